This is an optimization exercise on Yosys and OpenROAD, whose aim is small area, not a production implementation.
Function was checked by simulation only, so behaviour that the tests miss may differ from the original.
The runs stand in the order in which they began. Some may have run side by side, so a run need not build on the results above it, and the first need not be the original design.
The series may have gaps, and a smaller design here may also do less where the tests do not look.
Power and IR drop assume default switching activity.

==> flow/design.v <==
`resetall
`timescale 1ns / 1ps
`default_nettype none
module axis_delay # (
    parameter DATA_WIDTH = 8,
    parameter LATENCY = 10
)(
    input wire clk,
    input wire rst,
    input wire [DATA_WIDTH-1:0] s_axis_tdata,
    input wire s_axis_tvalid,
    input wire s_axis_tlast,
    output wire [DATA_WIDTH-1:0] m_axis_tdata,
    output wire m_axis_tvalid,
    output wire m_axis_tlast
);
    integer i;
    reg [DATA_WIDTH-1:0] tdata[LATENCY-1:0];
    reg tvalid[LATENCY-1:0];
    reg tlast[LATENCY-1:0];
    assign m_axis_tdata = tdata[LATENCY-1];
    assign m_axis_tvalid = tvalid[LATENCY-1];
    assign m_axis_tlast = tlast[LATENCY-1];
    always @ (posedge clk)
        if (rst) begin
            for (i = 0; i < LATENCY; i=i+1) begin
                tdata[i] <= {DATA_WIDTH{1'b0}};
                tvalid[i] <= 1'b0;
                tlast[i] <= 1'b0;
            end
        end else begin
            if (s_axis_tvalid) begin
                tdata[0] <= s_axis_tdata;
                tvalid[0] <= 1'b1;
                tlast[0] <= s_axis_tlast;
            end else begin
                tvalid[0] <= 1'b0;
                tlast[0] <= 1'b0;
            end
            for (i = 1; i < LATENCY; i=i+1) begin
                tdata[i] <= tdata[i-1];
                tvalid[i] <= tvalid[i-1];
                tlast[i] <= tlast[i-1];
            end
        end
endmodule
`resetall
`resetall
`timescale 1ns / 1ps
`default_nettype none
module averager_tree # (
    parameter IN_DATA_WIDTH = 256,
    parameter OUT_DATA_WIDTH = 16
)(
    input wire clk,
    input wire rst,
    input wire start_signal,
    input wire [15:0] persist_cycle_length,
    input wire [IN_DATA_WIDTH-1:0] s_tdata,   
    input wire s_tvalid,
    output wire [OUT_DATA_WIDTH-1:0] m_tdata,
    output wire m_tvalid
);
    reg [15:0] r1_adder_1;
    reg [15:0] r1_adder_2;
    reg [15:0] r1_adder_3;
    reg [15:0] r1_adder_4;
    reg [15:0] r1_adder_5;
    reg [15:0] r1_adder_6;
    reg [15:0] r1_adder_7;
    reg [15:0] r1_adder_8;
    reg [15:0] r2_adder_1;
    reg [15:0] r2_adder_2;
    reg [15:0] r2_adder_3;
    reg [15:0] r2_adder_4;
    reg [15:0] r3_adder_1;
    reg [15:0] r3_adder_2;
    reg [15:0] r4_adder_1;
    reg r1_valid;
    reg r2_valid;
    reg r3_valid;
    reg r4_valid;
    assign m_tdata = r4_adder_1;
    assign m_tvalid = r4_valid;
    reg [15:0] cycle_count;
    always @ (posedge clk) begin
        if (rst) begin
            r1_adder_1 <= 16'd0;
            r1_adder_2 <= 16'd0;
            r1_adder_3 <= 16'd0;
            r1_adder_4 <= 16'd0;
            r1_adder_5 <= 16'd0;
            r1_adder_6 <= 16'd0;
            r1_adder_7 <= 16'd0;
            r1_adder_8 <= 16'd0;
            r1_valid <= 1'b0;
            r2_adder_1 <= 16'd0;
            r2_adder_2 <= 16'd0;
            r2_adder_3 <= 16'd0;
            r2_adder_4 <= 16'd0;
            r2_valid <= 1'b0;
            r3_adder_1 <= 16'd0;
            r3_adder_2 <= 16'd0;
            r3_valid <= 1'b0;
            r4_adder_1 <= 16'd0;
            r4_valid <= 1'b0;
            cycle_count <= 0;
        end else if (start_signal) begin
            cycle_count <= 0;
        end else if (s_tvalid && cycle_count < persist_cycle_length + 4) begin   
            r1_adder_1 <= (s_tdata[15:0] + s_tdata[31:16])/2;
            r1_adder_2 <= (s_tdata[47:32] + s_tdata[63:48])/2;
            r1_adder_3 <= (s_tdata[79:64] + s_tdata[95:80])/2;
            r1_adder_4 <= (s_tdata[111:96] + s_tdata[127:112])/2;
            r1_adder_5 <= (s_tdata[143:128] + s_tdata[159:144])/2;
            r1_adder_6 <= (s_tdata[175:160] + s_tdata[191:176])/2;
            r1_adder_7 <= (s_tdata[207:192] + s_tdata[223:208])/2;
            r1_adder_8 <= (s_tdata[239:224] + s_tdata[255:240])/2;
            r1_valid <= s_tvalid;
            r2_adder_1 <= (r1_adder_1 + r1_adder_2)/2;
            r2_adder_2 <= (r1_adder_3 + r1_adder_4)/2;
            r2_adder_3 <= (r1_adder_5 + r1_adder_6)/2;
            r2_adder_4 <= (r1_adder_7 + r1_adder_8)/2;
            r2_valid <= r1_valid;
            r3_adder_1 <= (r2_adder_1 + r2_adder_2)/2;
            r3_adder_2 <= (r2_adder_3 + r2_adder_4)/2;
            r3_valid <= r2_valid;
            r4_adder_1 <= (r3_adder_1 + r3_adder_2)/2;
            r4_valid <= r3_valid;
            cycle_count <= cycle_count + 1;
        end else begin
            r4_adder_1 <= 0;
            r4_valid <= 0;
        end
    end
endmodule
`resetall
`resetall
`timescale 1ns / 1ps
`default_nettype none
module loss_compensator # (
    parameter DATA_WIDTH = 256,
    parameter WORD_WIDTH = 16
)(
    input wire clk,
    input wire rst,
    input wire [DATA_WIDTH-1:0] pre_mul_tdata,
    input wire pre_mul_tvalid,
    output reg pre_mul_tready,
    input wire [WORD_WIDTH-1:0] multiply,
    output reg [DATA_WIDTH-1:0] post_mul_tdata,
    output reg post_mul_tvalid,
    input wire post_mul_tready  
);
    integer i;
    reg [DATA_WIDTH-1:0] tdata;
    reg tvalid;
    wire [DATA_WIDTH-1:0] shifted_tdata;
    wire shifted_tvalid;
   always @ (posedge clk)
        if (rst) begin
            post_mul_tdata <= 0;
            post_mul_tvalid <= 1'b0;
            pre_mul_tready <= 1'b1;  
        end else begin
            post_mul_tdata <= tdata;
            post_mul_tvalid <= tvalid;
            pre_mul_tready <= 1'b1;  
        end
    always @ (posedge clk)
        if (rst) begin
            tdata <= 0;
            tvalid <= 0;
        end else begin
            if (pre_mul_tvalid) begin
                for (i=0; i<DATA_WIDTH/WORD_WIDTH; i=i+1) begin
                    tdata[i*WORD_WIDTH +: WORD_WIDTH] <= pre_mul_tdata[i*WORD_WIDTH+7 +: 8] * multiply;
                end
                tvalid <= 1'b1;
            end else begin
                tdata <= {DATA_WIDTH{1'b0}};
                tvalid <= 1'b0;
            end
        end
endmodule
`resetall
`resetall
`timescale 1ns / 1ps
`default_nettype none
module preamble_detect # (
    parameter CYCLE_SAMPLE_NUM = 16,
    parameter DATA_WIDTH = 256
)(
    input wire clk,
    input wire rst,
    input wire state_changed,
    input wire [DATA_WIDTH-1:0] input_adc_tdata,
    input wire input_adc_tvalid,
    input wire [15:0] monitor_cycle_length,
    input wire [15:0] preamble_cycle_length,
    output reg [255:0] pattern_match_agg,
    output reg [15:0]  matched_pattern,
    output reg [DATA_WIDTH-1:0] output_detected_tdata,
    output reg output_detected_tvalid
);
    reg [15:0] pattern_match [15:0];
    reg [15:0] pattern_match_error;
    wire [CYCLE_SAMPLE_NUM-1:0] average_tdata;
    wire average_tvalid;
    wire [DATA_WIDTH-1:0] delay_tdata;
    wire delay_tvalid;
    reg [DATA_WIDTH-1:0] buffer_tdata;
    reg buffer_tvalid;
    reg [DATA_WIDTH-1:0] post_tail_tdata;
    reg post_tail_tvalid;
    reg [15:0] compare_with_average;
    integer x;
    always @ (posedge clk)
        if (rst) begin
            output_detected_tdata <= {DATA_WIDTH{1'b0}};
            output_detected_tvalid <= 1'b0;
            for (x=0; x<16; x=x+1) begin
                pattern_match[x] <= 0;
            end
            pattern_match_error <= 0;
            compare_with_average <= 16'd0;
            pattern_match_agg <= 0;
            matched_pattern <= 16'd0;
            post_tail_tdata <= {DATA_WIDTH{1'b0}};
            post_tail_tvalid <= 1'b0;
        end else if (state_changed) begin
            output_detected_tdata <= {DATA_WIDTH{1'b0}};
            output_detected_tvalid <= 1'b0;
            for (x=0; x<16; x=x+1) begin
                pattern_match[x] <= 0;
            end
            pattern_match_error <= 0;
            compare_with_average <= 16'd0;
            pattern_match_agg <= 0;
        end else begin
            for (x=0; x<16; x=x+1) begin
                pattern_match_agg[x*16 +: 16] <= pattern_match[x];
            end
            if (average_tvalid) begin
                for (x=0; x<16; x=x+1) begin
                    if (delay_tdata[x*16 +: 16] < average_tdata) begin
                        compare_with_average[x] <= 1'b0;
                    end else begin
                        compare_with_average[x] <= 1'b1;
                    end
                end
                if (compare_with_average == 16'b0000_0000_1111_1111) begin
                    pattern_match[0] <= pattern_match[0] + 1;
                end else if (compare_with_average == 16'b0000_0001_1111_1110) begin
                    pattern_match[1] <= pattern_match[1] + 1;
                end else if (compare_with_average == 16'b0000_0011_1111_1100) begin
                    pattern_match[2] <= pattern_match[2] + 1;
                end else if (compare_with_average == 16'b0000_0111_1111_1000) begin
                    pattern_match[3] <= pattern_match[3] + 1;
                end else if (compare_with_average == 16'b0000_1111_1111_0000) begin
                    pattern_match[4] <= pattern_match[4] + 1;
                end else if (compare_with_average == 16'b0001_1111_1110_0000) begin
                    pattern_match[5] <= pattern_match[5] + 1;
                end else if (compare_with_average == 16'b0011_1111_1100_0000) begin
                    pattern_match[6] <= pattern_match[6] + 1;
                end else if (compare_with_average == 16'b0111_1111_1000_0000) begin
                    pattern_match[7] <= pattern_match[7] + 1;
                end else if (compare_with_average == 16'b1111_1111_0000_0000) begin
                    pattern_match[8] <= pattern_match[8] + 1;
                end else if (compare_with_average == 16'b1111_1110_0000_0001) begin
                    pattern_match[9] <= pattern_match[9] + 1;
                end else if (compare_with_average == 16'b1111_1100_0000_0011) begin
                    pattern_match[10] <= pattern_match[10] + 1;
                end else if (compare_with_average == 16'b1111_1000_0000_0111) begin
                    pattern_match[11] <= pattern_match[11] + 1;
                end else if (compare_with_average == 16'b1111_0000_0000_1111) begin
                    pattern_match[12] <= pattern_match[12] + 1;
                end else if (compare_with_average == 16'b1110_0000_0001_1111) begin
                    pattern_match[13] <= pattern_match[13] + 1;
                end else if (compare_with_average == 16'b1100_0000_0011_1111) begin
                    pattern_match[14] <= pattern_match[14] + 1;
                end else if (compare_with_average == 16'b1000_0000_0111_1111) begin
                    pattern_match[15] <= pattern_match[15] + 1;
                end else begin
                    pattern_match_error <= pattern_match_error + 1;
                end
            end 
            if (pattern_match[0] >= preamble_cycle_length && preamble_cycle_length > 0) begin
                output_detected_tdata <= post_tail_tdata;
                output_detected_tvalid <= post_tail_tvalid;
                matched_pattern <= 16'b0000_0000_1111_1111;
            end else if (pattern_match[1] >= preamble_cycle_length-1 && preamble_cycle_length > 0) begin
                output_detected_tdata <= {delay_tdata[15:0], post_tail_tdata[255:16]};
                output_detected_tvalid <= post_tail_tvalid;
                matched_pattern <= 16'b0000_0001_1111_1110;
            end else if (pattern_match[2] >= preamble_cycle_length-1 && preamble_cycle_length > 0) begin
                output_detected_tdata <= {delay_tdata[31:0], post_tail_tdata[255:32]};
                output_detected_tvalid <= post_tail_tvalid;
                matched_pattern <= 16'b0000_0011_1111_1100;
            end else if (pattern_match[3] >= preamble_cycle_length-1 && preamble_cycle_length > 0) begin
                output_detected_tdata <= {delay_tdata[47:0], post_tail_tdata[255:48]};
                output_detected_tvalid <= post_tail_tvalid;
                matched_pattern <= 16'b0000_0111_1111_1000;
            end else if (pattern_match[4] >= preamble_cycle_length-1 && preamble_cycle_length > 0) begin
                output_detected_tdata <= {delay_tdata[63:0], post_tail_tdata[255:64]};
                output_detected_tvalid <= post_tail_tvalid;
                matched_pattern <= 16'b0000_1111_1111_0000;
            end else if (pattern_match[5] >= preamble_cycle_length-1 && preamble_cycle_length > 0) begin
                output_detected_tdata <= {delay_tdata[79:0], post_tail_tdata[255:80]};
                output_detected_tvalid <= post_tail_tvalid;
                matched_pattern <= 16'b0001_1111_1110_0000;
            end else if (pattern_match[6] >= preamble_cycle_length-1 && preamble_cycle_length > 0) begin
                output_detected_tdata <= {delay_tdata[95:0], post_tail_tdata[255:96]};
                output_detected_tvalid <= post_tail_tvalid;
                matched_pattern <= 16'b0011_1111_1100_0000;
            end else if (pattern_match[7] >= preamble_cycle_length-1 && preamble_cycle_length > 0) begin
                output_detected_tdata <= {delay_tdata[111:0], post_tail_tdata[255:112]};
                output_detected_tvalid <= post_tail_tvalid;
                matched_pattern <= 16'b0111_1111_1000_0000;
            end else if (pattern_match[8] >= preamble_cycle_length-1 && preamble_cycle_length > 0) begin
                output_detected_tdata <= {delay_tdata[127:0], post_tail_tdata[255:128]};
                output_detected_tvalid <= post_tail_tvalid;
                matched_pattern <= 16'b1111_1111_0000_0000;
            end else if (pattern_match[9] >= preamble_cycle_length-1 && preamble_cycle_length > 0) begin
                output_detected_tdata <= {delay_tdata[143:0], post_tail_tdata[255:144]};
                output_detected_tvalid <= post_tail_tvalid;
                matched_pattern <= 16'b1111_1110_0000_0001;
            end else if (pattern_match[10] >= preamble_cycle_length-1 && preamble_cycle_length > 0) begin
                output_detected_tdata <= {delay_tdata[159:0], post_tail_tdata[255:160]};
                output_detected_tvalid <= post_tail_tvalid;
                matched_pattern <= 16'b1111_1100_0000_0011;
            end else if (pattern_match[11] >= preamble_cycle_length-1 && preamble_cycle_length > 0) begin
                output_detected_tdata <= {delay_tdata[175:0], post_tail_tdata[255:176]};
                output_detected_tvalid <= post_tail_tvalid;
                matched_pattern <= 16'b1111_1000_0000_0111;
            end else if (pattern_match[12] >= preamble_cycle_length-1 && preamble_cycle_length > 0) begin
                output_detected_tdata <= {delay_tdata[191:0], post_tail_tdata[255:192]};
                output_detected_tvalid <= post_tail_tvalid;
                matched_pattern <= 16'b1111_0000_0000_1111;
            end else if (pattern_match[13] >= preamble_cycle_length-1 && preamble_cycle_length > 0) begin
                output_detected_tdata <= {delay_tdata[207:0], post_tail_tdata[255:208]};
                output_detected_tvalid <= post_tail_tvalid;
                matched_pattern <= 16'b1110_0000_0001_1111;
            end else if (pattern_match[14] >= preamble_cycle_length-1 && preamble_cycle_length > 0) begin
                output_detected_tdata <= {delay_tdata[223:0], post_tail_tdata[255:224]};
                output_detected_tvalid <= post_tail_tvalid;
                matched_pattern <= 16'b1100_0000_0011_1111;
            end else if (pattern_match[15] >= preamble_cycle_length-1 && preamble_cycle_length > 0) begin
                output_detected_tdata <= {delay_tdata[239:0], post_tail_tdata[255:240]};
                output_detected_tvalid <= post_tail_tvalid;
                matched_pattern <= 16'b1000_0000_0111_1111;
            end else begin
                output_detected_tdata <= {DATA_WIDTH{1'b0}};
                output_detected_tvalid <= 1'b0;
                matched_pattern <= 16'd0;
            end
            post_tail_tdata <= delay_tdata;
            post_tail_tvalid <= delay_tvalid;
        end
    generate
        averager_tree # (
        ) averager_tree_preamble_detection_inst(
            .clk(clk),
            .rst(rst),
            .start_signal(state_changed),
            .persist_cycle_length(monitor_cycle_length),
            .s_tdata(input_adc_tdata),
            .s_tvalid(input_adc_tvalid),
            .m_tdata(average_tdata),
            .m_tvalid(average_tvalid)
        );
    endgenerate
    generate
        axis_delay # (
            .DATA_WIDTH(DATA_WIDTH),
            .LATENCY(4)  
        ) axis_delay_preamble_detection_inst (
            .clk(clk),
            .rst(rst),
            .s_axis_tdata(input_adc_tdata),
            .s_axis_tvalid(input_adc_tvalid),
            .s_axis_tlast(),
            .m_axis_tdata(delay_tdata),
            .m_axis_tvalid(delay_tvalid),
            .m_axis_tlast()
        );
    endgenerate
endmodule
`resetall
`resetall
`timescale 1ns / 1ps
`default_nettype none
module adc_frontend (
    input  wire         clk,
    input  wire         rst,
    input  wire [255:0] adc_tdata,
    input  wire         adc_tvalid,
    input  wire         state_changed,
    input  wire [15:0]  optical_loss,
    input  wire [15:0]  monitor_cycle_length,
    input  wire [15:0]  preamble_cycle_length,
    output wire [255:0] pattern_match_agg,
    output wire [15:0]  matched_pattern,
    output wire [255:0] detected_tdata,
    output wire         detected_tvalid
);
    wire [255:0] amplified_tdata;
    wire         amplified_tvalid;
    loss_compensator loss_compensator_inst (
        .clk(clk),
        .rst(rst),
        .pre_mul_tdata(adc_tdata),
        .pre_mul_tvalid(adc_tvalid),
        .pre_mul_tready(),
        .multiply(optical_loss),
        .post_mul_tdata(amplified_tdata),
        .post_mul_tvalid(amplified_tvalid),
        .post_mul_tready(1'b1)
    );
    preamble_detect preamble_detect_inst (
        .clk(clk),
        .rst(rst),
        .state_changed(state_changed),
        .input_adc_tdata(amplified_tdata),
        .input_adc_tvalid(amplified_tvalid),
        .monitor_cycle_length(monitor_cycle_length),
        .preamble_cycle_length(preamble_cycle_length),
        .pattern_match_agg(pattern_match_agg),
        .matched_pattern(matched_pattern),
        .output_detected_tdata(detected_tdata),
        .output_detected_tvalid(detected_tvalid)
    );
endmodule
`resetall
==> flow/run.sh <==
#!/bin/bash
# synth_recipe.tcl (not shown) runs the flow's synth.tcl, then flattens the netlist and writes it again
# the make line also repeats each setting of config.mk as NAME=value (left out here)
make -C /OpenROAD-flow-scripts/flow DESIGN_CONFIG=/design/flow/config.mk WORK_HOME=/design/flow/orfs CLKGATE_MAP_FILE= SYNTH_SCRIPT=/design/flow/synth_recipe.tcl finish
==> flow/config.mk <==
export PLATFORM = sky130hd
export DESIGN_NAME = adc_frontend
export DESIGN_NICKNAME = adc_frontend
export VERILOG_FILES = /design/flow/design.v
export SDC_FILE = /design/flow/constraint.sdc
export NUM_CORES = 8
export LEC_CHECK = 0
export CAP_MARGIN = 20
export CORE_MARGIN = 2
export CORE_UTILIZATION = 40
export SLEW_MARGIN = 20
==> flow/constraint.sdc <==
create_clock -name core_clock -period 6.0 [get_ports {clk}]
set_input_delay 1.2000 -clock core_clock [delete_from_list [all_inputs] [get_ports {clk}]]
set_output_delay 1.2000 -clock core_clock [all_outputs]
set_load 0.01 [all_outputs]
==> out/results.txt, run 1 <==
status - no timing/DRC/antenna violations
gpl congestion - 1.033
crit-path max FO - 12
Worst path slowest cell - or4_4
CP delay by family, top - compound AO/OA/AOI/OAI gates
Die Ht - 679.1 um
largest net degree at the start of global routing - 220
Mapped Cells - 20860
reg-to-reg startpoint - preamble_detect_inst.pattern_match[14][0]
Hold Violations, Final - 0
dpl cells - 27580
global route total overflow - 0
Switching Fraction - 0.3253
FF+latch count, synth - 2860
Internal Power - 39.61 mW
cell row count - 247
drt wl/cell - 27.99 um
async set-reset flop share out of synthesis - 0
Unique masters post-synth - 99
DR DRC count - 0
share of layout cells above drive strength 1 - 0.1197
crit path cell chain - clkdlybuf4s50_1 > buf_4 > or4_4 > buf_4 > nor3_1 > buf_4 > xnor2_2 > ha_1 > and3_1 > a221o_1 > a221oi_2 > buf_4 > and2_4 > buf_4 > buf_4 > a221oi_1 > o21ai_0 > buf_4 > nor2_1 > o31a_1 > o41ai_1
Die X - 679.1 um
storage element area - 57280 um2
fin crit share - 0.9773
Pleak - 89.93 nW
Final HPWL DP - 580400 um
RSZ-0062 raised after global routing - no
combinational cell fraction of total power - 0.310
WL final - 789000 um
Filler Cell Count - 42830
pwr dens - 268.5 nW/um2
ANT nets after route - 0
Tightest Pin Transition - 1.377 ns
H-tree levels - 5
mean post-synth cell area - 8.738 um2
most frequent CP cell - buf_4
Max Buffers Root-to-Sink - 4
multi-input logic area - 114000 um2
Clock Power Share - 0.345
overall power - 58.70 mW
startpoint types - input pin
critical path capture point type - register
Max-slew headroom - 0.08094
WP data arrival - 6.67 ns
clock transition at the registers of the reported paths - 0.06 ns
Core Box Area - 453100 um2
clock sinks - 2860
I/O Buffers - 708
HP Class - register to register
vias in the first global route - 159000
critical path type - input pin to register
initial DRC count - 20920
Slew Limit Fails - 0
sequential share of power - 0.345
mapped cell area - 182300 um2
Seq/Total Area, Yosys - 0.3141
CP required - 6.80 ns
crit-path max cell delay - 0.54 ns
antenna violations before repair - 78
all-layer global routing usage - 0.3308
nets@finish - 24330
vias - 167700
final number of setup-violating endpoints - 0
synthesis warning total - 8
VDD IR max - 0.3063 mV
clk_skew - 0.1019 ns
Psw - 19.09 mW
fmax - 170.5 MHz
worst setup path start - preamble_cycle_length[12]
synthesis-to-layout area growth - 19.93%
clock latency on the worst-skew pair - 1.01 ns
drt first pass iters - 10
post-layout min period - 5.864 ns
first-pass GRT wire length - 1135000 um
buffer and inverter count on the worst path - 8
Layout Cells excl Fill - 28190
full die area - 461100 um2
clock root buffer master - clkbuf_16
Initial Util - 0.4024
Max-Cap Viols - 0
TritonCTS clock tree - done
Post-synth EDFFs - 0
main flop type after synthesis - dfxtp_1
DR vias/cell - 5.949
total CTS buffers - 309
Ports - 837
-- power by group through the flow --
stage               Combinational (mW)  Sequential, mW  Clock [mW]
floorplan                         11.3            20.3           0
global placement                  17.8            20.6           0
detailed placement                18.0            20.6           0
CTS                               18.1            20.2        20.5
global route                      20.4            20.3        21.3
finish                            18.2            20.2        20.3
-- layout make-up --
class,instances,share of cell area
Multi-Input combinational cell,15010,0.5215
Sequential cell,2860,0.2620
Timing Repair Buffer,2637,0.1137
Clock buffer,393,0.03912
Tap cell,5976,0.03420
Inverter,1105,0.01897
Clock inverter,165,0.009930
Antenna cell,48,0.0005494
-- worst paths after layout --
check                                                     to  slack [ns]  depth (start not counted)
max reg2reg  preamble_detect_inst.output_detected_tdata[139]        1.14                         18
max          preamble_detect_inst.output_detected_tdata[139]        0.14                         21
min                                                 register        0.39                          1
min reg2reg                                         register        0.39                          1
-- placed cells by master (no fill, tap or decap), drive strengths merged, types with 66 or more instances in the layout --
cell type / n
ha: 1124
a221o: 267
o21a: 114
o31ai: 179
o21ai: 592
a211oi: 123
nor3: 318
and3: 98
clkbuf: 393
o211ai: 108
a31oi: 255
xor2: 342
fa: 975
nand2: 1754
nor2b: 1132
nand2b: 216
o31a: 136
a21oi: 655
clkinv: 79
mux2i: 539
a22oi: 308
o311ai: 187
clkdlybuf4s50: 690
nand3: 306
or3: 259
xnor2: 397
a221oi: 497
nor2: 1966
o22ai: 66
o32a: 174
a21o: 113
inv: 1130
o41ai: 215
buf: 1947
dfxtp: 2860
and2: 1089
-- what timing repair did --
| action | CTS | global route |
|---|---|---|
| setup endpoints to repair | 0 | 9 |
| gates resized for setup | 0 | 4 |
| hold buffers | 0 | 0 |
| buffers inserted | 0 | 2 |
-- synthesized netlist by cell type, drive strengths merged, types with 37 or more instances --
library cell  number  area share
xnor2            397       0.019
o31a             136      0.0065
o31ai            179      0.0074
o41ai            215       0.011
nand4             45      0.0015
o211ai           108      0.0044
nor2b           1132       0.039
a22o              49      0.0024
a21oi            655       0.018
fa               975        0.11
xor2             342       0.016
o2111ai           37      0.0018
dfxtp           2860        0.31
a211o             37      0.0018
a221o            267       0.015
o21a             114      0.0047
a21o             113      0.0047
mux2i            539       0.030
and3              98      0.0034
nor2            1966       0.041
o221ai            42      0.0020
nand2           1754       0.036
or3              259      0.0089
and2            1089       0.037
o32a             174      0.0096
o311ai           187      0.0090
a221oi           497       0.025
a31oi            255      0.0088
clkbuf          1584       0.033
inv             1105       0.023
ha              1124       0.077
nor3             318      0.0088
o21ai            592       0.016
o22ai             66      0.0023
buf              307      0.0082
nand2b           216      0.0074
a22oi            308       0.013
nand3            306      0.0084
a211oi           123      0.0051
-- metal layers --
layer  global-route usage  part of all wire  vias to the layer above
li1                     -                 -                    74250
met2               0.4615              0.39                    10170
met5             0.001041           0.00050                        -
met4               0.1992             0.075                       60
met3               0.1070              0.12                     2725
met1               0.4414              0.41                    80510
-- through the flow --
stage	worst slack [ns]	instance area [um2]	TNS, ns	util	hold WS [ns]
finish	0.1365	218600	0	0.4825	0.3899
global route	0.01724	218500	0	0.4823	0.4180
CTS	0.07515	218400	0	0.4822	0.3887
detailed placement	-0.8932	207700	-131.96	0.4585	0.4204
global placement	-0.9452	207700	-130.05	0.4585	0.4164
floorplan	0.03583	182300	0	-	0.4138
-- kinds of logic after synthesis --
group / count (synthesis) / share of synthesized area
AO/OA/AOI/OAI: 4343 / 0.1771
AND/OR/NAND/NOR: 7285 / 0.1957
XOR/XNOR: 739 / 0.03551
adder cells (fa/ha/maj): 2101 / 0.1843
flip-flops: 2860 / 0.3141
buffers and inverters: 2996 / 0.06361
multiplexers: 539 / 0.02960
==> run 2, diff against run 1 <==
==> flow/design.v (replaced) <==
`resetall
`timescale 1ns / 1ps
`default_nettype none
module averager_tree (
    input  wire [255:0] s_tdata,
    output wire [15:0]  m_tdata
);
    wire [16:0] l1 [0:7];
    wire [16:0] l2 [0:3];
    wire [16:0] l3 [0:1];
    wire [16:0] l4;
    genvar g;
    generate
        for (g = 0; g < 8; g = g + 1) begin : a1
            assign l1[g] = {1'b0, s_tdata[g*32 +: 16]} + {1'b0, s_tdata[g*32+16 +: 16]};
        end
        for (g = 0; g < 4; g = g + 1) begin : a2
            assign l2[g] = {1'b0, l1[2*g][16:1]} + {1'b0, l1[2*g+1][16:1]};
        end
        for (g = 0; g < 2; g = g + 1) begin : a3
            assign l3[g] = {1'b0, l2[2*g][16:1]} + {1'b0, l2[2*g+1][16:1]};
        end
    endgenerate
    assign l4 = {1'b0, l3[0][16:1]} + {1'b0, l3[1][16:1]};
    assign m_tdata = l4[16:1];
endmodule
`resetall
`resetall
`timescale 1ns / 1ps
`default_nettype none
module loss_compensator (
    input  wire [127:0] amp,
    input  wire [15:0]  gain,
    output wire [255:0] prod
);
    genvar g;
    generate
        for (g = 0; g < 16; g = g + 1) begin : lane
            assign prod[g*16 +: 16] = amp[g*8 +: 8] * gain;
        end
    endgenerate
endmodule
`resetall
`resetall
`timescale 1ns / 1ps
`default_nettype none
module adc_frontend (
    input  wire         clk,
    input  wire         rst,
    input  wire [255:0] adc_tdata,
    input  wire         adc_tvalid,
    input  wire         state_changed,
    input  wire [15:0]  optical_loss,
    input  wire [15:0]  monitor_cycle_length,
    input  wire [15:0]  preamble_cycle_length,
    output wire [255:0] pattern_match_agg,
    output wire [15:0]  matched_pattern,
    output wire [255:0] detected_tdata,
    output wire         detected_tvalid
);
    integer i;
    reg [127:0] t_amp;
    reg [15:0]  t_gain;
    reg         t_valid;
    reg [127:0] p_amp;
    reg [15:0]  p_gain;
    reg         p_valid;
    always @(posedge clk) begin
        if (adc_tvalid) begin
            for (i = 0; i < 16; i = i + 1)
                t_amp[i*8 +: 8] <= adc_tdata[i*16+7 +: 8];
            t_gain <= optical_loss;
        end
        t_valid <= !rst && adc_tvalid;
        p_amp   <= t_amp;
        p_gain  <= t_gain;
        p_valid <= !rst && t_valid;
    end
    wire [255:0] prod;
    loss_compensator mul_inst (
        .amp(p_amp),
        .gain(p_gain),
        .prod(prod)
    );
    reg [255:0] d0, d1, d2, d3;
    reg         v0, v1, v2, v3;
    always @(posedge clk) begin
        d0 <= prod;
        d1 <= d0;
        d2 <= d1;
        d3 <= d2;
        v0 <= !rst && p_valid;
        v1 <= !rst && v0;
        v2 <= !rst && v1;
        v3 <= !rst && v2;
    end
    reg [15:0] cycle_count;
    wire       avg_en = !rst && !state_changed && p_valid &&
                        ({1'b0, cycle_count} < {1'b0, monitor_cycle_length} + 17'd4);
    reg        avg_pend;        
    reg [15:0] avg_s1, avg_s2, avg_s3, avg_s4;
    reg [1:0]  avg_fill;        
    reg        avg_valid;
    wire [15:0] tree_avg;
    averager_tree tree_inst (
        .s_tdata(d0),
        .m_tdata(tree_avg)
    );
    wire [15:0] avg_stage1 = avg_pend ? tree_avg : avg_s1;
    always @(posedge clk) begin
        avg_pend <= avg_en;
        avg_s1   <= avg_stage1;
        if (avg_en) begin
            avg_s2 <= avg_stage1;
            avg_s3 <= avg_s2;
            avg_s4 <= avg_s3;
        end
        if (rst) begin
            cycle_count <= 16'd0;
            avg_fill    <= 2'd0;
            avg_valid   <= 1'b0;
        end else if (state_changed) begin
            cycle_count <= 16'd0;
        end else if (avg_en) begin
            cycle_count <= cycle_count + 16'd1;
            if (avg_fill != 2'd3)
                avg_fill <= avg_fill + 2'd1;
            avg_valid <= (avg_fill == 2'd3);
        end else begin
            avg_valid <= 1'b0;
        end
    end
    reg  [15:0] compare_with_average;
    reg  [255:0] agg;
    reg         inc_pend;
    reg  [3:0]  inc_idx;
    wire [15:0] pat_hit;
    genvar g;
    generate
        for (g = 0; g < 16; g = g + 1) begin : pat
            wire [31:0] rot = {16'h00FF, 16'h00FF} << g;
            assign pat_hit[g] = (compare_with_average == rot[31:16]);
        end
    endgenerate
    reg [3:0] hit_idx;
    always @(*) begin
        hit_idx = 4'd0;
        for (i = 15; i >= 0; i = i - 1)
            if (pat_hit[i]) hit_idx = i[3:0];
    end
    wire [255:0] cnt;
    generate
        for (g = 0; g < 16; g = g + 1) begin : counters
            assign cnt[g*16 +: 16] = agg[g*16 +: 16] +
                                     {15'd0, inc_pend && (inc_idx == g)};
        end
    endgenerate
    always @(posedge clk) begin
        if (rst || state_changed) begin
            compare_with_average <= 16'd0;
            agg      <= 256'd0;
            inc_pend <= 1'b0;
        end else begin
            if (avg_valid)
                for (i = 0; i < 16; i = i + 1)
                    compare_with_average[i] <= !(d3[i*16 +: 16] < avg_s4);
            agg      <= cnt;
            inc_pend <= avg_valid && (|pat_hit);
        end
        inc_idx <= hit_idx;
    end
    assign pattern_match_agg = agg;
    wire [15:0] qual;
    assign qual[0] = (preamble_cycle_length != 16'd0) &&
                     (cnt[15:0] >= preamble_cycle_length);
    generate
        for (g = 1; g < 16; g = g + 1) begin : q
            assign qual[g] = (preamble_cycle_length != 16'd0) &&
                             (cnt[g*16 +: 16] >= preamble_cycle_length - 16'd1);
        end
    endgenerate
    reg [3:0] sel_idx;
    always @(*) begin
        sel_idx = 4'd0;
        for (i = 15; i >= 0; i = i - 1)
            if (qual[i]) sel_idx = i[3:0];
    end
    reg [255:0] post_tail;
    reg         post_tail_valid;
    reg [255:0] prev_tail;
    reg         out_valid;
    reg         out_any;
    reg [3:0]   out_rot;
    always @(posedge clk) begin
        if (rst) begin
            post_tail_valid <= 1'b0;
            out_valid <= 1'b0;
            out_any   <= 1'b0;
        end else if (state_changed) begin
            out_valid <= 1'b0;
        end else begin
            post_tail       <= d3;
            post_tail_valid <= v3;
            out_valid <= (|qual) && post_tail_valid;
            out_any   <= |qual;
            out_rot   <= sel_idx;
        end
        prev_tail <= post_tail;
    end
    wire [511:0] both = {post_tail, prev_tail};
    assign detected_tdata  = both >> (out_rot * 16);
    assign detected_tvalid = out_valid;
    wire [31:0] mp = {16'h00FF, 16'h00FF} << out_rot;
    assign matched_pattern = out_any ? mp[31:16] : 16'd0;
endmodule
`resetall
==> run 2 against run 1 <==
  * Now fails the layout checks on setup timing
  * Non-clock buffer count down 1444
  * Die area down 25%
  * Clock skew up 0.0037 ns
==> out/results.txt, run 2 <==
status - finished with violations
Layout Check Failures - setup timing
fin crit share - 1.007 (+0.02932)
Ports - 837 (unchanged)
Final Cell Area - 161300 um2 (-26%)
clock latency on the worst-skew pair - 0.97 ns (-0.04 ns)
clk_skew - 0.1056 ns (+0.003706 ns)
WP data arrival - 6.66 ns (about the same)
largest family of logic cells by synthesized area - adder cells
reg-to-reg startpoint - d0[224]
largest net degree at the start of global routing - 126 (-43%)
CP required - 6.62 ns (-0.18 ns)
most frequent cells after synthesis - dfxtp_1, nand2_1, ha_1
reg-to-reg critical path endpoint - avg_s2[14]
Max-Cap Viols - 0 (unchanged)
Die X - 589.1 um (-13%)
full die area - 347000 um2 (-25%)
min setup slack post-route - -0.03946 ns (-0.1759 ns)
CP delay by family, top - compound AO/OA/AOI/OAI gates
Max-slew headroom - 0.2758 (+0.1948)
multiplexer area fraction after synthesis - 0.07494 (+0.04535)
crit-path max cell delay - 0.49 ns (-0.05 ns)
Layout Cells excl Fill - 18930 (-33%)
clock transition at the registers of the reported paths - 0.06 ns (about the same)
Post-Synth Simple-Gate Area - 0.1450 (-0.05076)
clock sinks - 2198 (-23%)
nets@finish - 16600 (-32%)
final number of setup-violating endpoints - 1 (+1)
main flop type after synthesis - dfxtp_1
Initial Util - 0.4023 (about the same)
Hold Violations, Final - 0 (unchanged)
I/O Buffers - 708 (unchanged)
Max Buffers Root-to-Sink - 4 (unchanged)
reg2reg setup slack - -0.04 ns (-1.18 ns)
share of layout cells above drive strength 1 - 0.1082 (-0.01146)
dominant cell type by area after synthesis - dfxtp_1
critical path capture point type - register
Setup TNS Final - -0.03946 ns (-0.03946 ns)
mean post-synth cell area - 10.29 um2 (+18%)
ANT nets after route - 0 (unchanged)
FF+latch count, synth - 2198 (-23%)
drt first pass iters - 6 (-4)
antenna violations before repair - 67 (-14%)
commonest non-fill, non-tap cell in the layout - dfxtp_1
buffer and inverter count on the worst path - 1 (-7)
global route total overflow - 0 (unchanged)
CTS Hold Bufs - 0 (unchanged)
post-layout min period - 6.039 ns (+0.1759 ns)
synthesis warning total - 2 (-6)
Die Ht - 589.1 um (-13%)
top-area cell type share of the netlist area - 0.2553 (-0.05880)
synth top area cells - dfxtp_1, fa_1, ha_1, edfxtp_1, and2_1
R2R cell count - 26 (+8)
pre-CTS WS - -0.3905 ns (+0.5027 ns)
H-tree levels - 4 (-1)
crit-path max FO - 6 (-6)
TritonCTS clock tree - done
synthesis-to-layout area growth - 17.78%
vias - 99750 (-41%)
Core Box Area - 340300 um2 (-25%)
dpl cells - 18430 (-33%)
Unique masters post-synth - 88 (-11%)
top-count cell post-synth - dfxtp_1
cell row count - 214 (-13%)
Tightest Pin Transition - 1.081 ns (-0.2957 ns)
fmax - 165.6 MHz (-2.9%)
clock root buffer master - clkbuf_16
startpoint types - register
first-pass GRT wire length - 647800 um (-43%)
Placed Area - 151600 um2 (-27%)
total CTS buffers - 241 (-22%)
Seq/Total Area, Yosys - 0.3544 (+0.04034)
DR vias/cell - 5.269 (-11%)
async set-reset flop share out of synthesis - 0 (unchanged)
Slew Limit Fails - 0 (unchanged)
Min-Delay Endpoint - d2[129]
DR DRC count - 0 (unchanged)
HP Start - d1[129]
Synth Area in Compound Gates - 0.07858 (-0.09855)
all-layer global routing usage - 0.2487 (-0.08211)
initial DRC count - 8832 (-58%)
most frequent cells in the layout - dfxtp_1, nand2_1, ha_1
vias in the first global route - 96980 (-39%)
Worst path slowest cell - or4_4
Mapped Cells - 13310 (-36%)
gpl congestion - 0.9792 (-5.2%)
critical path type - register to register
mapped cell area - 136900 um2 (-25%)
Post-synth EDFFs - 452 (+452)
adder-cell share of the synthesized area - 0.2482 (+0.06386)
WL final - 437300 um (-45%)
xor/xnor cell area share of the yosys netlist - 0.05303 (+0.01752)
Final HPWL DP - 352900 um (-39%)
HP Class - register to register
hold path cells - 0 (-1)
drt wl/cell - 23.10 um (-17%)
RSZ-0062 raised after global routing - yes
## run 2: what timing repair did
action | 4_1_cts | 5_1_grt
setup buffers | 8 | 17
endpoints found under the setup margin | 10 | 12
pin swaps | 28 | 87
resized for setup | 87 | 171
## run 2: cells by family after synthesis
group | Yosys count
and+or+nand+nor | 3986
adders and majority gates | 2131
xor gates and xnor gates | 829
AOI/OAI and AO/OA | 1759
DFF | 2198
buffers and inverters | 1650
muxes | 754
## run 2: worst max-delay path by stage
stage / start / depth (start not counted) / endpoint
2_1_floorplan: state_changed / 5 / out_rot[0]
3_3_place_gp: d0[97] / 27 / avg_s2[14]
3_5_place_dp: d0[113] / 24 / avg_s2[14]
4_1_cts: d0[225] / 27 / avg_s2[14]
5_1_grt: d0[224] / 28 / avg_s2[14]
6_report: d0[224] / 26 / avg_s2[14]
## run 2: area by class of cell
type	instances	area [um2]
Inverter	1064	4016
Antenna cell	27	67.56
Clock buffer	323	6686
Timing Repair Buffer	1193	11260
Fill cell	31560	179100
Clock inverter	131	1545
Tap cell	4536	5675
Sequential cell	2198	48600
Multi-Input combinational cell	9459	83410
## run 2: worst reg2reg max path, cell delays in order, from the launching register on
cell and delay (ns):
dfxtp_2 0.33, nand2_2 0.06, fa_2 0.40, nor2b_1 0.16, o31a_1 0.22, o21a_1 0.13, nor2_1 0.05, xnor2_1 0.25
ha_2 0.38, and3_1 0.19, a211o_1 0.32, a21oi_2 0.16, xnor2_1 0.12, ha_4 0.29, or2_4 0.12, o31ai_2 0.06
a21oi_2 0.21, buf_4 0.16, a211oi_2 0.05, or3_4 0.42, o21ai_1 0.23, xor2_1 0.13, ha_1 0.23, or4_4 0.49
a31oi_4 0.21, xnor2_2 0.09, mux2_4 0.27
## run 2: metrics by stage
| step | utilization | hold WS, ns |
|---|---|---|
| after global placement | 0.4453 | 0.3103 |
| after global routing | 0.4737 | 0.2693 |
| final | 0.4739 | 0.2695 |
| after CTS | 0.4709 | 0.2554 |
| after detailed placement | 0.4453 | 0.3121 |
| after floorplan | - | 0.3096 |
## run 2: layer usage
layer  track usage  wire (um)  vias up  part of all wire
li1              -          -    46550                 -
met1        0.3647     203200    49050              0.46
met2        0.3722     185200     3525              0.42
met3       0.03815      32410      609             0.074
met4       0.08395      16380       14             0.037
met5             0         93        -           0.00021
Power of run 2 is left out: the tool's default activity adds up to more than one toggle a clock period on the data nets, which glitch-free logic cannot reach.
==> run 3, diff against run 2 <==
==> flow/design.v (replaced) <==
`resetall
`timescale 1ns / 1ps
`default_nettype none
module averager_tree (
    input  wire [255:0] s_tdata,
    output wire [15:0]  m_tdata
);
    wire g1 = s_tdata[0] & s_tdata[16];
    wire g2 = s_tdata[32] & s_tdata[48];
    wire g3 = s_tdata[64] & s_tdata[80];
    wire g4 = s_tdata[96] & s_tdata[112];
    wire g5 = s_tdata[128] & s_tdata[144];
    wire g6 = s_tdata[160] & s_tdata[176];
    wire g7 = s_tdata[192] & s_tdata[208];
    wire g8 = s_tdata[224] & s_tdata[240];
    wire s9, c10;
    adder_fa u_s9 (.a(s_tdata[1]), .b(s_tdata[17]), .c(s_tdata[33]), .s(s9), .co(c10));
    wire s11, c12;
    adder_fa u_s11 (.a(s_tdata[49]), .b(g1), .c(g2), .s(s11), .co(c12));
    wire g13 = s9 & s11;
    wire s14, c15;
    adder_fa u_s14 (.a(s_tdata[65]), .b(s_tdata[81]), .c(s_tdata[97]), .s(s14), .co(c15));
    wire s16, c17;
    adder_fa u_s16 (.a(s_tdata[113]), .b(g3), .c(g4), .s(s16), .co(c17));
    wire g18 = s14 & s16;
    wire s19, c20;
    adder_fa u_s19 (.a(s_tdata[129]), .b(s_tdata[145]), .c(s_tdata[161]), .s(s19), .co(c20));
    wire s21, c22;
    adder_fa u_s21 (.a(s_tdata[177]), .b(g5), .c(g6), .s(s21), .co(c22));
    wire g23 = s19 & s21;
    wire s24, c25;
    adder_fa u_s24 (.a(s_tdata[193]), .b(s_tdata[209]), .c(s_tdata[225]), .s(s24), .co(c25));
    wire s26, c27;
    adder_fa u_s26 (.a(s_tdata[241]), .b(g7), .c(g8), .s(s26), .co(c27));
    wire g28 = s24 & s26;
    wire s29, c30;
    adder_fa u_s29 (.a(s_tdata[2]), .b(s_tdata[18]), .c(s_tdata[34]), .s(s29), .co(c30));
    wire s31, c32;
    adder_fa u_s31 (.a(s_tdata[50]), .b(s_tdata[66]), .c(s_tdata[82]), .s(s31), .co(c32));
    wire s33, c34;
    adder_fa u_s33 (.a(s_tdata[98]), .b(s_tdata[114]), .c(c10), .s(s33), .co(c34));
    wire s35, c36;
    adder_fa u_s35 (.a(c15), .b(s29), .c(s31), .s(s35), .co(c36));
    wire s37, c38;
    adder_fa u_s37 (.a(c12), .b(c17), .c(g13), .s(s37), .co(c38));
    wire s39, c40;
    adder_fa u_s39 (.a(g18), .b(s33), .c(s35), .s(s39), .co(c40));
    wire g41 = s37 & s39;
    wire s42, c43;
    adder_fa u_s42 (.a(s_tdata[130]), .b(s_tdata[146]), .c(s_tdata[162]), .s(s42), .co(c43));
    wire s44, c45;
    adder_fa u_s44 (.a(s_tdata[178]), .b(s_tdata[194]), .c(s_tdata[210]), .s(s44), .co(c45));
    wire s46, c47;
    adder_fa u_s46 (.a(s_tdata[226]), .b(s_tdata[242]), .c(c20), .s(s46), .co(c47));
    wire s48, c49;
    adder_fa u_s48 (.a(c25), .b(s42), .c(s44), .s(s48), .co(c49));
    wire s50, c51;
    adder_fa u_s50 (.a(c22), .b(c27), .c(g23), .s(s50), .co(c51));
    wire s52, c53;
    adder_fa u_s52 (.a(g28), .b(s46), .c(s48), .s(s52), .co(c53));
    wire g54 = s50 & s52;
    wire s55, c56;
    adder_fa u_s55 (.a(s_tdata[3]), .b(s_tdata[19]), .c(s_tdata[35]), .s(s55), .co(c56));
    wire s57, c58;
    adder_fa u_s57 (.a(s_tdata[51]), .b(s_tdata[67]), .c(s_tdata[83]), .s(s57), .co(c58));
    wire s59, c60;
    adder_fa u_s59 (.a(s_tdata[99]), .b(s_tdata[115]), .c(s_tdata[131]), .s(s59), .co(c60));
    wire s61, c62;
    adder_fa u_s61 (.a(s_tdata[147]), .b(s_tdata[163]), .c(s_tdata[179]), .s(s61), .co(c62));
    wire s63, c64;
    adder_fa u_s63 (.a(s_tdata[195]), .b(s_tdata[211]), .c(s_tdata[227]), .s(s63), .co(c64));
    wire s65, c66;
    adder_fa u_s65 (.a(s_tdata[243]), .b(c30), .c(c32), .s(s65), .co(c66));
    wire s67, c68;
    adder_fa u_s67 (.a(c43), .b(c45), .c(s55), .s(s67), .co(c68));
    wire s69, c70;
    adder_fa u_s69 (.a(s57), .b(s59), .c(s61), .s(s69), .co(c70));
    wire s71, c72;
    adder_fa u_s71 (.a(s63), .b(c34), .c(c47), .s(s71), .co(c72));
    wire s73, c74;
    adder_fa u_s73 (.a(c36), .b(c49), .c(s65), .s(s73), .co(c74));
    wire s75, c76;
    adder_fa u_s75 (.a(s67), .b(s69), .c(c38), .s(s75), .co(c76));
    wire s77, c78;
    adder_fa u_s77 (.a(c51), .b(s71), .c(c40), .s(s77), .co(c78));
    wire s79, c80;
    adder_fa u_s79 (.a(c53), .b(s73), .c(g41), .s(s79), .co(c80));
    wire s81, c82;
    adder_fa u_s81 (.a(g54), .b(s75), .c(s77), .s(s81), .co(c82));
    wire g83 = s79 & s81;
    wire s84, c85;
    adder_fa u_s84 (.a(s_tdata[4]), .b(s_tdata[20]), .c(s_tdata[36]), .s(s84), .co(c85));
    wire s86, c87;
    adder_fa u_s86 (.a(s_tdata[52]), .b(s_tdata[68]), .c(s_tdata[84]), .s(s86), .co(c87));
    wire s88, c89;
    adder_fa u_s88 (.a(s_tdata[100]), .b(s_tdata[116]), .c(s_tdata[132]), .s(s88), .co(c89));
    wire s90, c91;
    adder_fa u_s90 (.a(s_tdata[148]), .b(s_tdata[164]), .c(s_tdata[180]), .s(s90), .co(c91));
    wire s92, c93;
    adder_fa u_s92 (.a(s_tdata[196]), .b(s_tdata[212]), .c(s_tdata[228]), .s(s92), .co(c93));
    wire s94, c95;
    adder_fa u_s94 (.a(s_tdata[244]), .b(c56), .c(c58), .s(s94), .co(c95));
    wire s96, c97;
    adder_fa u_s96 (.a(c60), .b(c62), .c(c64), .s(s96), .co(c97));
    wire s98, c99;
    adder_fa u_s98 (.a(s84), .b(s86), .c(s88), .s(s98), .co(c99));
    wire s100, c101;
    adder_fa u_s100 (.a(s90), .b(s92), .c(c66), .s(s100), .co(c101));
    wire s102, c103;
    adder_fa u_s102 (.a(c68), .b(c70), .c(s94), .s(s102), .co(c103));
    wire s104, c105;
    adder_fa u_s104 (.a(s96), .b(s98), .c(c72), .s(s104), .co(c105));
    wire s106, c107;
    adder_fa u_s106 (.a(c74), .b(s100), .c(s102), .s(s106), .co(c107));
    wire s108, c109;
    adder_fa u_s108 (.a(c76), .b(s104), .c(c78), .s(s108), .co(c109));
    wire s110, c111;
    adder_fa u_s110 (.a(s106), .b(c80), .c(c82), .s(s110), .co(c111));
    wire s112, c113;
    adder_ha u_s112 (.a(s108), .b(g83), .s(s112), .co(c113));
    wire s114, c115;
    adder_fa u_s114 (.a(s_tdata[5]), .b(s_tdata[21]), .c(s_tdata[37]), .s(s114), .co(c115));
    wire s116, c117;
    adder_fa u_s116 (.a(s_tdata[53]), .b(s_tdata[69]), .c(s_tdata[85]), .s(s116), .co(c117));
    wire s118, c119;
    adder_fa u_s118 (.a(s_tdata[101]), .b(s_tdata[117]), .c(s_tdata[133]), .s(s118), .co(c119));
    wire s120, c121;
    adder_fa u_s120 (.a(s_tdata[149]), .b(s_tdata[165]), .c(s_tdata[181]), .s(s120), .co(c121));
    wire s122, c123;
    adder_fa u_s122 (.a(s_tdata[197]), .b(s_tdata[213]), .c(s_tdata[229]), .s(s122), .co(c123));
    wire s124, c125;
    adder_fa u_s124 (.a(s_tdata[245]), .b(c85), .c(c87), .s(s124), .co(c125));
    wire s126, c127;
    adder_fa u_s126 (.a(c89), .b(c91), .c(c93), .s(s126), .co(c127));
    wire s128, c129;
    adder_fa u_s128 (.a(s114), .b(s116), .c(s118), .s(s128), .co(c129));
    wire s130, c131;
    adder_fa u_s130 (.a(s120), .b(s122), .c(c95), .s(s130), .co(c131));
    wire s132, c133;
    adder_fa u_s132 (.a(c97), .b(c99), .c(s124), .s(s132), .co(c133));
    wire s134, c135;
    adder_fa u_s134 (.a(s126), .b(s128), .c(c101), .s(s134), .co(c135));
    wire s136, c137;
    adder_fa u_s136 (.a(c103), .b(s130), .c(s132), .s(s136), .co(c137));
    wire s138, c139;
    adder_fa u_s138 (.a(c105), .b(s134), .c(c107), .s(s138), .co(c139));
    wire s140, c141;
    adder_fa u_s140 (.a(s136), .b(c109), .c(s138), .s(s140), .co(c141));
    wire s142, c143;
    adder_ha u_s142 (.a(c111), .b(c113), .s(s142), .co(c143));
    wire s144, c145;
    adder_fa u_s144 (.a(s_tdata[6]), .b(s_tdata[22]), .c(s_tdata[38]), .s(s144), .co(c145));
    wire s146, c147;
    adder_fa u_s146 (.a(s_tdata[54]), .b(s_tdata[70]), .c(s_tdata[86]), .s(s146), .co(c147));
    wire s148, c149;
    adder_fa u_s148 (.a(s_tdata[102]), .b(s_tdata[118]), .c(s_tdata[134]), .s(s148), .co(c149));
    wire s150, c151;
    adder_fa u_s150 (.a(s_tdata[150]), .b(s_tdata[166]), .c(s_tdata[182]), .s(s150), .co(c151));
    wire s152, c153;
    adder_fa u_s152 (.a(s_tdata[198]), .b(s_tdata[214]), .c(s_tdata[230]), .s(s152), .co(c153));
    wire s154, c155;
    adder_fa u_s154 (.a(s_tdata[246]), .b(c115), .c(c117), .s(s154), .co(c155));
    wire s156, c157;
    adder_fa u_s156 (.a(c119), .b(c121), .c(c123), .s(s156), .co(c157));
    wire s158, c159;
    adder_fa u_s158 (.a(s144), .b(s146), .c(s148), .s(s158), .co(c159));
    wire s160, c161;
    adder_fa u_s160 (.a(s150), .b(s152), .c(c125), .s(s160), .co(c161));
    wire s162, c163;
    adder_fa u_s162 (.a(c127), .b(c129), .c(s154), .s(s162), .co(c163));
    wire s164, c165;
    adder_fa u_s164 (.a(s156), .b(s158), .c(c131), .s(s164), .co(c165));
    wire s166, c167;
    adder_fa u_s166 (.a(c133), .b(s160), .c(s162), .s(s166), .co(c167));
    wire s168, c169;
    adder_fa u_s168 (.a(c135), .b(s164), .c(c137), .s(s168), .co(c169));
    wire s170, c171;
    adder_fa u_s170 (.a(s166), .b(c139), .c(s168), .s(s170), .co(c171));
    wire s172, c173;
    adder_ha u_s172 (.a(c141), .b(s170), .s(s172), .co(c173));
    wire s174, c175;
    adder_fa u_s174 (.a(s_tdata[7]), .b(s_tdata[23]), .c(s_tdata[39]), .s(s174), .co(c175));
    wire s176, c177;
    adder_fa u_s176 (.a(s_tdata[55]), .b(s_tdata[71]), .c(s_tdata[87]), .s(s176), .co(c177));
    wire s178, c179;
    adder_fa u_s178 (.a(s_tdata[103]), .b(s_tdata[119]), .c(s_tdata[135]), .s(s178), .co(c179));
    wire s180, c181;
    adder_fa u_s180 (.a(s_tdata[151]), .b(s_tdata[167]), .c(s_tdata[183]), .s(s180), .co(c181));
    wire s182, c183;
    adder_fa u_s182 (.a(s_tdata[199]), .b(s_tdata[215]), .c(s_tdata[231]), .s(s182), .co(c183));
    wire s184, c185;
    adder_fa u_s184 (.a(s_tdata[247]), .b(c145), .c(c147), .s(s184), .co(c185));
    wire s186, c187;
    adder_fa u_s186 (.a(c149), .b(c151), .c(c153), .s(s186), .co(c187));
    wire s188, c189;
    adder_fa u_s188 (.a(s174), .b(s176), .c(s178), .s(s188), .co(c189));
    wire s190, c191;
    adder_fa u_s190 (.a(s180), .b(s182), .c(c155), .s(s190), .co(c191));
    wire s192, c193;
    adder_fa u_s192 (.a(c157), .b(c159), .c(s184), .s(s192), .co(c193));
    wire s194, c195;
    adder_fa u_s194 (.a(s186), .b(s188), .c(c161), .s(s194), .co(c195));
    wire s196, c197;
    adder_fa u_s196 (.a(c163), .b(s190), .c(s192), .s(s196), .co(c197));
    wire s198, c199;
    adder_fa u_s198 (.a(c165), .b(s194), .c(c167), .s(s198), .co(c199));
    wire s200, c201;
    adder_fa u_s200 (.a(s196), .b(c169), .c(s198), .s(s200), .co(c201));
    wire s202, c203;
    adder_ha u_s202 (.a(c171), .b(s200), .s(s202), .co(c203));
    wire s204, c205;
    adder_fa u_s204 (.a(s_tdata[8]), .b(s_tdata[24]), .c(s_tdata[40]), .s(s204), .co(c205));
    wire s206, c207;
    adder_fa u_s206 (.a(s_tdata[56]), .b(s_tdata[72]), .c(s_tdata[88]), .s(s206), .co(c207));
    wire s208, c209;
    adder_fa u_s208 (.a(s_tdata[104]), .b(s_tdata[120]), .c(s_tdata[136]), .s(s208), .co(c209));
    wire s210, c211;
    adder_fa u_s210 (.a(s_tdata[152]), .b(s_tdata[168]), .c(s_tdata[184]), .s(s210), .co(c211));
    wire s212, c213;
    adder_fa u_s212 (.a(s_tdata[200]), .b(s_tdata[216]), .c(s_tdata[232]), .s(s212), .co(c213));
    wire s214, c215;
    adder_fa u_s214 (.a(s_tdata[248]), .b(c175), .c(c177), .s(s214), .co(c215));
    wire s216, c217;
    adder_fa u_s216 (.a(c179), .b(c181), .c(c183), .s(s216), .co(c217));
    wire s218, c219;
    adder_fa u_s218 (.a(s204), .b(s206), .c(s208), .s(s218), .co(c219));
    wire s220, c221;
    adder_fa u_s220 (.a(s210), .b(s212), .c(c185), .s(s220), .co(c221));
    wire s222, c223;
    adder_fa u_s222 (.a(c187), .b(c189), .c(s214), .s(s222), .co(c223));
    wire s224, c225;
    adder_fa u_s224 (.a(s216), .b(s218), .c(c191), .s(s224), .co(c225));
    wire s226, c227;
    adder_fa u_s226 (.a(c193), .b(s220), .c(s222), .s(s226), .co(c227));
    wire s228, c229;
    adder_fa u_s228 (.a(c195), .b(s224), .c(c197), .s(s228), .co(c229));
    wire s230, c231;
    adder_fa u_s230 (.a(s226), .b(c199), .c(s228), .s(s230), .co(c231));
    wire s232, c233;
    adder_ha u_s232 (.a(c201), .b(s230), .s(s232), .co(c233));
    wire s234, c235;
    adder_fa u_s234 (.a(s_tdata[9]), .b(s_tdata[25]), .c(s_tdata[41]), .s(s234), .co(c235));
    wire s236, c237;
    adder_fa u_s236 (.a(s_tdata[57]), .b(s_tdata[73]), .c(s_tdata[89]), .s(s236), .co(c237));
    wire s238, c239;
    adder_fa u_s238 (.a(s_tdata[105]), .b(s_tdata[121]), .c(s_tdata[137]), .s(s238), .co(c239));
    wire s240, c241;
    adder_fa u_s240 (.a(s_tdata[153]), .b(s_tdata[169]), .c(s_tdata[185]), .s(s240), .co(c241));
    wire s242, c243;
    adder_fa u_s242 (.a(s_tdata[201]), .b(s_tdata[217]), .c(s_tdata[233]), .s(s242), .co(c243));
    wire s244, c245;
    adder_fa u_s244 (.a(s_tdata[249]), .b(c205), .c(c207), .s(s244), .co(c245));
    wire s246, c247;
    adder_fa u_s246 (.a(c209), .b(c211), .c(c213), .s(s246), .co(c247));
    wire s248, c249;
    adder_fa u_s248 (.a(s234), .b(s236), .c(s238), .s(s248), .co(c249));
    wire s250, c251;
    adder_fa u_s250 (.a(s240), .b(s242), .c(c215), .s(s250), .co(c251));
    wire s252, c253;
    adder_fa u_s252 (.a(c217), .b(c219), .c(s244), .s(s252), .co(c253));
    wire s254, c255;
    adder_fa u_s254 (.a(s246), .b(s248), .c(c221), .s(s254), .co(c255));
    wire s256, c257;
    adder_fa u_s256 (.a(c223), .b(s250), .c(s252), .s(s256), .co(c257));
    wire s258, c259;
    adder_fa u_s258 (.a(c225), .b(s254), .c(c227), .s(s258), .co(c259));
    wire s260, c261;
    adder_fa u_s260 (.a(s256), .b(c229), .c(s258), .s(s260), .co(c261));
    wire s262, c263;
    adder_ha u_s262 (.a(c231), .b(s260), .s(s262), .co(c263));
    wire s264, c265;
    adder_fa u_s264 (.a(s_tdata[10]), .b(s_tdata[26]), .c(s_tdata[42]), .s(s264), .co(c265));
    wire s266, c267;
    adder_fa u_s266 (.a(s_tdata[58]), .b(s_tdata[74]), .c(s_tdata[90]), .s(s266), .co(c267));
    wire s268, c269;
    adder_fa u_s268 (.a(s_tdata[106]), .b(s_tdata[122]), .c(s_tdata[138]), .s(s268), .co(c269));
    wire s270, c271;
    adder_fa u_s270 (.a(s_tdata[154]), .b(s_tdata[170]), .c(s_tdata[186]), .s(s270), .co(c271));
    wire s272, c273;
    adder_fa u_s272 (.a(s_tdata[202]), .b(s_tdata[218]), .c(s_tdata[234]), .s(s272), .co(c273));
    wire s274, c275;
    adder_fa u_s274 (.a(s_tdata[250]), .b(c235), .c(c237), .s(s274), .co(c275));
    wire s276, c277;
    adder_fa u_s276 (.a(c239), .b(c241), .c(c243), .s(s276), .co(c277));
    wire s278, c279;
    adder_fa u_s278 (.a(s264), .b(s266), .c(s268), .s(s278), .co(c279));
    wire s280, c281;
    adder_fa u_s280 (.a(s270), .b(s272), .c(c245), .s(s280), .co(c281));
    wire s282, c283;
    adder_fa u_s282 (.a(c247), .b(c249), .c(s274), .s(s282), .co(c283));
    wire s284, c285;
    adder_fa u_s284 (.a(s276), .b(s278), .c(c251), .s(s284), .co(c285));
    wire s286, c287;
    adder_fa u_s286 (.a(c253), .b(s280), .c(s282), .s(s286), .co(c287));
    wire s288, c289;
    adder_fa u_s288 (.a(c255), .b(s284), .c(c257), .s(s288), .co(c289));
    wire s290, c291;
    adder_fa u_s290 (.a(s286), .b(c259), .c(s288), .s(s290), .co(c291));
    wire s292, c293;
    adder_ha u_s292 (.a(c261), .b(s290), .s(s292), .co(c293));
    wire s294, c295;
    adder_fa u_s294 (.a(s_tdata[11]), .b(s_tdata[27]), .c(s_tdata[43]), .s(s294), .co(c295));
    wire s296, c297;
    adder_fa u_s296 (.a(s_tdata[59]), .b(s_tdata[75]), .c(s_tdata[91]), .s(s296), .co(c297));
    wire s298, c299;
    adder_fa u_s298 (.a(s_tdata[107]), .b(s_tdata[123]), .c(s_tdata[139]), .s(s298), .co(c299));
    wire s300, c301;
    adder_fa u_s300 (.a(s_tdata[155]), .b(s_tdata[171]), .c(s_tdata[187]), .s(s300), .co(c301));
    wire s302, c303;
    adder_fa u_s302 (.a(s_tdata[203]), .b(s_tdata[219]), .c(s_tdata[235]), .s(s302), .co(c303));
    wire s304, c305;
    adder_fa u_s304 (.a(s_tdata[251]), .b(c265), .c(c267), .s(s304), .co(c305));
    wire s306, c307;
    adder_fa u_s306 (.a(c269), .b(c271), .c(c273), .s(s306), .co(c307));
    wire s308, c309;
    adder_fa u_s308 (.a(s294), .b(s296), .c(s298), .s(s308), .co(c309));
    wire s310, c311;
    adder_fa u_s310 (.a(s300), .b(s302), .c(c275), .s(s310), .co(c311));
    wire s312, c313;
    adder_fa u_s312 (.a(c277), .b(c279), .c(s304), .s(s312), .co(c313));
    wire s314, c315;
    adder_fa u_s314 (.a(s306), .b(s308), .c(c281), .s(s314), .co(c315));
    wire s316, c317;
    adder_fa u_s316 (.a(c283), .b(s310), .c(s312), .s(s316), .co(c317));
    wire s318, c319;
    adder_fa u_s318 (.a(c285), .b(s314), .c(c287), .s(s318), .co(c319));
    wire s320, c321;
    adder_fa u_s320 (.a(s316), .b(c289), .c(s318), .s(s320), .co(c321));
    wire s322, c323;
    adder_ha u_s322 (.a(c291), .b(s320), .s(s322), .co(c323));
    wire s324, c325;
    adder_fa u_s324 (.a(s_tdata[12]), .b(s_tdata[28]), .c(s_tdata[44]), .s(s324), .co(c325));
    wire s326, c327;
    adder_fa u_s326 (.a(s_tdata[60]), .b(s_tdata[76]), .c(s_tdata[92]), .s(s326), .co(c327));
    wire s328, c329;
    adder_fa u_s328 (.a(s_tdata[108]), .b(s_tdata[124]), .c(s_tdata[140]), .s(s328), .co(c329));
    wire s330, c331;
    adder_fa u_s330 (.a(s_tdata[156]), .b(s_tdata[172]), .c(s_tdata[188]), .s(s330), .co(c331));
    wire s332, c333;
    adder_fa u_s332 (.a(s_tdata[204]), .b(s_tdata[220]), .c(s_tdata[236]), .s(s332), .co(c333));
    wire s334, c335;
    adder_fa u_s334 (.a(s_tdata[252]), .b(c295), .c(c297), .s(s334), .co(c335));
    wire s336, c337;
    adder_fa u_s336 (.a(c299), .b(c301), .c(c303), .s(s336), .co(c337));
    wire s338, c339;
    adder_fa u_s338 (.a(s324), .b(s326), .c(s328), .s(s338), .co(c339));
    wire s340, c341;
    adder_fa u_s340 (.a(s330), .b(s332), .c(c305), .s(s340), .co(c341));
    wire s342, c343;
    adder_fa u_s342 (.a(c307), .b(c309), .c(s334), .s(s342), .co(c343));
    wire s344, c345;
    adder_fa u_s344 (.a(s336), .b(s338), .c(c311), .s(s344), .co(c345));
    wire s346, c347;
    adder_fa u_s346 (.a(c313), .b(s340), .c(s342), .s(s346), .co(c347));
    wire s348, c349;
    adder_fa u_s348 (.a(c315), .b(s344), .c(c317), .s(s348), .co(c349));
    wire s350, c351;
    adder_fa u_s350 (.a(s346), .b(c319), .c(s348), .s(s350), .co(c351));
    wire s352, c353;
    adder_ha u_s352 (.a(c321), .b(s350), .s(s352), .co(c353));
    wire s354, c355;
    adder_fa u_s354 (.a(s_tdata[13]), .b(s_tdata[29]), .c(s_tdata[45]), .s(s354), .co(c355));
    wire s356, c357;
    adder_fa u_s356 (.a(s_tdata[61]), .b(s_tdata[77]), .c(s_tdata[93]), .s(s356), .co(c357));
    wire s358, c359;
    adder_fa u_s358 (.a(s_tdata[109]), .b(s_tdata[125]), .c(s_tdata[141]), .s(s358), .co(c359));
    wire s360, c361;
    adder_fa u_s360 (.a(s_tdata[157]), .b(s_tdata[173]), .c(s_tdata[189]), .s(s360), .co(c361));
    wire s362, c363;
    adder_fa u_s362 (.a(s_tdata[205]), .b(s_tdata[221]), .c(s_tdata[237]), .s(s362), .co(c363));
    wire s364, c365;
    adder_fa u_s364 (.a(s_tdata[253]), .b(c325), .c(c327), .s(s364), .co(c365));
    wire s366, c367;
    adder_fa u_s366 (.a(c329), .b(c331), .c(c333), .s(s366), .co(c367));
    wire s368, c369;
    adder_fa u_s368 (.a(s354), .b(s356), .c(s358), .s(s368), .co(c369));
    wire s370, c371;
    adder_fa u_s370 (.a(s360), .b(s362), .c(c335), .s(s370), .co(c371));
    wire s372, c373;
    adder_fa u_s372 (.a(c337), .b(c339), .c(s364), .s(s372), .co(c373));
    wire s374, c375;
    adder_fa u_s374 (.a(s366), .b(s368), .c(c341), .s(s374), .co(c375));
    wire s376, c377;
    adder_fa u_s376 (.a(c343), .b(s370), .c(s372), .s(s376), .co(c377));
    wire s378, c379;
    adder_fa u_s378 (.a(c345), .b(s374), .c(c347), .s(s378), .co(c379));
    wire s380, c381;
    adder_fa u_s380 (.a(s376), .b(c349), .c(s378), .s(s380), .co(c381));
    wire s382, c383;
    adder_ha u_s382 (.a(c351), .b(s380), .s(s382), .co(c383));
    wire s384, c385;
    adder_fa u_s384 (.a(s_tdata[14]), .b(s_tdata[30]), .c(s_tdata[46]), .s(s384), .co(c385));
    wire s386, c387;
    adder_fa u_s386 (.a(s_tdata[62]), .b(s_tdata[78]), .c(s_tdata[94]), .s(s386), .co(c387));
    wire s388, c389;
    adder_fa u_s388 (.a(s_tdata[110]), .b(s_tdata[126]), .c(s_tdata[142]), .s(s388), .co(c389));
    wire s390, c391;
    adder_fa u_s390 (.a(s_tdata[158]), .b(s_tdata[174]), .c(s_tdata[190]), .s(s390), .co(c391));
    wire s392, c393;
    adder_fa u_s392 (.a(s_tdata[206]), .b(s_tdata[222]), .c(s_tdata[238]), .s(s392), .co(c393));
    wire s394, c395;
    adder_fa u_s394 (.a(s_tdata[254]), .b(c355), .c(c357), .s(s394), .co(c395));
    wire s396, c397;
    adder_fa u_s396 (.a(c359), .b(c361), .c(c363), .s(s396), .co(c397));
    wire s398, c399;
    adder_fa u_s398 (.a(s384), .b(s386), .c(s388), .s(s398), .co(c399));
    wire s400, c401;
    adder_fa u_s400 (.a(s390), .b(s392), .c(c365), .s(s400), .co(c401));
    wire s402, c403;
    adder_fa u_s402 (.a(c367), .b(c369), .c(s394), .s(s402), .co(c403));
    wire s404, c405;
    adder_fa u_s404 (.a(s396), .b(s398), .c(c371), .s(s404), .co(c405));
    wire s406, c407;
    adder_fa u_s406 (.a(c373), .b(s400), .c(s402), .s(s406), .co(c407));
    wire s408, c409;
    adder_fa u_s408 (.a(c375), .b(s404), .c(c377), .s(s408), .co(c409));
    wire s410, c411;
    adder_fa u_s410 (.a(s406), .b(c379), .c(s408), .s(s410), .co(c411));
    wire s412, c413;
    adder_ha u_s412 (.a(c381), .b(s410), .s(s412), .co(c413));
    wire s414, c415;
    adder_fa u_s414 (.a(s_tdata[15]), .b(s_tdata[31]), .c(s_tdata[47]), .s(s414), .co(c415));
    wire s416, c417;
    adder_fa u_s416 (.a(s_tdata[63]), .b(s_tdata[79]), .c(s_tdata[95]), .s(s416), .co(c417));
    wire s418, c419;
    adder_fa u_s418 (.a(s_tdata[111]), .b(s_tdata[127]), .c(s_tdata[143]), .s(s418), .co(c419));
    wire s420, c421;
    adder_fa u_s420 (.a(s_tdata[159]), .b(s_tdata[175]), .c(s_tdata[191]), .s(s420), .co(c421));
    wire s422, c423;
    adder_fa u_s422 (.a(s_tdata[207]), .b(s_tdata[223]), .c(s_tdata[239]), .s(s422), .co(c423));
    wire s424, c425;
    adder_fa u_s424 (.a(s_tdata[255]), .b(c385), .c(c387), .s(s424), .co(c425));
    wire s426, c427;
    adder_fa u_s426 (.a(c389), .b(c391), .c(c393), .s(s426), .co(c427));
    wire s428, c429;
    adder_fa u_s428 (.a(s414), .b(s416), .c(s418), .s(s428), .co(c429));
    wire s430, c431;
    adder_fa u_s430 (.a(s420), .b(s422), .c(c395), .s(s430), .co(c431));
    wire s432, c433;
    adder_fa u_s432 (.a(c397), .b(c399), .c(s424), .s(s432), .co(c433));
    wire s434, c435;
    adder_fa u_s434 (.a(s426), .b(s428), .c(c401), .s(s434), .co(c435));
    wire s436, c437;
    adder_fa u_s436 (.a(c403), .b(s430), .c(s432), .s(s436), .co(c437));
    wire s438, c439;
    adder_fa u_s438 (.a(c405), .b(s434), .c(c407), .s(s438), .co(c439));
    wire s440, c441;
    adder_fa u_s440 (.a(s436), .b(c409), .c(s438), .s(s440), .co(c441));
    wire s442, c443;
    adder_ha u_s442 (.a(c411), .b(s440), .s(s442), .co(c443));
    wire s444, c445;
    adder_fa u_s444 (.a(c415), .b(c417), .c(c419), .s(s444), .co(c445));
    wire s446, c447;
    adder_fa u_s446 (.a(c421), .b(c423), .c(c425), .s(s446), .co(c447));
    wire s448, c449;
    adder_fa u_s448 (.a(c427), .b(c429), .c(s444), .s(s448), .co(c449));
    wire s450, c451;
    adder_fa u_s450 (.a(c431), .b(c433), .c(s446), .s(s450), .co(c451));
    wire s452, c453;
    adder_fa u_s452 (.a(s448), .b(c435), .c(c437), .s(s452), .co(c453));
    wire s454, c455;
    adder_fa u_s454 (.a(s450), .b(c439), .c(s452), .s(s454), .co(c455));
    wire s456, c457;
    adder_ha u_s456 (.a(c441), .b(s454), .s(s456), .co(c457));
    wire s458, c459;
    adder_fa u_s458 (.a(c445), .b(c447), .c(c449), .s(s458), .co(c459));
    wire s460, c461;
    adder_fa u_s460 (.a(c451), .b(s458), .c(c453), .s(s460), .co(c461));
    wire s462, c463;
    adder_ha u_s462 (.a(c455), .b(s460), .s(s462), .co(c463));
    wire s464, c465;
    adder_ha u_s464 (.a(c459), .b(c461), .s(s464), .co(c465));
    avg_cpa u_cpa (
        .a({c465, c463, c457, c443, c413, c383, c353, c323, c293, c263, c233, c203, c173, c143, s140, s110}),
        .b({1'b0, s464, s462, s456, s442, s412, s382, s352, s322, s292, s262, s232, s202, s172, s142, s112}),
        .s(m_tdata)
    );
endmodule
module avg_cpa (
    input  wire [15:0] a,
    input  wire [15:0] b,
    output wire [15:0] s
);
    assign s = a + b;
endmodule
`resetall
`resetall
`timescale 1ns / 1ps
`default_nettype none
module loss_compensator (
    input  wire [127:0] amp,
    input  wire [15:0]  gain,
    input  wire [15:0]  gain3,      
    output wire [255:0] prod
);
    genvar g;
    generate
        for (g = 0; g < 16; g = g + 1) begin : lane
            mul_lane u_lane (
                .amp(amp[g*8 +: 8]),
                .m(gain),
                .m3(gain3),
                .p(prod[g*16 +: 16])
            );
        end
    endgenerate
endmodule
module mul_lane (
    input  wire [7:0]  amp,
    input  wire [15:0] m,
    input  wire [15:0] m3,
    output wire [15:0] p
);
    wire s1_0 = amp[0] & ~amp[1];
    wire s2_0 = ~amp[0] & amp[1];
    wire s3_0 = amp[0] & amp[1];
    wire ppn0_0;
    mul_pp0 u_ppn0_0 (.s1(s1_0), .s3(s3_0), .x1(m[0]), .x3(m3[0]), .y_n(ppn0_0));
    wire ppn0_1;
    mul_pp u_ppn0_1 (.s1(s1_0), .s2(s2_0), .s3(s3_0), .x1(m[1]), .x2(m[0]), .x3(m3[1]), .y_n(ppn0_1));
    wire ppn0_2;
    mul_pp u_ppn0_2 (.s1(s1_0), .s2(s2_0), .s3(s3_0), .x1(m[2]), .x2(m[1]), .x3(m3[2]), .y_n(ppn0_2));
    wire ppn0_3;
    mul_pp u_ppn0_3 (.s1(s1_0), .s2(s2_0), .s3(s3_0), .x1(m[3]), .x2(m[2]), .x3(m3[3]), .y_n(ppn0_3));
    wire ppn0_4;
    mul_pp u_ppn0_4 (.s1(s1_0), .s2(s2_0), .s3(s3_0), .x1(m[4]), .x2(m[3]), .x3(m3[4]), .y_n(ppn0_4));
    wire ppn0_5;
    mul_pp u_ppn0_5 (.s1(s1_0), .s2(s2_0), .s3(s3_0), .x1(m[5]), .x2(m[4]), .x3(m3[5]), .y_n(ppn0_5));
    wire ppn0_6;
    mul_pp u_ppn0_6 (.s1(s1_0), .s2(s2_0), .s3(s3_0), .x1(m[6]), .x2(m[5]), .x3(m3[6]), .y_n(ppn0_6));
    wire ppn0_7;
    mul_pp u_ppn0_7 (.s1(s1_0), .s2(s2_0), .s3(s3_0), .x1(m[7]), .x2(m[6]), .x3(m3[7]), .y_n(ppn0_7));
    wire ppn0_8;
    mul_pp u_ppn0_8 (.s1(s1_0), .s2(s2_0), .s3(s3_0), .x1(m[8]), .x2(m[7]), .x3(m3[8]), .y_n(ppn0_8));
    wire ppn0_9;
    mul_pp u_ppn0_9 (.s1(s1_0), .s2(s2_0), .s3(s3_0), .x1(m[9]), .x2(m[8]), .x3(m3[9]), .y_n(ppn0_9));
    wire ppn0_10;
    mul_pp u_ppn0_10 (.s1(s1_0), .s2(s2_0), .s3(s3_0), .x1(m[10]), .x2(m[9]), .x3(m3[10]), .y_n(ppn0_10));
    wire ppn0_11;
    mul_pp u_ppn0_11 (.s1(s1_0), .s2(s2_0), .s3(s3_0), .x1(m[11]), .x2(m[10]), .x3(m3[11]), .y_n(ppn0_11));
    wire ppn0_12;
    mul_pp u_ppn0_12 (.s1(s1_0), .s2(s2_0), .s3(s3_0), .x1(m[12]), .x2(m[11]), .x3(m3[12]), .y_n(ppn0_12));
    wire ppn0_13;
    mul_pp u_ppn0_13 (.s1(s1_0), .s2(s2_0), .s3(s3_0), .x1(m[13]), .x2(m[12]), .x3(m3[13]), .y_n(ppn0_13));
    wire ppn0_14;
    mul_pp u_ppn0_14 (.s1(s1_0), .s2(s2_0), .s3(s3_0), .x1(m[14]), .x2(m[13]), .x3(m3[14]), .y_n(ppn0_14));
    wire ppn0_15;
    mul_pp u_ppn0_15 (.s1(s1_0), .s2(s2_0), .s3(s3_0), .x1(m[15]), .x2(m[14]), .x3(m3[15]), .y_n(ppn0_15));
    wire s1_1 = amp[2] & ~amp[3];
    wire s2_1 = ~amp[2] & amp[3];
    wire s3_1 = amp[2] & amp[3];
    wire ppn1_2;
    mul_pp0 u_ppn1_2 (.s1(s1_1), .s3(s3_1), .x1(m[0]), .x3(m3[0]), .y_n(ppn1_2));
    wire ppn1_3;
    mul_pp u_ppn1_3 (.s1(s1_1), .s2(s2_1), .s3(s3_1), .x1(m[1]), .x2(m[0]), .x3(m3[1]), .y_n(ppn1_3));
    wire ppn1_4;
    mul_pp u_ppn1_4 (.s1(s1_1), .s2(s2_1), .s3(s3_1), .x1(m[2]), .x2(m[1]), .x3(m3[2]), .y_n(ppn1_4));
    wire ppn1_5;
    mul_pp u_ppn1_5 (.s1(s1_1), .s2(s2_1), .s3(s3_1), .x1(m[3]), .x2(m[2]), .x3(m3[3]), .y_n(ppn1_5));
    wire ppn1_6;
    mul_pp u_ppn1_6 (.s1(s1_1), .s2(s2_1), .s3(s3_1), .x1(m[4]), .x2(m[3]), .x3(m3[4]), .y_n(ppn1_6));
    wire ppn1_7;
    mul_pp u_ppn1_7 (.s1(s1_1), .s2(s2_1), .s3(s3_1), .x1(m[5]), .x2(m[4]), .x3(m3[5]), .y_n(ppn1_7));
    wire ppn1_8;
    mul_pp u_ppn1_8 (.s1(s1_1), .s2(s2_1), .s3(s3_1), .x1(m[6]), .x2(m[5]), .x3(m3[6]), .y_n(ppn1_8));
    wire ppn1_9;
    mul_pp u_ppn1_9 (.s1(s1_1), .s2(s2_1), .s3(s3_1), .x1(m[7]), .x2(m[6]), .x3(m3[7]), .y_n(ppn1_9));
    wire ppn1_10;
    mul_pp u_ppn1_10 (.s1(s1_1), .s2(s2_1), .s3(s3_1), .x1(m[8]), .x2(m[7]), .x3(m3[8]), .y_n(ppn1_10));
    wire ppn1_11;
    mul_pp u_ppn1_11 (.s1(s1_1), .s2(s2_1), .s3(s3_1), .x1(m[9]), .x2(m[8]), .x3(m3[9]), .y_n(ppn1_11));
    wire ppn1_12;
    mul_pp u_ppn1_12 (.s1(s1_1), .s2(s2_1), .s3(s3_1), .x1(m[10]), .x2(m[9]), .x3(m3[10]), .y_n(ppn1_12));
    wire ppn1_13;
    mul_pp u_ppn1_13 (.s1(s1_1), .s2(s2_1), .s3(s3_1), .x1(m[11]), .x2(m[10]), .x3(m3[11]), .y_n(ppn1_13));
    wire ppn1_14;
    mul_pp u_ppn1_14 (.s1(s1_1), .s2(s2_1), .s3(s3_1), .x1(m[12]), .x2(m[11]), .x3(m3[12]), .y_n(ppn1_14));
    wire ppn1_15;
    mul_pp u_ppn1_15 (.s1(s1_1), .s2(s2_1), .s3(s3_1), .x1(m[13]), .x2(m[12]), .x3(m3[13]), .y_n(ppn1_15));
    wire s1_2 = amp[4] & ~amp[5];
    wire s2_2 = ~amp[4] & amp[5];
    wire s3_2 = amp[4] & amp[5];
    wire ppn2_4;
    mul_pp0 u_ppn2_4 (.s1(s1_2), .s3(s3_2), .x1(m[0]), .x3(m3[0]), .y_n(ppn2_4));
    wire ppn2_5;
    mul_pp u_ppn2_5 (.s1(s1_2), .s2(s2_2), .s3(s3_2), .x1(m[1]), .x2(m[0]), .x3(m3[1]), .y_n(ppn2_5));
    wire ppn2_6;
    mul_pp u_ppn2_6 (.s1(s1_2), .s2(s2_2), .s3(s3_2), .x1(m[2]), .x2(m[1]), .x3(m3[2]), .y_n(ppn2_6));
    wire ppn2_7;
    mul_pp u_ppn2_7 (.s1(s1_2), .s2(s2_2), .s3(s3_2), .x1(m[3]), .x2(m[2]), .x3(m3[3]), .y_n(ppn2_7));
    wire ppn2_8;
    mul_pp u_ppn2_8 (.s1(s1_2), .s2(s2_2), .s3(s3_2), .x1(m[4]), .x2(m[3]), .x3(m3[4]), .y_n(ppn2_8));
    wire ppn2_9;
    mul_pp u_ppn2_9 (.s1(s1_2), .s2(s2_2), .s3(s3_2), .x1(m[5]), .x2(m[4]), .x3(m3[5]), .y_n(ppn2_9));
    wire ppn2_10;
    mul_pp u_ppn2_10 (.s1(s1_2), .s2(s2_2), .s3(s3_2), .x1(m[6]), .x2(m[5]), .x3(m3[6]), .y_n(ppn2_10));
    wire ppn2_11;
    mul_pp u_ppn2_11 (.s1(s1_2), .s2(s2_2), .s3(s3_2), .x1(m[7]), .x2(m[6]), .x3(m3[7]), .y_n(ppn2_11));
    wire ppn2_12;
    mul_pp u_ppn2_12 (.s1(s1_2), .s2(s2_2), .s3(s3_2), .x1(m[8]), .x2(m[7]), .x3(m3[8]), .y_n(ppn2_12));
    wire ppn2_13;
    mul_pp u_ppn2_13 (.s1(s1_2), .s2(s2_2), .s3(s3_2), .x1(m[9]), .x2(m[8]), .x3(m3[9]), .y_n(ppn2_13));
    wire ppn2_14;
    mul_pp u_ppn2_14 (.s1(s1_2), .s2(s2_2), .s3(s3_2), .x1(m[10]), .x2(m[9]), .x3(m3[10]), .y_n(ppn2_14));
    wire ppn2_15;
    mul_pp u_ppn2_15 (.s1(s1_2), .s2(s2_2), .s3(s3_2), .x1(m[11]), .x2(m[10]), .x3(m3[11]), .y_n(ppn2_15));
    wire s1_3 = amp[6] & ~amp[7];
    wire s2_3 = ~amp[6] & amp[7];
    wire s3_3 = amp[6] & amp[7];
    wire ppn3_6;
    mul_pp0 u_ppn3_6 (.s1(s1_3), .s3(s3_3), .x1(m[0]), .x3(m3[0]), .y_n(ppn3_6));
    wire ppn3_7;
    mul_pp u_ppn3_7 (.s1(s1_3), .s2(s2_3), .s3(s3_3), .x1(m[1]), .x2(m[0]), .x3(m3[1]), .y_n(ppn3_7));
    wire ppn3_8;
    mul_pp u_ppn3_8 (.s1(s1_3), .s2(s2_3), .s3(s3_3), .x1(m[2]), .x2(m[1]), .x3(m3[2]), .y_n(ppn3_8));
    wire ppn3_9;
    mul_pp u_ppn3_9 (.s1(s1_3), .s2(s2_3), .s3(s3_3), .x1(m[3]), .x2(m[2]), .x3(m3[3]), .y_n(ppn3_9));
    wire ppn3_10;
    mul_pp u_ppn3_10 (.s1(s1_3), .s2(s2_3), .s3(s3_3), .x1(m[4]), .x2(m[3]), .x3(m3[4]), .y_n(ppn3_10));
    wire ppn3_11;
    mul_pp u_ppn3_11 (.s1(s1_3), .s2(s2_3), .s3(s3_3), .x1(m[5]), .x2(m[4]), .x3(m3[5]), .y_n(ppn3_11));
    wire ppn3_12;
    mul_pp u_ppn3_12 (.s1(s1_3), .s2(s2_3), .s3(s3_3), .x1(m[6]), .x2(m[5]), .x3(m3[6]), .y_n(ppn3_12));
    wire ppn3_13;
    mul_pp u_ppn3_13 (.s1(s1_3), .s2(s2_3), .s3(s3_3), .x1(m[7]), .x2(m[6]), .x3(m3[7]), .y_n(ppn3_13));
    wire ppn3_14;
    mul_pp u_ppn3_14 (.s1(s1_3), .s2(s2_3), .s3(s3_3), .x1(m[8]), .x2(m[7]), .x3(m3[8]), .y_n(ppn3_14));
    wire ppn3_15;
    mul_pp u_ppn3_15 (.s1(s1_3), .s2(s2_3), .s3(s3_3), .x1(m[9]), .x2(m[8]), .x3(m3[9]), .y_n(ppn3_15));
    wire s1, c2;
    adder_fa u_s1 (.a(ppn0_2), .b(ppn1_2), .c(1'b1), .s(s1), .co(c2));
    wire s3, c4;
    adder_fa u_s3 (.a(ppn0_3), .b(ppn1_3), .c(c2), .s(s3), .co(c4));
    wire s5, c6;
    adder_fa u_s5 (.a(ppn0_4), .b(ppn1_4), .c(ppn2_4), .s(s5), .co(c6));
    wire s7, c8;
    adder_fa u_s7 (.a(s5), .b(c4), .c(1'b1), .s(s7), .co(c8));
    wire s9, c10;
    adder_fa u_s9 (.a(ppn0_5), .b(ppn1_5), .c(ppn2_5), .s(s9), .co(c10));
    wire s11, c12;
    adder_fa u_s11 (.a(c6), .b(s9), .c(c8), .s(s11), .co(c12));
    wire s13, c14;
    adder_fa u_s13 (.a(ppn0_6), .b(ppn1_6), .c(ppn2_6), .s(s13), .co(c14));
    wire s15, c16;
    adder_fa u_s15 (.a(ppn3_6), .b(c10), .c(s13), .s(s15), .co(c16));
    wire s17, c18;
    adder_fa u_s17 (.a(s15), .b(c12), .c(1'b1), .s(s17), .co(c18));
    wire s19, c20;
    adder_fa u_s19 (.a(ppn0_7), .b(ppn1_7), .c(ppn2_7), .s(s19), .co(c20));
    wire s21, c22;
    adder_fa u_s21 (.a(ppn3_7), .b(c14), .c(s19), .s(s21), .co(c22));
    wire s23, c24;
    adder_fa u_s23 (.a(c16), .b(s21), .c(c18), .s(s23), .co(c24));
    wire s25, c26;
    adder_fa u_s25 (.a(ppn0_8), .b(ppn1_8), .c(ppn2_8), .s(s25), .co(c26));
    wire s27, c28;
    adder_fa u_s27 (.a(ppn3_8), .b(c20), .c(s25), .s(s27), .co(c28));
    wire s29, c30;
    adder_fa u_s29 (.a(ppn0_9), .b(ppn1_9), .c(ppn2_9), .s(s29), .co(c30));
    wire s31, c32;
    adder_fa u_s31 (.a(ppn3_9), .b(c26), .c(s29), .s(s31), .co(c32));
    wire s33, c34;
    adder_fa u_s33 (.a(ppn0_10), .b(ppn1_10), .c(ppn2_10), .s(s33), .co(c34));
    wire s35, c36;
    adder_fa u_s35 (.a(ppn3_10), .b(c30), .c(s33), .s(s35), .co(c36));
    wire s37, c38;
    adder_fa u_s37 (.a(ppn0_11), .b(ppn1_11), .c(ppn2_11), .s(s37), .co(c38));
    wire s39, c40;
    adder_fa u_s39 (.a(ppn3_11), .b(c34), .c(s37), .s(s39), .co(c40));
    wire s41, c42;
    adder_fa u_s41 (.a(ppn0_12), .b(ppn1_12), .c(ppn2_12), .s(s41), .co(c42));
    wire s43, c44;
    adder_fa u_s43 (.a(ppn3_12), .b(c38), .c(s41), .s(s43), .co(c44));
    wire s45, c46;
    adder_fa u_s45 (.a(ppn0_13), .b(ppn1_13), .c(ppn2_13), .s(s45), .co(c46));
    wire s47, c48;
    adder_fa u_s47 (.a(ppn3_13), .b(c42), .c(s45), .s(s47), .co(c48));
    wire s49, c50;
    adder_fa u_s49 (.a(ppn0_14), .b(ppn1_14), .c(ppn2_14), .s(s49), .co(c50));
    wire s51, c52;
    adder_fa u_s51 (.a(ppn3_14), .b(c46), .c(s49), .s(s51), .co(c52));
    wire s53, c54;
    adder_fa u_s53 (.a(ppn0_15), .b(ppn1_15), .c(ppn2_15), .s(s53), .co(c54));
    wire s55, c56;
    adder_fa u_s55 (.a(ppn3_15), .b(c50), .c(s53), .s(s55), .co(c56));
    assign p[0] = ~ppn0_0;
    assign p[1] = ~ppn0_1;
    assign p[2] = ~s1;
    assign p[3] = ~s3;
    assign p[4] = ~s7;
    assign p[5] = ~s11;
    assign p[6] = ~s17;
    assign p[7] = ~s23;
    wire [7:0] hi_n;
    mul_cpa u_cpa (.a({c52, c48, c44, c40, c36, c32, c28, c22}), .b({s55, s51, s47, s43, s39, s35, s31, s27}), .ci(c24), .s(hi_n));
    assign p[15:8] = ~hi_n;
endmodule
module mul_pp (
    input  wire s1, s2, s3, x1, x2, x3,
    output wire y_n
);
    assign y_n = ~((s1 & x1) | (s2 & x2) | (s3 & x3));
endmodule
module mul_pp0 (
    input  wire s1, s3, x1, x3,
    output wire y_n
);
    assign y_n = ~((s1 & x1) | (s3 & x3));
endmodule
module mul_cpa (
    input  wire [7:0] a,
    input  wire [7:0] b,
    input  wire        ci,
    output wire [7:0] s
);
    assign s = a + b + {7'd0, ci};
endmodule
module adder_fa (
    input  wire a, b, c,
    output wire s, co
);
    assign s  = a ^ b ^ c;
    assign co = (a & b) | (c & (a ^ b));
endmodule
module adder_ha (
    input  wire a, b,
    output wire s, co
);
    assign s  = a ^ b;
    assign co = a & b;
endmodule
`resetall
`resetall
`timescale 1ns / 1ps
`default_nettype none
module adc_frontend (
    input  wire         clk,
    input  wire         rst,
    input  wire [255:0] adc_tdata,
    input  wire         adc_tvalid,
    input  wire         state_changed,
    input  wire [15:0]  optical_loss,
    input  wire [15:0]  monitor_cycle_length,
    input  wire [15:0]  preamble_cycle_length,
    output wire [255:0] pattern_match_agg,
    output wire [15:0]  matched_pattern,
    output wire [255:0] detected_tdata,
    output wire         detected_tvalid
);
    integer i;
    genvar g;
    reg [127:0] t_amp;
    reg [15:0]  t_gain;
    reg         t_valid;
    always @(posedge clk) begin
        if (adc_tvalid) begin
            for (i = 0; i < 16; i = i + 1)
                t_amp[i*8 +: 8] <= adc_tdata[i*16+7 +: 8];
            t_gain <= optical_loss;
        end
        t_valid <= !rst && adc_tvalid;
    end
    reg [127:0] p_amp, d0_amp, d1_amp;
    reg [15:0]  p_gain, d0_gain, d1_gain, d1_gain3;
    reg         p_valid;
    always @(posedge clk) begin
        p_amp    <= t_amp;
        p_gain   <= t_gain;
        p_valid  <= !rst && t_valid;
        d0_amp   <= p_amp;
        d0_gain  <= p_gain;
        d1_amp   <= d0_amp;
        d1_gain  <= d0_gain;
        d1_gain3 <= d0_gain + {d0_gain[14:0], 1'b0};
    end
    wire [255:0] prod;
    loss_compensator mul_inst (
        .amp(d1_amp),
        .gain(d1_gain),
        .gain3(d1_gain3),
        .prod(prod)
    );
    reg [255:0] d2, d3;
    reg         v0, v1, v2, v3;
    always @(posedge clk) begin
        d2 <= prod;
        d3 <= d2;
        v0 <= !rst && p_valid;
        v1 <= !rst && v0;
        v2 <= !rst && v1;
        v3 <= !rst && v2;
    end
    reg [15:0] cycle_count;
    wire       avg_en = !rst && !state_changed && p_valid &&
                        ({1'b0, cycle_count} < {1'b0, monitor_cycle_length} + 17'd4);
    reg [1:0]  avg_fill;        
    reg        avg_valid;
    reg        ev1, ev2, ev3;   
    always @(posedge clk) begin
        ev1 <= avg_en;
        ev2 <= ev1;
        ev3 <= ev2;
        if (rst) begin
            cycle_count <= 16'd0;
            avg_fill    <= 2'd0;
            avg_valid   <= 1'b0;
        end else if (state_changed) begin
            cycle_count <= 16'd0;
        end else if (avg_en) begin
            cycle_count <= cycle_count + 16'd1;
            if (avg_fill != 2'd3)
                avg_fill <= avg_fill + 2'd1;
            avg_valid <= (avg_fill == 2'd3);
        end else begin
            avg_valid <= 1'b0;
        end
    end
    wire [15:0] tree_avg;
    averager_tree tree_inst (
        .s_tdata(d2),
        .m_tdata(tree_avg)
    );
    reg [15:0] avg_q1, avg_q2, avg_q3, avg_q4;
    always @(posedge clk) begin
        if (ev3) begin
            avg_q1 <= tree_avg;
            avg_q2 <= avg_q1;
            avg_q3 <= avg_q2;
            avg_q4 <= avg_q3;
        end
    end
    reg [15:0] avg_cur;
    always @(*) begin
        case ({1'b0, ev1} + {1'b0, ev2} + {1'b0, ev3})
            2'd0:    avg_cur = avg_q4;
            2'd1:    avg_cur = avg_q3;
            2'd2:    avg_cur = avg_q2;
            default: avg_cur = avg_q1;
        endcase
    end
    reg  [15:0]  compare_with_average;
    reg  [255:0] agg;
    reg          inc_pend;
    reg  [3:0]   inc_idx;
    wire [15:0] avg_cur_n = ~avg_cur;
    wire [15:0] lane_ge;
    generate
        for (g = 0; g < 16; g = g + 1) begin : cmp
            cmp_ge u_ge (
                .a(d3[g*16 +: 16]),
                .bn(avg_cur_n),
                .y(lane_ge[g])
            );
        end
    endgenerate
    wire [15:0] pat_hit;
    generate
        for (g = 0; g < 16; g = g + 1) begin : pat
            wire [31:0] rot = {16'h00FF, 16'h00FF} << g;
            assign pat_hit[g] = (compare_with_average == rot[31:16]);
        end
    endgenerate
    reg [3:0] hit_idx;
    always @(*) begin
        hit_idx = 4'd0;
        for (i = 15; i >= 0; i = i - 1)
            if (pat_hit[i]) hit_idx = i[3:0];
    end
    wire [255:0] cnt;
    generate
        for (g = 0; g < 16; g = g + 1) begin : counters
            cnt_inc u_inc (
                .a(agg[g*16 +: 16]),
                .b(inc_pend && (inc_idx == g)),
                .y(cnt[g*16 +: 16])
            );
        end
    endgenerate
    always @(posedge clk) begin
        if (rst || state_changed) begin
            compare_with_average <= 16'd0;
            agg      <= 256'd0;
            inc_pend <= 1'b0;
        end else begin
            if (avg_valid)
                compare_with_average <= lane_ge;
            agg      <= cnt;
            inc_pend <= avg_valid && (|pat_hit);
        end
        inc_idx <= hit_idx;
    end
    assign pattern_match_agg = agg;
    wire [15:0] qual;
    wire        thr_ok = (preamble_cycle_length != 16'd0);
    wire [15:0] thr0_n = ~preamble_cycle_length;
    wire [15:0] thr1_n = ~(preamble_cycle_length - 16'd1);
    generate
        for (g = 0; g < 16; g = g + 1) begin : q
            wire ge;
            cmp_ge u_ge (
                .a(cnt[g*16 +: 16]),
                .bn(g == 0 ? thr0_n : thr1_n),
                .y(ge)
            );
            assign qual[g] = thr_ok && ge;
        end
    endgenerate
    reg [3:0] sel_idx;
    always @(*) begin
        sel_idx = 4'd0;
        for (i = 15; i >= 0; i = i - 1)
            if (qual[i]) sel_idx = i[3:0];
    end
    reg [255:0] post_tail;
    reg         post_tail_valid;
    reg [255:0] prev_tail;
    reg         out_valid;
    reg         out_any;
    reg [3:0]   out_rot;
    always @(posedge clk) begin
        if (rst) begin
            post_tail_valid <= 1'b0;
            out_valid <= 1'b0;
            out_any   <= 1'b0;
        end else if (state_changed) begin
            out_valid <= 1'b0;
        end else begin
            post_tail[255:16] <= d3[255:16];
            post_tail_valid   <= v3;
            out_valid <= (|qual) && post_tail_valid;
            out_any   <= |qual;
            out_rot   <= sel_idx;
        end
        post_tail[15:0] <= d3[15:0];
        prev_tail <= post_tail;
    end
    wire [511:0] both = {post_tail, prev_tail};
    assign detected_tdata  = both >> (out_rot * 16);
    assign detected_tvalid = out_valid;
    wire [31:0] mp = {16'h00FF, 16'h00FF} << out_rot;
    assign matched_pattern = out_any ? mp[31:16] : 16'd0;
endmodule
module cnt_inc (
    input  wire [15:0] a,
    input  wire        b,
    output wire [15:0] y
);
    wire [15:0] c;
    wire        c8 = b & (&a[7:0]);
    genvar i;
    generate
        for (i = 0; i < 15; i = i + 1) begin : h
            if (i == 7) begin : mid
                assign y[i] = a[i] ^ c[i];
            end else begin : ha
                adder_ha u (.a(a[i]), .b(i == 0 ? b : (i == 8 ? c8 : c[i])), .s(y[i]), .co(c[i+1]));
            end
        end
    endgenerate
    assign c[0] = b;
    assign c[8] = c8;
    assign y[15] = a[15] ^ c[15];
endmodule
module cmp_ge (
    input  wire [15:0] a,
    input  wire [15:0] bn,
    output wire        y
);
    wire [8:0] lo;
    wire [8:0] h0, h1;
    assign lo[1] = a[0] | bn[0];
    assign h0[1] = a[8] & bn[8];
    assign h1[1] = a[8] | bn[8];
    genvar i;
    generate
        for (i = 1; i < 8; i = i + 1) begin : ch
            cmp_maj ul (.a(a[i]),   .b(bn[i]),   .c(lo[i]), .y(lo[i+1]));
            cmp_maj u0 (.a(a[i+8]), .b(bn[i+8]), .c(h0[i]), .y(h0[i+1]));
            cmp_maj u1 (.a(a[i+8]), .b(bn[i+8]), .c(h1[i]), .y(h1[i+1]));
        end
    endgenerate
    assign y = lo[8] ? h1[8] : h0[8];
endmodule
module cmp_maj (
    input  wire a, b, c,
    output wire y
);
    assign y = (a & b) | (c & (a | b));
endmodule
`resetall
==> flow/flow/run.sh (new file) <==
#!/bin/bash
# Layout flow: the standard flow (standard.sh, unchanged synthesis), with
# the ports buffered by the smallest buffer (buf_1) instead of the delay buffer
# that buffer_ports picks by default. Every port still gets its buffer.
set -euo pipefail
cd "$(dirname "$0")/.."
echo 'export BUFFER_PORTS_ARGS = -buffer_cell sky130_fd_sc_hd__buf_1' >> config.mk
bash standard.sh > flow_make.log 2>&1
==> flow/standard.sh (new file) <==
#!/bin/bash
# synth_recipe.tcl (not shown) runs the flow's synth.tcl, then flattens the netlist and writes it again
# the make line also repeats each setting of config.mk as NAME=value (left out here)
make -C /OpenROAD-flow-scripts/flow DESIGN_CONFIG=/design/flow/config.mk WORK_HOME=/design/flow/orfs CLKGATE_MAP_FILE= SYNTH_SCRIPT=/design/flow/synth_recipe.tcl "${@:-finish}"
--- a/flow/config.mk
+++ b/flow/config.mk
@@ -10,2 +10,8 @@
 export CORE_UTILIZATION = 40
+export CTS_BUF_LIST = sky130_fd_sc_hd__clkbuf_8
+export CTS_CLUSTER_DIAMETER = 50
+export CTS_CLUSTER_SIZE = 16
 export SLEW_MARGIN = 20
+export SYNTH_HIERARCHICAL = 1
+export SYNTH_MINIMUM_KEEP_SIZE = 0
+export BUFFER_PORTS_ARGS = -buffer_cell sky130_fd_sc_hd__buf_1
removed: flow/run.sh
==> run 3 against run 2 <==
  * The run now finishes clean
  * Register-to-register slack better by 0.33 ns
  * Highest routed layer unchanged
  * Non-clock buffer count down 186
  * Synthesized cell count shrank 33%
  * Final cell count down 28%
  * Clock skew is 0.030 ns higher
==> out/results.txt, run 3 <==
status - no timing/DRC/antenna violations
largest family of logic cells by synthesized area - adder cells
dominant cell type by area after synthesis - dfxtp_1
I/O Buffers - 708 (unchanged)
Core Box Area - 271200 um2 (-20%)
antenna violations before repair - 34 (-49%)
clk_skew - 0.1357 ns (+0.03013 ns)
most frequent cells in the layout - dfxtp_1, a222oi_1, buf_1
commonest non-fill, non-tap cell in the layout - dfxtp_1
CP required - 4.80 ns (-1.82 ns)
all-layer global routing usage - 0.2794 (+0.03069)
Min-Delay Endpoint - d0_gain[5]
Slew Limit Fails - 0 (unchanged)
Max-slew headroom - 0.2233 (-0.05250)
DR DRC count - 0 (unchanged)
Die Ht - 526.8 um (-11%)
TritonCTS clock tree - done
multi-input logic area - 62400 um2 (-25%)
gpl congestion - 1.004 (+2.6%)
HP Class - register to register
top-area cell type share of the netlist area - 0.2819 (+0.02657)
post-CTS sizing - 0 (-100%)
critical path capture point type - output pin
Placed Area - 118300 um2 (-22%)
reg-to-reg critical path endpoint - out_any
Filler Cell Count - 24900 (-21%)
crit-path max FO - 169 (+163)
Post-synth EDFFs - 452 (unchanged)
WL final - 399700 um (-8.6%)
reg-to-reg startpoint - inc_idx[0]
Hold Violations, Final - 0 (unchanged)
xor/xnor cell area share of the yosys netlist - 0.01258 (-0.04045)
DR vias/cell - 6.075 (+15%)
synthesis-to-layout area growth - 13.58%
FF+latch count, synth - 1991 (-9.4%)
mean post-synth cell area - 12.23 um2 (+19%)
hold path cells - 0 (unchanged)
async set-reset flop share out of synthesis - 0 (unchanged)
ANT nets after route - 0 (unchanged)
Max-Cap Viols - 0 (unchanged)
vias - 83270 (-17%)
Max Buffers Root-to-Sink - 4 (unchanged)
Final Cell Area - 124200 um2 (-23%)
storage element area - 44460 um2 (-8.5%)
Unique masters post-synth - 92 (+4.5%)
main flop type after synthesis - dfxtp_1
Post-Synth Simple-Gate Area - 0.08329 (-0.06169)
most frequent cells after synthesis - dfxtp_1, a222oi_1, fa_1
Mapped Cells - 8935 (-33%)
synth top area cells - dfxtp_1, fa_1, edfxtp_1, a222oi_1, maj3_2
post-CTS setup buffers - 0 (-8)
Synth Area in Compound Gates - 0.1339 (+0.05529)
mapped cell area - 109300 um2 (-20%)
first-pass GRT wire length - 576200 um (-11%)
adder-cell share of the synthesized area - 0.2400 (-0.008208)
final number of setup-violating endpoints - 0 (-1)
initial DRC count - 15160 (+72%)
fmax - 175.1 MHz (+5.8%)
Final HPWL DP - 312800 um (-11%)
top-count cell post-synth - dfxtp_1
multiplexer area fraction after synthesis - 0.09709 (+0.02215)
Tightest Pin Transition - 1.153 ns (+0.07188 ns)
drt wl/cell - 29.16 um (+26%)
RSZ-0062 raised after global routing - no
critical path type - register to output pin
HP Start - p_gain[5]
Initial Util - 0.4030 (+0.0006678)
R2R cell count - 21 (-19%)
Ports - 837 (unchanged)
Layout Cells excl Fill - 13710 (-28%)
cell row count - 191 (-11%)
clock transition at the registers of the reported paths - 0.09 ns (+0.03 ns)
global route total overflow - 0 (unchanged)
clock root buffer master - clkbuf_8
full die area - 277500 um2 (-20%)
reg2reg setup slack - 0.29 ns (+0.33 ns)
nets@finish - 11300 (-32%)
share of layout cells above drive strength 1 - 0.2188 (+0.1106)
clock latency on the worst-skew pair - 1.08 ns (+0.11 ns)
startpoint types - register
synthesis warning total - 7 (+5)
H-tree levels - 4 (unchanged)
post-layout min period - 5.711 ns (-0.3289 ns)
total CTS buffers - 246 (+2.1%)
Seq/Total Area, Yosys - 0.4060 (+0.05161)
CTS Hold Bufs - 0 (unchanged)
clock sinks - 1991 (-9.4%)
WP data arrival - 4.51 ns (-2.15 ns)
largest net degree at the start of global routing - 238 (+89%)
vias in the first global route - 81190 (-16%)
dpl cells - 13240 (-28%)
fin crit share - 0.9518 (-0.05481)
Die X - 526.8 um (-11%)
drt first pass iters - 17 (+11)
[run 3: modules after synthesis (local to each module, per instance), excerpt]
| module | cells | copies in the design |
|---|---|---|
| adc_frontend | 5070 | 1 |
| adder_ha | 1 | 239 |
| averager_tree | 16 | 1 |
| cmp_ge | 4 | 32 |
| mul_cpa | 41 | 16 |
| mul_lane | 29 | 16 |
[run 3: how the worst max path moves through the flow]
stage | from | endpoint | slack, ns | cells past startpoint
2_1_floorplan | preamble_cycle_length[3] | out_any | 0.05 | 19
4_1_cts | inc_pend | out_any | 0.09 | 22
6_report | out_rot[0] | detected_tdata[96] | 0.29 | 7
5_1_grt | inc_pend | out_any | 0.03 | 22
3_5_place_dp | preamble_cycle_length[0] | out_any | -0.70 | 23
3_3_place_gp | preamble_cycle_length[0] | out_any | -0.68 | 23
[run 3: cell type report]
cell class,count,share of cell area
multi-input combinational,6282,0.5026
sequential,1991,0.3581
timing repair buffer,1007,0.04498
tap,3570,0.03598
clock buffer,256,0.02838
clock inverter,193,0.01771
inverter,390,0.01195
antenna,19,0.0003830
[run 3: routing by layer]
| metal | wire length, um | vias to the layer above | GRT usage |
|---|---|---|---|
| met2 | 169100 | 5088 | 0.4112 |
| li1 | - | 36010 | - |
| met1 | 169700 | 41370 | 0.3910 |
| met4 | 22460 | 10 | 0.1351 |
| met5 | 97 | - | 0 |
| met3 | 38410 | 791 | 0.05598 |
[run 3: logic make-up (layout without fill, tap and decap cells)]
| family | count (synthesis) | after routing |
|---|---|---|
| DFF | 1991 | 1991 |
| buffers and inverters | 694 | 1846 |
| AOI/OAI and AO/OA | 1870 | 1870 |
| muxes | 816 | 816 |
| xor gates and xnor gates | 157 | 157 |
| other | 17 | 68 |
| adders and majority gates | 1748 | 1748 |
| and+or+nand+nor | 1642 | 1642 |
[run 3: stage by stage]
stage,setup slack (ns),hold slack (ns),setup TNS [ns],util
floorplan,0.04630,0.3096,0,-
finish,0.2894,0.2807,0,0.4577
global route,0.02516,0.2894,0,0.4576
CTS,0.09357,0.2384,0,0.4574
detailed placement,-0.7015,0.3121,-2.975,0.4363
global placement,-0.6844,0.3109,-2.947,0.4362
[run 3: worst max-delay path: stages (launching register included)]
cell	delay [ns]
edfxtp_1	0.85
buf_4	0.29
buf_12	0.45
mux4_2	0.63
mux2_2	0.30
nand2_1	0.07
o21ai_0	0.29
buf_1	0.23
Power of run 3 is not shown: the default activity estimate is doubtful for this run.
==> run 4, diff against run 3 <==
--- a/flow/design.v
+++ b/flow/design.v
@@ -937,3 +937,6 @@
     wire [511:0] both = {post_tail, prev_tail};
-    assign detected_tdata  = both >> (out_rot * 16);
+    wire [383:0] rot8 = out_rot[3] ? both[511:128] : both[383:0];
+    wire [319:0] rot4 = out_rot[2] ? rot8[383:64] : rot8[319:0];
+    wire [287:0] rot2 = out_rot[1] ? rot4[319:32] : rot4[287:0];
+    assign detected_tdata = out_rot[0] ? rot2[271:16] : rot2[255:0];
     assign detected_tvalid = out_valid;
--- a/flow/config.mk
+++ b/flow/config.mk
@@ -8,4 +8,6 @@
 export CAP_MARGIN = 20
+export CELL_PAD_IN_SITES_DETAIL_PLACEMENT = 1
+export CELL_PAD_IN_SITES_GLOBAL_PLACEMENT = 1
 export CORE_MARGIN = 2
-export CORE_UTILIZATION = 40
+export CORE_UTILIZATION = 55
 export CTS_BUF_LIST = sky130_fd_sc_hd__clkbuf_8
@@ -13,2 +15,3 @@
 export CTS_CLUSTER_SIZE = 16
+export PLACE_DENSITY = 0.7
 export SLEW_MARGIN = 20
==> run 4 against run 3 <==
  * Non-clock buffer count down 24
  * Critical path depth up 10
  * Via count down 6.1%
  * Final cell count down 15%
  * Utilization up 16 points
  * Maximum frequency down 0.48%
  * Synthesized cell count down 11%
  * Die area down 30%
==> out/results.txt, run 4 <==
Final Cell Area - 117100 um2 (-5.7%)
WL final - 375100 um (-6.2%)
final hold slack - 0.3108 ns (+0.03005 ns)
antenna violations before repair - 51 (+50%)
H-tree levels - 4 (unchanged)
ANT nets after route - 0 (unchanged)
min setup slack post-route - 0.2621 ns (-0.02735 ns)
status - no timing/DRC/antenna violations
drt first pass iters - 17 (unchanged)
top-count cell post-synth - dfxtp_1
crit-path max FO - 39 (-77%)
Post-synth EDFFs - 452 (unchanged)
Max-slew headroom - 0.1416 (-0.08163)
Unique masters post-synth - 86 (-6.5%)
full die area - 194300 um2 (-30%)
DR vias/cell - 6.676 (+9.9%)
Ports - 837 (unchanged)
vias - 78210 (-6.1%)
WP data arrival - 6.65 ns (+2.14 ns)
post-layout min period - 5.738 ns (+0.02735 ns)
global route total overflow - 0 (unchanged)
routed wl met3 - 37860 um (-1.4%)
Placed Area - 112900 um2 (-4.6%)
mapped cell area - 105000 um2 (-4.0%)
FF+latch count, synth - 1991 (unchanged)
Final HPWL DP - 294100 um (-6.0%)
Die X - 440.8 um (-16%)
critical path capture point type - register
fmax - 174.3 MHz (-0.48%)
Hold Violations, Final - 0 (unchanged)
most frequent cells in the layout - dfxtp_1, a222oi_1, buf_1
startpoint types - register
clock sinks - 1991 (unchanged)
Slew Limit Fails - 0 (unchanged)
dominant cell type by area after synthesis - dfxtp_1
Die Ht - 440.8 um (-16%)
Top Metal Used - met5
Max Buffers Root-to-Sink - 3 (-1)
Seq/Total Area, Yosys - 0.4229 (+0.01684)
main flop type after synthesis - dfxtp_1
cell row count - 160 (-16%)
all-layer global routing usage - 0.3763 (+0.09695)
DR DRC count - 0 (unchanged)
CP required - 6.91 ns (+2.11 ns)
drt wl/cell - 32.02 um (+9.8%)
nets@finish - 10380 (-8.2%)
largest net degree at the start of global routing - 115 (-52%)
mean post-synth cell area - 13.14 um2 (+7.4%)
final number of setup-violating endpoints - 0 (unchanged)
vias in the first global route - 79800 (-1.7%)
clk_skew - 0.07233 ns (-0.06336 ns)
Mapped Cells - 7989 (-11%)
most frequent cells after synthesis - dfxtp_1, a222oi_1, fa_1
top-area cell type share of the netlist area - 0.2936 (+0.01169)
HP Class - register to register
met1 wire length - 148900 um (-12%)
async set-reset flop share out of synthesis - 0 (unchanged)
critical path type - register to register
commonest non-fill, non-tap cell in the layout - dfxtp_1
clock transition at the registers of the reported paths - 0.10 ns (about the same)
first-pass GRT wire length - 539000 um (-6.5%)
synthesis warning total - 7 (unchanged)
Max-Cap Viols - 0 (unchanged)
synth top area cells - dfxtp_1, fa_1, edfxtp_1, a222oi_1, maj3_2
gpl congestion - 1.007 (+0.25%)
share of layout cells above drive strength 1 - 0.2102 (-0.008569)
RSZ-0062 raised after global routing - no
Initial Util - 0.5530 (+0.1500)
clock latency on the worst-skew pair - 1.03 ns (-0.05 ns)
I/O Buffers - 708 (unchanged)
total CTS buffers - 186 (-24%)
Setup TNS Final - 0 ns (unchanged)
CTS Hold Bufs - 0 (unchanged)
Core Box Area - 189800 um2 (-30%)
initial DRC count - 14290 (-5.7%)
pre-CTS WS - -0.6093 ns (+0.09215 ns)
synthesis-to-layout area growth - 11.57%
clock root buffer master - clkbuf_8
TritonCTS clock tree - done
reg2reg setup slack - 0.26 ns (-0.03 ns)
metal2 WL - 162800 um (-3.7%)
Tightest Pin Transition - 1.286 ns (+0.1329 ns)
fin crit share - 0.9563 (+0.004558)
run 4: changes by cell type after synthesis, sizes merged, moves of 79 or more:
cell    change
a21oi     -182
a211oi    -102
mux2      -133
nor2      -104
nand2     -248
mux2i     +229
o21ai     -166
buf        -79
run 4: cell type report:
type	count	area, um2
multi-input combinational	5441	58660
antenna	53	132.6
fill	18640	72680
inverter	390	1479
clock inverter	155	1403
timing repair buffer	983	5199
sequential	1991	44450
tap	2511	3142
clock buffer	192	2643
run 4: path summary, 6_finish.rpt:
path | start | end | depth (start not counted)
setup / recovery | d1_gain3[0] | d2[14] | 17
hold / removal | p_amp[59] | d0_amp[59] | 0
hold reg to reg | p_amp[59] | d0_amp[59] | 0
setup reg to reg | d1_gain3[0] | d2[14] | 17
run 4: cells by family after synthesis:
group / count (synthesis) / synth area share
xor gates and xnor gates: 155 / 0.01293
buffers and inverters: 589 / 0.02194
other: 17 / 0.0006080
and+or+nand+nor: 1178 / 0.06730
muxes: 922 / 0.1108
adders and majority gates: 1748 / 0.2499
AOI/OAI and AO/OA: 1389 / 0.1136
DFF: 1991 / 0.4229
run 4: metrics by stage:
step,instances,utilization
after floorplan,8021,-
after global placement,11310,0.5949
after detailed placement,11320,0.5949
after CTS,11660,0.6162
after global routing,11700,0.6169
final,11720,0.6170
run 4: layer usage:
layer / track usage / up-vias
met3: 0.08051 / 1071
met2: 0.5607 / 4959
li1: - / 32710
met1: 0.5095 / 39460
met5: 0 / -
met4: 0.2153 / 16
run 4: per-module statistics from Yosys, one instance, submodules excluded, a selection:
module,copies in the design,cells inside,flops+latches
adc_frontend,1,4124,1991
adder_fa,658,1,0
adder_ha,239,1,0
averager_tree,1,16,0
avg_cpa,1,104,0
cmp_ge,32,4,0
cmp_maj,672,1,0
cnt_inc,16,6,0
mul_cpa,16,41,0
mul_lane,16,29,0
mul_pp,768,1,0
mul_pp0,64,1,0
run 4: critical path: stages, from the launching register on:
cell,delay (ns)
dfxtp_4,0.78
buf_4,0.30
buf_12,0.18
a22oi_2,0.11
fa_2,0.36
fa_1,0.40
fa_1,0.42
fa_1,0.41
fa_1,0.43
fa_1,0.40
fa_1,0.46
inv_1,0.10
fa_1,0.28
nor2b_4,0.06
o31a_1,0.29
or4_1,0.47
nand3_1,0.13
inv_1,0.05
run 4: what timing repair did:
| action | CTS | global route |
|---|---|---|
| resized for setup | 0 | 1 |
| buffers inserted | 0 | 1 |
| setup endpoints to repair | 0 | 2 |
Power of run 4 is not shown: default switching activity piles up to over one toggle a cycle in this logic, so the estimate is an artifact.
==> run 5, diff against run 4 <==
--- a/flow/design.v
+++ b/flow/design.v
@@ -516,6 +516,6 @@
     wire s3_0 = amp[0] & amp[1];
-    wire ppn0_0;
-    mul_pp0 u_ppn0_0 (.s1(s1_0), .s3(s3_0), .x1(m[0]), .x3(m3[0]), .y_n(ppn0_0));
-    wire ppn0_1;
-    mul_pp u_ppn0_1 (.s1(s1_0), .s2(s2_0), .s3(s3_0), .x1(m[1]), .x2(m[0]), .x3(m3[1]), .y_n(ppn0_1));
+    wire ppt0_0;
+    mul_ppt0 u_ppt0_0 (.s1(s1_0), .s3(s3_0), .x1(m[0]), .x3(m3[0]), .y(ppt0_0));
+    wire ppt0_1;
+    mul_ppt u_ppt0_1 (.s1(s1_0), .s2(s2_0), .s3(s3_0), .x1(m[1]), .x2(m[0]), .x3(m3[1]), .y(ppt0_1));
     wire ppn0_2;
@@ -685,4 +685,4 @@
     adder_fa u_s55 (.a(ppn3_15), .b(c50), .c(s53), .s(s55), .co(c56));
-    assign p[0] = ~ppn0_0;
-    assign p[1] = ~ppn0_1;
+    assign p[0] = ppt0_0;
+    assign p[1] = ppt0_1;
     assign p[2] = ~s1;
@@ -709,2 +709,14 @@
 endmodule
+module mul_ppt (
+    input  wire s1, s2, s3, x1, x2, x3,
+    output wire y
+);
+    assign y = (s1 & x1) | (s2 & x2) | (s3 & x3);
+endmodule
+module mul_ppt0 (
+    input  wire s1, s3, x1, x3,
+    output wire y
+);
+    assign y = (s1 & x1) | (s3 & x3);
+endmodule
 module mul_cpa (
@@ -862,8 +874,7 @@
     endgenerate
-    reg [3:0] hit_idx;
-    always @(*) begin
-        hit_idx = 4'd0;
-        for (i = 15; i >= 0; i = i - 1)
-            if (pat_hit[i]) hit_idx = i[3:0];
-    end
+    wire [3:0] hit_idx;
+    assign hit_idx[0] = |(pat_hit & 16'hAAAA);
+    assign hit_idx[1] = |(pat_hit & 16'hCCCC);
+    assign hit_idx[2] = |(pat_hit & 16'hF0F0);
+    assign hit_idx[3] = |(pat_hit & 16'hFF00);
     wire [255:0] cnt;
--- a/flow/config.mk
+++ b/flow/config.mk
@@ -11,7 +11,6 @@
 export CORE_MARGIN = 2
-export CORE_UTILIZATION = 55
+export CORE_UTILIZATION = 40
 export CTS_BUF_LIST = sky130_fd_sc_hd__clkbuf_8
-export CTS_CLUSTER_DIAMETER = 50
-export CTS_CLUSTER_SIZE = 16
-export PLACE_DENSITY = 0.7
+export CTS_CLUSTER_DIAMETER = 55
+export CTS_CLUSTER_SIZE = 18
 export SLEW_MARGIN = 20
==> run 5 against run 4 <==
  * Still clean
  * Sequential share of layout area down 0.53 points
  * Global-route usage decreased by 9.4 points
  * Synthesized cell count grew 0.45%
  * Design area rose by 1.4%
  * Maximum frequency up 0.77%
==> out/results.txt, run 5 <==
metal2 WL - 164000 um (+0.77%)
share of layout cells above drive strength 1 - 0.2115 (+0.001290)
startpoint types - register
fin util - 0.4536 (-0.1634)
DR DRC count - 0 (unchanged)
CTS Hold Bufs - 0 (unchanged)
all-layer global routing usage - 0.2820 (-0.09432)
drt wl/cell - 30.42 um (-5.0%)
Max-slew headroom - 0.2506 (+0.1090)
vias in the first global route - 76710 (-3.9%)
drt first pass iters - 17 (unchanged)
top-count cell post-synth - dfxtp_1
clock sinks - 1991 (unchanged)
Max-Cap Viols - 0 (unchanged)
clock root buffer master - clkbuf_8
Die Ht - 516.5 um (+17%)
Core Box Area - 261800 um2 (+38%)
initial DRC count - 12270 (-14%)
Hold Violations, Final - 0 (unchanged)
post-layout min period - 5.694 ns (-0.04389 ns)
gpl congestion - 0.9625 (-4.4%)
final number of setup-violating endpoints - 0 (unchanged)
I/O Buffers - 708 (unchanged)
Slew Limit Fails - 0 (unchanged)
Initial Util - 0.4013 (-0.1518)
Seq/Total Area, Yosys - 0.4225 (about the same)
ANT nets after route - 0 (unchanged)
fin crit share - 0.9490 (-0.007315)
H-tree levels - 4 (unchanged)
dominant cell type by area after synthesis - dfxtp_1
TritonCTS clock tree - done
Post-synth EDFFs - 452 (unchanged)
fmax - 175.6 MHz (+0.77%)
Unique masters post-synth - 81 (-5.8%)
nets@finish - 10400 (+0.21%)
most frequent cells in the layout - dfxtp_1, a222oi_1, buf_1
crit-path max FO - 4 (-90%)
commonest non-fill, non-tap cell in the layout - dfxtp_1
HP Class - input pin to register
full die area - 266800 um2 (+37%)
main flop type after synthesis - dfxtp_1
clock transition at the registers of the reported paths - 0.11 ns (about the same)
clock latency on the worst-skew pair - 1.05 ns (+0.02 ns)
mean post-synth cell area - 13.09 um2 (-0.35%)
cell row count - 188 (+18%)
vias - 76020 (-2.8%)
Die X - 516.5 um (+17%)
WL final - 386800 um (+3.1%)
critical path type - register to register
Filler Cell Count - 27220 (+46%)
most frequent cells after synthesis - dfxtp_1, a222oi_1, fa_1
largest net degree at the start of global routing - 174 (+51%)
clk_skew - 0.07209 ns (-0.0002376 ns)
critical path capture point type - register
top-area cell type share of the netlist area - 0.2933 (about the same)
first-pass GRT wire length - 552700 um (+2.6%)
synthesis-to-layout area growth - 13.05%
met1 wire length - 171500 um (+15%)
antenna violations before repair - 23 (-55%)
global route total overflow - 0 (unchanged)
CP required - 6.92 ns (about the same)
FF+latch count, synth - 1991 (unchanged)
synthesis warning total - 7 (unchanged)
DR vias/cell - 5.980 (-10%)
async set-reset flop share out of synthesis - 0 (unchanged)
Final HPWL DP - 302700 um (+2.9%)
post-CTS sizing - 0 (unchanged)
total CTS buffers - 203 (+9.1%)
status - no timing/DRC/antenna violations
Mapped Cells - 8025 (+0.45%)
WP data arrival - 6.61 ns (-0.04 ns)
post-CTS setup buffers - 0 (unchanged)
Max Buffers Root-to-Sink - 4 (+1)
Tightest Pin Transition - 1.124 ns (-0.1617 ns)
RSZ-0062 raised after global routing - no
routed wl met3 - 33210 um (-12%)
mapped cell area - 105100 um2 (about the same)
synth top area cells - dfxtp_1, fa_1, edfxtp_1, a222oi_1, maj3_2
Top Metal Used - met5
Ports - 837 (unchanged)
[run 5: logic make-up after synthesis]
group / synth area share
buffers and inverters: 0.02322
adder cells (fa/ha/maj): 0.2497
multiplexers: 0.1106
other: 0.0006074
AO/OA/AOI/OAI: 0.1127
AND/OR/NAND/NOR: 0.06796
XOR/XNOR: 0.01276
flip-flops: 0.4225
[run 5: cell type report]
| cell class | instances | area (um2) | area share |
|---|---|---|---|
| timing repair buffer | 984 | 5241 | 0.04413 |
| clock inverter | 163 | 1795 | 0.01512 |
| inverter | 376 | 1426 | 0.01201 |
| antenna | 12 | 30.03 | 0.0002528 |
| multi-input combinational | 5459 | 58490 | 0.4925 |
| sequential | 1991 | 44460 | 0.3743 |
| clock buffer | 213 | 2932 | 0.02468 |
| tap | 3515 | 4398 | 0.03703 |
[run 5: path summary, 6_finish.rpt]
kind | startpoint | end | slack (ns) | cells after the start
setup / recovery | inc_idx[2] | out_any | 0.31 | 21
hold / removal | adc_tdata[74] | t_amp[35] | 0.32 | 1
setup reg to reg | inc_idx[2] | out_any | 0.31 | 21
hold reg to reg | p_amp[108] | d0_amp[108] | 0.32 | 0
[run 5: routing by layer]
layer  vias up  track usage
li1      32750            -
met5         -            0
met2      3824       0.4162
met4         4       0.1178
met1     38880       0.4086
met3       560      0.04520
[run 5: stage by stage]
stage / setup TNS [ns] / instance area, um2 / setup WS, ns / instances / hold slack (ns)
global placement: -1.587 / 114000 / -0.4596 / 12320 / 0.3108
floorplan: 0 / 105200 / 0.07477 / 8057 / 0.3096
CTS: 0 / 118700 / 0.1126 / 12700 / 0.1900
global route: 0 / 118700 / 0.004578 / 12710 / 0.2580
detailed placement: -1.821 / 114000 / -0.5506 / 12330 / 0.3132
finish: 0 / 118800 / 0.3059 / 12710 / 0.3207
[run 5: modules after synthesis (local to each module, per instance), excerpt]
module	flip-flops and latches	times used	cells
cnt_inc	0	16	6
mul_cpa	0	16	41
avg_cpa	0	1	104
adder_fa	0	658	1
cmp_maj	0	672	1
mul_ppt	0	16	2
cmp_ge	0	32	4
adc_frontend	1991	1	4144
[run 5: worst max-delay path: stages, from the launching register on]
cell and delay (ns):
dfxtp_1 0.35, nand3b_1 0.24, nor3_2 0.23, buf_4 0.19, nand4_1 0.12, nor3_2 0.28, ha_1 0.30, or2_2 0.28
maj3_2 0.31, maj3_2 0.31, maj3_2 0.31, maj3_2 0.31, maj3_2 0.31, maj3_2 0.31, maj3_2 0.30, mux2_4 0.31
nor4_2 0.28, buf_4 0.15, and3_1 0.19, a31oi_2 0.19, mux2i_1 0.21, nor2_1 0.05
Power of run 5 is not shown: the default activity estimate is doubtful for this run.
==> run 6, diff against run 5 <==
--- a/flow/config.mk
+++ b/flow/config.mk
@@ -11,3 +11,3 @@
 export CORE_MARGIN = 2
-export CORE_UTILIZATION = 40
+export CORE_UTILIZATION = 55
 export CTS_BUF_LIST = sky130_fd_sc_hd__clkbuf_8
@@ -15,2 +15,3 @@
 export CTS_CLUSTER_SIZE = 18
+export PLACE_DENSITY = 0.7
 export SLEW_MARGIN = 20
==> run 6 against run 5 <==
  * Setup slack lost 0.031 ns
  * Critical path depth shrank 3
  * Largest cell class unchanged
  * Synthesized area is the same
  * Final cell count shrank 8.4%
  * Via count grew 2.7%
  * Clock skew is essentially flat
==> out/results.txt, run 6 <==
HP Class - register to register
critical path capture point type - register
main flop type after synthesis - dfxtp_1
cell row count - 160 (-15%)
commonest non-fill, non-tap cell in the layout - dfxtp_1
CP delay by family, top - adder cells
crit-path max FO - 4 (unchanged)
mean post-synth cell area - 13.09 um2 (unchanged)
total CTS buffers - 174 (-14%)
Die X - 441.0 um (-15%)
startpoint types - register
synthesis warning total - 7 (unchanged)
dominant cell type by area after synthesis - dfxtp_1
dpl cells - 11290 (-8.4%)
top-area cell type share of the netlist area - 0.2933 (unchanged)
met2 GRT Util - 0.5534 (+0.1372)
async set-reset flop share out of synthesis - 0 (unchanged)
Ports - 837 (unchanged)
crit path cell chain - or3b_2 > nor2_1 > nand4_1 > nor3_2 > ha_1 > or2_2 > maj3_2 > maj3_2 > maj3_2 > maj3_2 > maj3_2 > maj3_2 > maj3_2 > mux2_4 > nor3_1 > a31oi_1 > mux2i_1 > nor2_1
ANT nets after route - 0 (unchanged)
Worst path slowest cell - or3b_2
Max-slew headroom - 0.2233 (-0.02735)
FF+latch count, synth - 1991 (unchanged)
critical path type - register to register
fin crit share - 0.9542 (+0.005150)
met1 usage - 0.5174 (+0.1087)
TritonCTS clock tree - done
HP Start - t_amp[37]
clock sinks - 1991 (unchanged)
M3 GR Usage - 0.08085 (+0.03564)
Max Buffers Root-to-Sink - 3 (-1)
Die Ht - 441.0 um (-15%)
post-CTS setup buffers - 0 (unchanged)
most frequent cells after synthesis - dfxtp_1, a222oi_1, fa_1
I/O Buffers - 708 (unchanged)
drt wl/cell - 32.07 um (+5.4%)
final number of setup-violating endpoints - 0 (unchanged)
top-count cell post-synth - dfxtp_1
vias in the first global route - 78730 (+2.6%)
first-pass GRT wire length - 536200 um (-3.0%)
most frequent CP cell - maj3_2
worst setup path start - inc_pend
WP data arrival - 6.57 ns (-0.04 ns)
share of layout cells above drive strength 1 - 0.2026 (-0.008948)
H-tree levels - 4 (unchanged)
Slew Limit Fails - 0 (unchanged)
status - no timing/DRC/antenna violations
crit-path max cell delay - 0.52 ns (+0.17 ns)
gpl congestion - 0.9827 (+2.1%)
Filler Cell Count - 18870 (-31%)
most frequent cells in the layout - dfxtp_1, a222oi_1, buf_1
global route total overflow - 0 (unchanged)
antenna violations before repair - 46 (+100%)
GRT busiest layer - met2
WL final - 373300 um (-3.5%)
nets@finish - 10340 (-0.54%)
initial DRC count - 14690 (+20%)
DR vias/cell - 6.704 (+12%)
Layout Cells excl Fill - 11640 (-8.4%)
Unique masters post-synth - 81 (unchanged)
CP required - 6.85 ns (-0.07 ns)
drt first pass iters - 14 (-3)
all-layer global routing usage - 0.3753 (+0.09330)
clk_skew - 0.07211 ns (+0.00001250 ns)
post-layout min period - 5.725 ns (+0.03090 ns)
clock transition at the registers of the reported paths - 0.10 ns (about the same)
synth top area cells - dfxtp_1, fa_1, edfxtp_1, a222oi_1, maj3_2
reg-to-reg startpoint - inc_pend
buffer and inverter count on the worst path - 0 (-2)
synthesis-to-layout area growth - 10.92%
Seq/Total Area, Yosys - 0.4225 (unchanged)
vias - 78040 (+2.7%)
Hold Violations, Final - 0 (unchanged)
clock root buffer master - clkbuf_8
Final HPWL DP - 289400 um (-4.4%)
Core Box Area - 190000 um2 (-27%)
clock latency on the worst-skew pair - 1.03 ns (-0.02 ns)
Tightest Pin Transition - 1.154 ns (+0.03038 ns)
full die area - 194500 um2 (-27%)
Initial Util - 0.5530 (+0.1517)
mapped cell area - 105100 um2 (unchanged)
fmax - 174.7 MHz (-0.54%)
DR DRC count - 0 (unchanged)
largest net degree at the start of global routing - 239 (+37%)
Post-synth EDFFs - 452 (unchanged)
Mapped Cells - 8025 (unchanged)
Max-Cap Viols - 0 (unchanged)
[run 6: per-stage QoR]
step | util | setup slack [ns] | TNS [ns] | area, um2 | hold slack [ns]
2_1_floorplan | - | 0.07477 | 0 | 105200 | 0.3096
3_3_place_gp | 0.5929 | -0.3649 | -1.401 | 112600 | 0.3095
3_5_place_dp | 0.5931 | -0.4888 | -1.708 | 112700 | 0.3132
4_1_cts | 0.6130 | 0.2403 | 0 | 116500 | 0.2775
5_1_grt | 0.6132 | -0.01427 | -0.01427 | 116500 | 0.2977
6_report | 0.6133 | 0.2750 | 0 | 116500 | 0.2982
[run 6: per-module statistics from Yosys (local to each module, per instance), a selection]
module | cell area (um2) | flops+latches | copies in the design | cells
mul_lane | 171.4 | 0 | 16 | 29
adder_ha | 12.51 | 0 | 239 | 1
adc_frontend | 62340 | 1991 | 1 | 4144
cmp_maj | 11.26 | 0 | 672 | 1
cmp_ge | 33.78 | 0 | 32 | 4
mul_ppt | 13.76 | 0 | 16 | 2
mul_pp | 10.01 | 0 | 752 | 1
cnt_inc | 42.54 | 0 | 16 | 6
mul_pp0 | 12.51 | 0 | 48 | 1
[run 6: logic make-up after synthesis]
logic type               synth area share
flip-flops                         0.4225
adder cells (fa/ha/maj)            0.2497
AO/OA/AOI/OAI                      0.1127
AND/OR/NAND/NOR                   0.06796
multiplexers                       0.1106
buffers and inverters             0.02322
XOR/XNOR                          0.01276
other                           0.0006074
[run 6: area by class of cell]
| cell class | count | area (um2) | area share |
|---|---|---|---|
| multi-input combinational | 5459 | 58510 | 0.5022 |
| sequential | 1991 | 44460 | 0.3815 |
| timing repair buffer | 957 | 5146 | 0.04416 |
| tap | 2511 | 3142 | 0.02696 |
| clock buffer | 184 | 2532 | 0.02173 |
| inverter | 376 | 1426 | 0.01224 |
| clock inverter | 141 | 1255 | 0.01077 |
| antenna | 21 | 52.55 | 0.0004510 |
[run 6: routing by layer]
metal / part of all wire / up-vias
met2: 0.43 / 4843
li1: - / 32600
met3: 0.10 / 985
met4: 0.065 / 12
met1: 0.40 / 39600
met5: 0.00030 / -
[run 6: worst paths after layout]
path	slack, ns	cells past startpoint	end
setup / recovery	0.28	18	out_any
hold / removal	0.30	0	p_amp[37]
setup reg to reg	0.28	18	out_any
hold reg to reg	0.30	0	p_amp[37]
[run 6: timing repair]
| item | 4_1_cts | 5_1_grt |
|---|---|---|
| endpoints found under the setup margin | 0 | 1 |
| hold buffers | 0 | 0 |
| resized for setup | 0 | 4 |
Power of run 6 is not shown: the default activity estimate is doubtful for this run.
==> run 7, diff against run 6 <==
--- a/flow/flow/run.sh
+++ b/flow/flow/run.sh
@@ -6,3 +6,3 @@
 cd "$(dirname "$0")/.."
-echo 'export BUFFER_PORTS_ARGS = -buffer_cell sky130_fd_sc_hd__buf_1' >> config.mk
+printf '\n'>> config.mk; echo 'export BUFFER_PORTS_ARGS = -buffer_cell sky130_fd_sc_hd__buf_1' >> config.mk
 bash standard.sh > flow_make.log 2>&1
--- a/flow/config.mk
+++ b/flow/config.mk
@@ -11,3 +11,3 @@
 export CORE_MARGIN = 2
-export CORE_UTILIZATION = 55
+export CORE_UTILIZATION = 65
 export CTS_BUF_LIST = sky130_fd_sc_hd__clkbuf_8
@@ -15,3 +15,3 @@
 export CTS_CLUSTER_SIZE = 18
-export PLACE_DENSITY = 0.7
+export PLACE_DENSITY = 0.8
 export SLEW_MARGIN = 20
@@ -19,2 +19,3 @@
 export SYNTH_MINIMUM_KEEP_SIZE = 0
+
 export BUFFER_PORTS_ARGS = -buffer_cell sky130_fd_sc_hd__buf_1
==> run 7 against run 6 <==
  * The run now fails in global routing (5_1_grt)
  * Synthesized cell count unchanged
  * Synthesized area stayed put
==> out/results.txt, run 7 <==
status - aborted with a tool error
failing step - global routing (5_1_grt)
Err - [ERROR GRT-0232] Routing congestion too high. Check the congestion heatmap in the GUI.
mean post-synth cell area - 13.09 um2 (unchanged)
Ports - 837 (unchanged)
main flop type after synthesis - dfxtp_1
FF+latch count, synth - 1991 (unchanged)
CTS Hold Bufs - 0 (unchanged)
dpl cells - 10930 (-3.3%)
largest net degree at the start of global routing - 146
clock sinks - 1991 (unchanged)
Mapped Cells - 8025 (unchanged)
total CTS buffers - 167 (-4.0%)
gpl congestion - 1.009 (+2.6%)
all-layer global routing usage - 0.7746
worst endpoint left by the global-route repair_timing run - d2[30]$_DFF_P_/D
Initial Util - 0.6543 (+0.1013)
most frequent cells after synthesis - dfxtp_1, a222oi_1, fa_1
Die X - 406.0 um (-7.9%)
kind of the worst endpoint - register input
top-count cell post-synth - dfxtp_1
I/O Buffers - 708 (unchanged)
H-tree levels - 4 (unchanged)
dominant cell type by area after synthesis - dfxtp_1
mapped cell area - 105100 um2 (unchanged)
clock root buffer master - clkbuf_8
synth top area cells - dfxtp_1, fa_1, edfxtp_1, a222oi_1, maj3_2
global route total overflow - 17
Post-synth EDFFs - 452 (unchanged)
top-area cell type share of the netlist area - 0.2933 (unchanged)
Seq/Total Area, Yosys - 0.4225 (unchanged)
pre-CTS WS - -0.3904 ns (+0.09839 ns)
synthesis warning total - 7 (unchanged)
Unique masters post-synth - 81 (unchanged)
post-CTS setup buffers - 0 (unchanged)
Max Buffers Root-to-Sink - 3 (unchanged)
Die Ht - 406.0 um (-7.9%)
async set-reset flop share out of synthesis - 0 (unchanged)
cell row count - 147 (-8.1%)
Final HPWL DP - 318200 um (+10%)
[run 7: cell counts after synthesis]
Identical to the previous run, type by type.
[run 7: cell families after synthesis]
group	after synthesis	synth area share
DFF	1991	0.4225
adders and majority gates	1748	0.2497
AOI/OAI and AO/OA	1398	0.1127
and+or+nand+nor	1190	0.06796
muxes	921	0.1106
buffers and inverters	607	0.02322
xor gates and xnor gates	153	0.01276
other	17	0.0006074
[run 7: metal layers]
metal | global-route usage | GRT overflow
met5 | 0.3571 | 1
met4 | 0.7594 | 7
met3 | 0.6318 | 0
met2 | 0.9224 | 9
met1 | 0.7833 | 0
[run 7: worst min path at each step]
stage                   from    endpoint
2_1_floorplan       p_amp[0]   d0_amp[0]
3_5_place_dp       p_gain[1]  d0_gain[1]
3_3_place_gp      d0_amp[36]  d1_amp[36]
4_1_cts        adc_tdata[39]   t_amp[16]
[run 7: repair_timing]
action,in CTS
gates cloned,0
resized for setup,2
setup endpoints to repair,3
[run 7: stage by stage]
| stage | instance area, um2 | hold slack, ns | TNS (ns) | utilization |
|---|---|---|---|---|
| after floorplan | 105200 | 0.3096 | 0 | - |
| after global placement | 112000 | 0.3099 | -0.6598 | 0.6975 |
| after detailed placement | 112000 | 0.3132 | -1.519 | 0.6977 |
| after CTS | 115700 | 0.2793 | 0 | 0.7204 |
[run 7: modules after synthesis (local to each module, per instance), excerpt]
module,flops+latches,copies in the design,cells inside,area [um2]
avg_cpa,0,1,104,809.5
cmp_maj,0,672,1,11.26
adder_ha,0,239,1,12.51
mul_pp,0,752,1,10.01
mul_lane,0,16,29,171.4
cmp_ge,0,32,4,33.78
adder_fa,0,658,1,20.02
averager_tree,0,1,16,97.59
mul_ppt0,0,16,1,8.758

==> separate check: timing with driven ports <==
How much do the figures lean on ideal ports? The routed layouts below were timed once more, with nothing changed but the port constraints. Step 1 (the two cells are an assumption about what drives the block):
set clk [get_ports {clk}]
set_driving_cell -lib_cell sky130_fd_sc_hd__clkbuf_16 $clk
set_driving_cell -lib_cell sky130_fd_sc_hd__buf_2 [delete_from_list [all_inputs] $clk]
Step 2 adds t to the input delays and takes it off the output delays; t is the mean of the earliest and latest rising clock arrival at the registers after step 1. Input paths then give back, and output paths get back, about the clock's delay inside the block. Three values: no drivers, after step 1, after step 2; two values: the first two.
run	shift t [ns]	setup WS [ns]	cell pins on the clock port's net
run 1	1.076	0.136 / 0.231 / -0.846	1
run 2	1.024	-0.039 / -0.051 / -0.090	1
run 3	1.115	0.289 / 0.189 / -0.564	1
run 4	1.099	0.262 / 0.262 / -0.578	1
run 5	1.111	0.306 / 0.266 / -0.527	1
run 6	1.076	0.275 / 0.275 / -0.602	1
Met with ideal ports but missed after step 2: setup timing in 5 of these runs. The setup slack of run 1, which loses most, moves by +0.095 ns with the drivers and by -0.982 ns with both steps.
